Background: an optimization exercise with open tools, aiming at small area. Do not read the settings as production practice.
At most, simulation tests tie the RTL to the original design; equivalence was not proved.
Order is by start time. A run may have started before the one above it ended, and the first run may already hold edits.
The series may have gaps, and a smaller design here may also do less where the tests do not look.
No functional check of the RTL was part of run 16.
The clock cells of runs 9 to 16 come from the design's own scripts or RTL, not from TritonCTS.
No driver is modelled on the clock port, so clock power and skew are understated where the tree is cut down; a real chip needs a root buffer or a tree.

==> flow/config.mk <==
export PLATFORM = sky130hd
export DESIGN_NAME = test_program
export DESIGN_NICKNAME = test_program
export VERILOG_FILES = /design/flow/design.v
export SDC_FILE = /design/flow/constraint.sdc
export NUM_CORES = 4
export LEC_CHECK = 0
export CAP_MARGIN = 20
export CORE_MARGIN = 2
export CORE_UTILIZATION = 40
export SLEW_MARGIN = 20
==> flow/constraint.sdc <==
create_clock -name core_clock -period 10.0 [get_ports {CLOCK_50}]
set_input_delay 2.0000 -clock core_clock [delete_from_list [all_inputs] [get_ports {CLOCK_50}]]
set_output_delay 2.0000 -clock core_clock [all_outputs]
set_load 0.01 [all_outputs]
==> flow/design.v <==
module mod_7seg#
  ( parameter DEFAULT_STATE = 7'b0000000  
  ) ( output logic [0:6] o_segments  
  , input logic [3:0] i_value  
  , input logic i_clk  
  , input logic i_nrst  
  );
  always @(posedge i_clk or negedge i_nrst)
    if (!i_nrst) begin
      o_segments <= ~DEFAULT_STATE;
    end else begin
      case (i_value)
        4'h0: begin
          o_segments <= ~7'b1111110;
        end
        4'h1: begin
          o_segments <= ~7'b0110000;
        end
        4'h2: begin
          o_segments <= ~7'b1101101;
        end
        4'h3: begin
          o_segments <= ~7'b1111001;
        end
        4'h4: begin
          o_segments <= ~7'b0110011;
        end
        4'h5: begin
          o_segments <= ~7'b1011011;
        end
        4'h6: begin
          o_segments <= ~7'b1011111;
        end
        4'h7: begin
          o_segments <= ~7'b1110000;
        end
        4'h8: begin
          o_segments <= ~7'b1111111;
        end
        4'h9: begin
          o_segments <= ~7'b1111011;
        end
        4'ha: begin
          o_segments <= ~7'b1110111;
        end
        4'hb: begin
          o_segments <= ~7'b0011111;
        end
        4'hc: begin
          o_segments <= ~7'b1001110;
        end
        4'hd: begin
          o_segments <= ~7'b0111101;
        end
        4'he: begin
          o_segments <= ~7'b1001111;
        end
        4'hf: begin
          o_segments <= ~7'b1000111;
        end
        default: begin
          o_segments <= ~DEFAULT_STATE;
        end
      endcase
    end
endmodule
module mod_byte_display
  ( output logic [0:6] o_lcd_upper_nibble
  , output logic [0:6] o_lcd_lower_nibble
  , input logic [7:0] i_value
  , input logic i_clk
  , input logic i_nrst
  );
  mod_7seg u_lcd_upper
    ( .o_segments(o_lcd_upper_nibble)
    , .i_value(i_value[7:4])
    , .i_clk(i_clk)
    , .i_nrst(i_nrst)
    );
  mod_7seg u_lcd_lower
    ( .o_segments(o_lcd_lower_nibble)
    , .i_value(i_value[3:0])
    , .i_clk(i_clk)
    , .i_nrst(i_nrst)
    );
endmodule
module midi_to_freq(
  input logic [23:0] midi,
  output logic [15:0] freq,
  input logic rst_n);
  always_comb case (midi[15:8])
    8'd66 : freq = 262;
    8'd67 : freq = 277;
    8'd68 : freq = 294;
    8'd69 : freq = 311;
    8'd70 : freq = 330;
    8'd71 : freq = 349;
    8'd72 : freq = 370;
    8'd73 : freq = 392;
    8'd74 : freq = 415;
    8'd75 : freq = 440;
    8'd76 : freq = 466;
    8'd77 : freq = 494;
    default: freq = 0;
  endcase
endmodule
module midi_custom(
    input logic clk,
    input logic serial,
	  input logic rst_n,
    output logic [23:0] out_bytes,
    output logic [3:0] state);
    logic [15:0] count;
    logic [7:0] index;
    logic [1:0] byte_count;
    always @(posedge clk) begin
		if (!rst_n) begin
			state <= 4'b0;
			count <= 15'b0;
			index <= 8'b0;
			out_bytes <= 24'b0;
			byte_count <= 2'b0;
		end else begin
	    if(state == 0 && serial == 0) begin
			state <= 1;
			count <= 0;
		end
        if(state > 0) count <= count + 1;
        if(state == 1 && count > 800) begin
            state <= 2;
            count <= 0;
        end
        if(index >= 8) begin
            index <= 0;
            state <= 3;
            count <= 0;
            byte_count <= byte_count + 1;
        end
        if(state == 2 && count > 1600 )begin
            out_bytes[index + 8*byte_count] <= serial;
            index <= index + 1;
            count <= 0;
        end
        if(byte_count >= 3) begin
            byte_count <= 0;
            state <= 3;
            count <= 0;
        end
        if(state == 3 && count > 800) begin
            state <= 0;
            count <= 0;
        end
        end
    end
endmodule
module leap_in(
    input logic clk,
    input logic serial,
	input logic rst_n,
    output logic [159:0] out_bytes,
    output logic [3:0] state);
    logic [15:0] count;
    logic [7:0] index;
    logic [5:0] byte_count;
    always @(posedge clk) begin
		if (!rst_n) begin
			state <= 4'b0;
			count <= 15'b0;
			index <= 8'b0;
			out_bytes <= 24'b0;
			byte_count <= 2'b0;
		end else begin
	    if(state == 0 && serial == 0) begin
			state <= 1;
			count <= 0;
		end
        if(state > 0) count <= count + 1;
        if(state == 1 && count > 800) begin
            state <= 2;
            count <= 0;
        end
        if(index >= 8) begin
            index <= 0;
            state <= 3;
            count <= 0;
            byte_count <= byte_count + 1;
        end
        if(state == 2 && count > 1600 )begin
            out_bytes[index + 8*byte_count] <= serial;
            index <= index + 1;
            count <= 0;
        end
        if(byte_count >= 20) begin
            byte_count <= 0;
            state <= 3;
            count <= 0;
        end
        if(state == 3 && count > 800) begin
            state <= 0;
            count <= 0;
        end
        end
    end
endmodule
module test_program(
	input logic CLOCK_50, KEY, SERIAL_IN, 
	input logic [6:0] EX_IO, 
	output logic [17:0] LEDR, 
	output logic debug_out, 
	output logic [15:0] o_freq,
	output logic [0:6] o_lcd7_0, o_lcd7_1,o_lcd7_2, o_lcd7_3,o_lcd7_4, o_lcd7_5);
	reg [3:0] leap_state;
	reg [159:0] leap_bits;
	leap_in myleap(
		.clk(CLOCK_50),
		.serial(EX_IO[5]),
		.rst_n(KEY),
		.out_bytes(leap_bits),
		.state(leap_state)
	);
	reg [3:0] midi_state;
	reg [23:0]midi_bits;
	midi_custom mymidi(
		.clk(CLOCK_50),
		.serial(EX_IO[6]),
		.rst_n(KEY),
		.out_bytes(midi_bits),
		.state(midi_state)
	);
	assign debug_out = EX_IO[6];
	assign LEDR = 18'b0;
	midi_to_freq get_freq(
		.midi(midi_bits),
		.freq(o_freq),
		.rst_n(KEY)
	);
	mod_byte_display u_7seg_0
		( .o_lcd_upper_nibble(o_lcd7_1),
		.o_lcd_lower_nibble(o_lcd7_0),
		.i_value(leap_bits[159:152]),
		.i_clk(CLOCK_50),
		.i_nrst(1'b1));
	mod_byte_display u_7seg_1
		( .o_lcd_upper_nibble(o_lcd7_3),
		.o_lcd_lower_nibble(o_lcd7_2),
		.i_value(leap_bits[151:144]),
		.i_clk(CLOCK_50),
		.i_nrst(1'b1));
	mod_byte_display u_7seg_2
		( .o_lcd_upper_nibble(o_lcd7_5),
		.o_lcd_lower_nibble(o_lcd7_4),
		.i_value(midi_bits[15:8]),
		.i_clk(CLOCK_50),
		.i_nrst(1'b1));
endmodule
==> flow/run.sh <==
#!/bin/bash
# synth_recipe.tcl (not shown) runs the flow's synth.tcl, then flattens the netlist and writes it again
# the make line also repeats each setting of config.mk as NAME=value (left out here)
make -C /OpenROAD-flow-scripts/flow DESIGN_CONFIG=/design/flow/config.mk WORK_HOME=/design/flow/orfs CLKGATE_MAP_FILE= SYNTH_SCRIPT=/design/flow/synth_recipe.tcl finish
==> summary.txt, run 1 <==
Cell Area, Synth=7720 um^2; Iter 0 DRT Violations=between 400 and 500; Post-synth EDFFs=0; setup TNS=0 ps; WP data required=~8000 ps; pin count of the biggest net entering global routing=32; layout cells sized above 1=under 10%; remaining global-route overflow=0; post-CTS resize count=0; CP max FO=6; relative slew slack=44.4%; CTS tree=done; drt wl/cell=between 10 and 15 um; Total GRT Usage=15.6%; die area=around 20000 um^2; delay-heaviest family, CP=buffers and inverters; H-tree levels=4; Most used DFF post-synth=dfxtp_1; Clock Latency Late Sink=about 420 ps; Clock Sinks=approximately 130; initial antenna violation count=0; final wirelength=15.6 mm; Critical Path Sink Type=output port; Chip Height=between 100 and 150 um; Routed Antenna Nets=0; WS Path Type=in -> out; startpoint types=input pin; CP max stage cell=clkdlybuf4s50_1; Max Root-Sink Buffers=2; fraction of registers with async set/reset=0%; Max Cap Viol=0; final period utilization=about half; root buffer cell=clkbuf_16; Syn Inst Count=~930; vias in the first global route=approximately 5.7k; synthesized flop and latch total=about 130; Ports=slightly below 90; max layer used=met4; Met2 Wirelength=7.15 mm; Synth area leader=dfxtp_1; Least-Margin Pin Slew=just over 800 ps; total CTS buffers=17; crit path DAT=3200 ps; Crit path top cell by count=clkdlybuf4s50_1; fillers=approximately 1.8k; Met1 Wirelength=between 7 and 8 mm; Final Max Slew Viols=0; min-delay worst type=reg -> reg; hold buffers post-CTS=0; n_diodes=0; Max Fclk=approximately 190 MHz; Initial Util=41.0%; commonest non-fill, non-tap cell in the layout=dfxtp_1; Period minus WS final=just over 5000 ps; sequential fraction of the synthesis area=approximately a third; DIE WIDTH=between 100 and 150 um; # nets final=about 1k; status=finished clean; DRC viols=0; final hold violation count=0; setup bufs post-CTS=0; clock slew seen by the registers of the worst setup and hold paths=60 ps; Finish-stage setup viols=0; Met3 Wirelength=~430 um; DP HPWL=approximately 11 mm; Mapped Avg Cell Area=slightly above 8 um^2; P&R area growth vs syn=15.2%; yosys warns=4; first-pass GRT wire length=26.3 mm; vias=6362; RSZ-0062 raised after global routing=false; Core ar.=about 19000 um^2; skew final=11.6 ps; CP peak stage delay=~610 ps; critical path cell sequence=clkdlybuf4s50_1, clkdlybuf4s50_1; Synth top area share=32.7%; final RePlAce weighted congestion=just under 0.8; DRT Pass-1 Iters=4; Avg Vias per Cell=between 5 and 6; most frequent cells in the layout=dfxtp_1 (126), nor2_1 (100), nand2_1 (92); post-synth cell types=70; Buf/Inv on CP=2; num rows=50; largest cells by area after synthesis=dfxtp_1 (33%), ha_1 (9.1%), mux2i_1 (4.9%), nor2_1 (4.9%), nand2_1 (4.5%); I/O Buffers=55
## Yosys cell counts, types with 13 or more instances
library cell / n
xor2_1: 13
xnor2_1: 13
o21a_1: 13
mux2i_1: 38
buf_4: 26
a21oi_1: 41
clkbuf_1: 42
nor2_1: 100
dfxtp_1: 126
nand2_1: 92
nand4_1: 22
nor2b_1: 14
or3_1: 16
ha_1: 56
nand3_1: 38
o21ai_0: 33
inv_1: 38
nor3_1: 22
## cell type report
| type | count | area [um^2] | area share [%] |
|---|---|---|---|
| clock inverters | 6 | 105 | 1.18 |
| clock buffers | 26 | 499 | 5.61 |
| repair buffers | 57 | 566 | 6.36 |
| well taps | 260 | 325 | 3.66 |
| multi-input cells | 716 | 4740 | 53.2 |
| flip-flops and latches | 126 | 2520 | 28.4 |
| inverters | 38 | 143 | 1.60 |
## per-stage QoR
stage / setup WS [ps] / util (%) / std cells / area, um^2 / hold WS, ps
global placement: 4790 / 44.0 / 1197 / 8290 / 447
detailed placement: 4810 / 44.0 / 1197 / 8290 / 459
finish: 4800 / 47.2 / 1229 / 8900 / 468
global route: 4770 / 47.2 / 1229 / 8900 / 503
floorplan: 5880 / - / 957 / 7820 / 433
CTS: 4800 / 47.2 / 1229 / 8900 / 469
## registers in the layout (all words and copies together) (netlist names), 8 cells and up
name,flops
myleap.count,16
myleap.out_bytes,16
mymidi.count,16
myleap.index,8
mymidi.index,8
mymidi.out_bytes,8
## final timing paths
kind                     from  slack [ps]  cells after the start                     to
max                  EX_IO[6]        4800                      2              debug_out
min          mymidi.count[15]         470                      2       mymidi.count[15]
max reg2reg   myleap.index[3]        6540                     12  myleap.out_bytes[148]
min reg2reg  mymidi.count[15]         470                      2       mymidi.count[15]
## cell families (layout without fill, tap and decap cells)
kind of cell    after synthesis  count (layout)  share of synthesized area (%)
compound gates              170             170                           15.1
xor+xnor                     26              26                           2.95
fa+ha+maj                    58              58                           9.59
buf+inv                     115             127                           7.19
flops                       126             126                           32.7
mux                          50              50                           7.41
other cells                   1              26                         0.0486
simple gates                386             386                           25.1
## metal layers
layer  vias up  global-route usage (%)
li1       3302                       -
met2        88                    25.2
met3        12                    3.76
met5         -                       0
met1      2960                    20.7
met4         0                    4.85
Power of run 1 is not shown: the default activity estimate is doubtful for this run.
==> run 2, diff against run 1 <==
==> flow/design.v (replaced) <==
module mod_7seg(
    output logic [0:6] o_segments,
    input  logic [3:0] i_value);
  localparam logic [15:0] SEG_A = 16'b0010100000010010;
  localparam logic [15:0] SEG_B = 16'b1101100001100000;
  localparam logic [15:0] SEG_C = 16'b1101000000000100;
  localparam logic [15:0] SEG_D = 16'b1000010010010010;
  localparam logic [15:0] SEG_E = 16'b0000001010111010;
  localparam logic [15:0] SEG_F = 16'b0010000010001110;
  localparam logic [15:0] SEG_G = 16'b0001000010000011;
  assign o_segments = {SEG_A[i_value], SEG_B[i_value], SEG_C[i_value],
                       SEG_D[i_value], SEG_E[i_value], SEG_F[i_value],
                       SEG_G[i_value]};
endmodule
module mod_byte_display(
    output logic [0:6] o_lcd_upper_nibble,
    output logic [0:6] o_lcd_lower_nibble,
    input  logic [7:0] i_value);
  mod_7seg u_lcd_upper(.o_segments(o_lcd_upper_nibble), .i_value(i_value[7:4]));
  mod_7seg u_lcd_lower(.o_segments(o_lcd_lower_nibble), .i_value(i_value[3:0]));
endmodule
module midi_to_freq(
  input logic [7:0] note,
  output logic [15:0] freq);
  localparam logic [15:0] F0 = 16'b0000010010101000;
  localparam logic [15:0] F1 = 16'b0011010101110100;
  localparam logic [15:0] F2 = 16'b0010010010111100;
  localparam logic [15:0] F3 = 16'b0010111011000000;
  localparam logic [15:0] F4 = 16'b0001110110101000;
  localparam logic [15:0] F5 = 16'b0010100100110000;
  localparam logic [15:0] F6 = 16'b0011000111000000;
  localparam logic [15:0] F7 = 16'b0011111000000000;
  localparam logic [15:0] F8 = 16'b0011111111111100;
  wire [3:0] lo = note[3:0];
  wire hit = note[7:4] == 4'h4;
  assign freq = hit ? {7'b0, F8[lo], F7[lo], F6[lo], F5[lo], F4[lo],
                       F3[lo], F2[lo], F1[lo], F0[lo]} : 16'd0;
endmodule
module midi_custom(
    input  logic       clk,
    input  logic       serial,
    input  logic       rst_n,
    output logic [7:0] note,        
    output logic [7:0] note_now);   
    logic [3:0]  ph;
    logic [10:0] count;
    logic [1:0]  byte_count;
    wire is_bit = ~ph[3];
    wire idle   = ph == 4'd10;
    wire start  = ph == 4'd11;
    wire stop   = ph == 4'd9;
    wire half   = count[9] & count[8] & count[5] & count[0];     
    wire full   = count[10] & count[9] & count[6] & count[0];    
    wire wrap   = byte_count == 2'd3;
    wire adv    = idle ? ~serial : is_bit ? full : (start | stop) ? half : 1'b1;
    wire we     = is_bit & full & (byte_count == 2'd1);
    always_comb begin
        note_now = note;
        if (we) note_now[ph[2:0]] = serial;
        if (!rst_n) note_now = 8'b0;
    end
    always_ff @(posedge clk) begin
        note  <= note_now;
        count <= (idle | adv | wrap) ? 11'd0 : count + 11'd1;
        if (!rst_n) begin
            ph <= 4'd10;
            byte_count <= 2'd0;
        end else begin
            if (adv) ph <= (ph == 4'd11) ? 4'd0 : ph + 4'd1;
            if (ph == 4'd8) byte_count <= byte_count + 2'd1;
            if (wrap) byte_count <= 2'd0;
        end
    end
endmodule
module leap_in(
    input  logic       clk,
    input  logic       serial,
    input  logic       rst_n,
    output logic [7:0] byte18,
    output logic [7:0] byte19);
    logic [3:0]  ph;
    logic [10:0] count;
    logic [4:0]  byte_count;
    wire is_bit = ~ph[3];
    wire idle   = ph == 4'd10;
    wire start  = ph == 4'd11;
    wire stop   = ph == 4'd9;
    wire half   = count[9] & count[8] & count[5] & count[0];     
    wire full   = count[10] & count[9] & count[6] & count[0];    
    wire wrap   = byte_count == 5'd20;
    wire adv    = idle ? ~serial : is_bit ? full : (start | stop) ? half : 1'b1;
    wire we     = is_bit & full;
    always_ff @(posedge clk) begin
        count <= (idle | adv | wrap) ? 11'd0 : count + 11'd1;
        if (!rst_n) begin
            ph <= 4'd10;
            byte_count <= 5'd0;
            byte18 <= 8'b0;
            byte19 <= 8'b0;
        end else begin
            if (adv) ph <= (ph == 4'd11) ? 4'd0 : ph + 4'd1;
            if (ph == 4'd8) byte_count <= byte_count + 5'd1;
            if (wrap) byte_count <= 5'd0;
            if (we && byte_count == 5'd18) byte18[ph[2:0]] <= serial;
            if (we && byte_count == 5'd19) byte19[ph[2:0]] <= serial;
        end
    end
endmodule
module test_program(
	input logic CLOCK_50, KEY, SERIAL_IN,
	input logic [6:0] EX_IO,
	output logic [17:0] LEDR,
	output logic debug_out,
	output logic [15:0] o_freq,
	output logic [0:6] o_lcd7_0, o_lcd7_1,o_lcd7_2, o_lcd7_3,o_lcd7_4, o_lcd7_5);
	logic key_d, leap_d, midi_d;
	always_ff @(posedge CLOCK_50) begin
		key_d  <= KEY;
		leap_d <= EX_IO[5];
		midi_d <= EX_IO[6];
	end
	logic [7:0] leap_b18, leap_b19;
	leap_in myleap(
		.clk(CLOCK_50),
		.serial(leap_d),
		.rst_n(key_d),
		.byte18(leap_b18),
		.byte19(leap_b19)
	);
	logic [7:0] note, note_now;
	midi_custom mymidi(
		.clk(CLOCK_50),
		.serial(midi_d),
		.rst_n(key_d),
		.note(note),
		.note_now(note_now)
	);
	assign debug_out = EX_IO[6];
	assign LEDR = 18'b0;
	midi_to_freq get_freq(
		.note(note_now),
		.freq(o_freq)
	);
	mod_byte_display u_7seg_0
		( .o_lcd_upper_nibble(o_lcd7_1),
		.o_lcd_lower_nibble(o_lcd7_0),
		.i_value(leap_b19));
	mod_byte_display u_7seg_1
		( .o_lcd_upper_nibble(o_lcd7_3),
		.o_lcd_lower_nibble(o_lcd7_2),
		.i_value(leap_b18));
	mod_byte_display u_7seg_2
		( .o_lcd_upper_nibble(o_lcd7_5),
		.o_lcd_lower_nibble(o_lcd7_4),
		.i_value(note));
endmodule
--- a/flow/config.mk
+++ b/flow/config.mk
@@ -7,2 +7,3 @@
 export LEC_CHECK = 0
+export ABC_AREA = 1
 export CAP_MARGIN = 20
==> summary.txt, run 2 <==
Most used DFF post-synth=dfxtp_1; n_diodes=0; DIE WIDTH=between 100 and 150 um; Chip Height=116 um; Mapped Avg Cell Area=between 6 and 7 um^2; fraction of registers with async set/reset=0%; Least-Margin Pin Slew=slightly below 600 ps; vias in the first global route=4259; Synth area leader=dfxtp_1; root buffer cell=clkbuf_16; CTS tree=done; post-CTS resize count=0; Critical Path Sink Type=output port; min-delay worst type=reg -> reg; clock slew seen by the registers of the worst setup and hold paths=~50 ps; Clock Latency Late Sink=approximately 330 ps; final period utilization=about 55%; commonest non-fill, non-tap cell in the layout=nand2_1; largest cells by area after synthesis=dfxtp_1 (25%), ha_1 (15%), nand2_1 (9.7%), nand3_1 (7.8%), nor2_1 (7.5%); final hold violation count=0; Max Fclk=between 150 and 200 MHz; vias=about 4.7k; worst r2r path cells=8; final wirelength=between 10 and 15 mm; Avg Vias per Cell=just under 5; Layout Utilization=48.7%; drt wl/cell=~11 um; skew final=roughly 4.1 ps; WP data required=roughly 8000 ps; Syn Inst Count=about 750; CP max FO=8; setup bufs post-CTS=0; Final Max Slew Viols=0; synthesized flop and latch total=between 60 and 70; first-pass GRT wire length=roughly 18 mm; sequential fraction of the synthesis area=around 25%; Iter 0 DRT Violations=230; startpoint types=flip-flop; # nets final=868; status=finished clean; DRC viols=0; Synth top area share=25.5%; total CTS buffers=9; Post-synth EDFFs=0; Initial Util=between 40 and 50%; RSZ-0062 raised after global routing=false; remaining global-route overflow=0; Routed Antenna Nets=0; Total GRT Usage=16.4%; Period minus WS final=approximately 5500 ps; Finish-stage setup viols=0; most frequent cells in the layout=nand2_1 (130), nor2_1 (101), inv_1 (85); most numerous cell in the Yosys netlist=nand2_1; Max Root-Sink Buffers=2; crit path DAT=~3500 ps; die area=~13000 um^2; DP HPWL=between 8 and 9 mm; pin count of the biggest net entering global routing=20; relative slew slack=approximately three fifths; DRT Pass-1 Iters=4; Largest regs=myleap.count x11, mymidi.count x11; P&R area growth vs syn=17.6%; Cell Area, Synth=a little over 5000 um^2; initial antenna violation count=0; num rows=40; WS Path Type=reg -> out; hold path depth=1; H-tree levels=3; post-synth cell types=43; Core ar.=12200 um^2; I/O Buffers=55; Max Cap Viol=0; yosys warns=3; Clock Sinks=64; hold buffers post-CTS=0; worst hold slack=465 ps; setup TNS=0 ps; Ports=87; most common library cells after synthesis=nand2_1 (130), nor2_1 (101), inv_1 (85); final RePlAce weighted congestion=approximately 0.87; layout cells sized above 1=a little under 6%
==> run 2: metal layers <==
metal	vias to the layer above	wire, um	global-route usage [%]
met4	0	128	6.43
met2	85	5030	28.7
met1	2130	4990	20.3
met3	10	419	2.23
met5	-	0	0
li1	2488	-	-
==> run 2: through the flow <==
| stage | setup slack [ps] | cells | area, um^2 |
|---|---|---|---|
| 2_1_floorplan | 5700 | 777 | 5120 |
| 3_3_place_gp | 4890 | 956 | 5610 |
| 3_5_place_dp | 4900 | 956 | 5610 |
| 4_1_cts | 4510 | 971 | 5920 |
| 5_1_grt | 4190 | 971 | 5920 |
| 6_report | 4520 | 971 | 5920 |
==> run 2: path summary, 6_finish.rpt <==
| path | from | to | slack (ps) |
|---|---|---|---|
| worst max register to register | myleap.ph[0] | myleap.byte19[3] | 7920 |
| worst min-delay path | myleap.count[0] | myleap.count[0] | 470 |
| worst min register to register | myleap.count[0] | myleap.count[0] | 470 |
| worst max-delay path | mymidi.ph[0] | o_freq[5] | 4520 |
==> run 2: critical path, stage by stage, from the launching register on <==
cell and delay (ps):
dfxtp_1 480, inv_1 150, ha_1 380, nor2_1 140, nand3_1 90, nor2_1 150, inv_1 60, nand2_1 50
inv_1 50, nor2_2 240, inv_1 170, ha_1 320, nand2_1 60, o21ai_0 80, nand2_1 70, nand2_1 40
nor2_1 80, clkdlybuf4s50_1 550
==> run 2: area by class of cell <==
cell class                      instances  area (um^2)
Multi-Input combinational cell        574         3200
Inverter                               94          355
Fill cell                            1237         6240
Timing Repair Buffer                   56          558
Clock buffer                           13          270
Sequential cell                        64         1280
Tap cell                              168          210
Clock inverter                          2         37.5
==> run 2: logic make-up (layout without fill, tap and decap cells) <==
group | after synthesis | count (layout) | share of synthesized area [%]
AO/OA/AOI/OAI | 123 | 123 | 13.5
XOR/XNOR | 15 | 15 | 2.61
adder cells (fa/ha/maj) | 59 | 59 | 14.7
buffers and inverters | 139 | 165 | 12.6
flip-flops | 64 | 64 | 25.5
other | 1 | 25 | 0.0745
AND/OR/NAND/NOR | 352 | 352 | 31.1
Power of run 2 is not shown: the default activity estimate is doubtful for this run.
==> run 3, diff against run 2 <==
--- a/flow/config.mk
+++ b/flow/config.mk
@@ -10,3 +10,4 @@
 export CORE_MARGIN = 2
-export CORE_UTILIZATION = 40
+export CORE_UTILIZATION = 60
+export CTS_BUF_LIST = sky130_fd_sc_hd__clkbuf_4 sky130_fd_sc_hd__clkbuf_2
 export SLEW_MARGIN = 20
==> summary.txt, run 3 <==
RSZ-0062 raised after global routing=false; vias in the first global route=about 4.4k; CP startpoint=mymidi.ph[0]; Largest regs=myleap.count x11, mymidi.count x11; CP max FO=8; total CTS buffers=9; WP data required=approximately 8000 ps; Routed Antenna Nets=0; final wirelength=~10 mm; Post-synth EDFFs=0; final RePlAce weighted congestion=slightly above 0.9; post-synth cell types=43; Least-Margin Pin Slew=~760 ps; final period utilization=a little under three fifths; crit path DAT=~3700 ps; most frequent cells in the layout=nand2_1 (130), nor2_1 (101), inv_1 (85); layout cells sized above 1=around 6.0%; skew final=8.34 ps; DP HPWL=about 8 mm; setup bufs post-CTS=0; Initial Util=61.5%; H-tree levels=3; Max Fclk=about 180 MHz; critical path cell sequence=inv_1, ha_1, nor2_1, nand3_1, nor2_1, inv_1, nand2_1, inv_1, nor2_2, inv_1, ha_1, nand2_1, o21ai_0, nand2_1, nand2_1, nor2_1, clkdlybuf4s50_1; multi-input logic area=between 3000 and 4000 um^2; most common library cells after synthesis=nand2_1 (130), nor2_1 (101), inv_1 (85); Critical Path Sink Type=output port; Clock Sinks=between 60 and 70; Ports=87; I/O Buffers=55; first-pass GRT wire length=~18 mm; n_diodes=0; fillers=approximately 720; startpoint types=flip-flop; CP peak stage delay=around 530 ps; Max Root-Sink Buffers=2; hold buffers post-CTS=0; Syn Inst Count=about 750; commonest non-fill, non-tap cell in the layout=nand2_1; sequential fraction of the synthesis area=approximately 25%; num rows=33; Most used DFF post-synth=dfxtp_1; root buffer cell=clkbuf_4; Avg Vias per Cell=between 5 and 6; drt wl/cell=11.5 um; CTS tree=done; post-CTS resize count=0; Worst R2R Start=key_d; Iter 0 DRT Violations=between 150 and 200; Synth top area share=between 20% and 30%; # nets final=867; status=finished clean; final hold violation count=0; vias=around 4.7k; largest cells by area after synthesis=dfxtp_1 (25%), ha_1 (15%), nand2_1 (9.7%), nand3_1 (7.8%), nor2_1 (7.5%); Finish-stage setup viols=0; DRT Pass-1 Iters=4; origin of the worst min-delay path=myleap.byte_count[3]; synthesized flop and latch total=between 60 and 70; Total GRT Usage=about a quarter; DRC viols=0; Buf/Inv on CP=5; delay-heaviest family, CP=buffers and inverters; Mapped Avg Cell Area=approximately 6.7 um^2; die area=between 9000 and 10000 um^2; fraction of registers with async set/reset=0%; Chip Height=95.6 um; DIE WIDTH=roughly 96 um; remaining global-route overflow=0; Period minus WS final=roughly 5700 ps; WS Path Type=reg -> out; CP max stage cell=clkdlybuf4s50_1; setup TNS=0 ps; Max Cap Viol=0; Cell Area, Synth=about 5000 um^2; Final Max Slew Viols=0; Synth area leader=dfxtp_1; initial antenna violation count=0; Core ar.=a little over 8000 um^2; Reg area=approximately 1300 um^2; pin count of the biggest net entering global routing=20; yosys warns=3; most numerous cell in the Yosys netlist=nand2_1; relative slew slack=49.3%; P&R area growth vs syn=12.2%; min-delay worst type=reg -> reg; Layout Utilization=approximately 69%; clock slew seen by the registers of the worst setup and hold paths=120 ps; Clock Latency Late Sink=around 430 ps
==> run 3: cell count changes in the layout (fill, tap and decap cells not counted), moves of 3 or more <==
cell / previous run / this run
clkbuf_4: 0 / 9
clkbuf_16: 9 / 0
clkbuf_8: 3 / 0
inv_6: 0 / 3
==> run 3: worst reg2reg max path, cell delays in order (launching register included) <==
cell and delay (ps):
dfxtp_1 830, clkinv_1 750, a21oi_1 350, nand2_2 170, inv_4 130
==> run 3: stage by stage <==
stage          instances  hold WS [ps]  area (um^2)  setup WS, ps
4_1_cts              908           485         5650          4320
3_3_place_gp         892           452         5520          4920
6_report             908           482         5650          4310
2_1_floorplan        777           430         5120          5700
5_1_grt              908           521         5650          4020
3_5_place_dp         892           467         5520          4860
==> run 3: final cells by class <==
type                    count  share of cell area, %
clock buffers               9                   1.20
flip-flops and latches     64                   22.7
clock inverters             7                  0.975
multi-input cells         574                   56.8
well taps                 105                   2.33
inverters                  94                   6.29
repair buffers             55                   9.75
==> run 3: cell families (layout without fill, tap and decap cells) <==
family | Yosys count | after routing | synth area share (%)
AO/OA/AOI/OAI | 123 | 123 | 13.5
XOR/XNOR | 15 | 15 | 2.61
adder cells (fa/ha/maj) | 59 | 59 | 14.7
buffers and inverters | 139 | 165 | 12.6
flip-flops | 64 | 64 | 25.5
other | 1 | 25 | 0.0745
AND/OR/NAND/NOR | 352 | 352 | 31.1
==> run 3: final timing paths <==
check / to / slack (ps) / depth (start not counted)
min: myleap.byte_count[3] / 480 / 1
max: o_freq[5] / 4310 / 17
min reg2reg: myleap.byte_count[3] / 480 / 1
max reg2reg: mymidi.note[2] / 7720 / 4
==> run 3: layer usage <==
layer / wire length, um / track usage (%) / vias up
met3: 344 / 3.08 / 16
met4: 185 / 10.0 / 0
li1: - / - / 2481
met1: 4580 / 27.6 / 2147
met5: 0 / 0 / -
met2: 5310 / 44.3 / 95
Power of run 3 is not shown: the default activity estimate is doubtful for this run.
==> run 4, diff against run 3 <==
--- a/flow/design.v
+++ b/flow/design.v
@@ -45,4 +45,5 @@
     logic [3:0]  ph;
+    logic [1:0]  byte_count;
+    localparam logic [10:0] SEED = 11'd1972;
     logic [10:0] count;
-    logic [1:0]  byte_count;
     wire is_bit = ~ph[3];
@@ -51,4 +52,4 @@
     wire stop   = ph == 4'd9;
-    wire half   = count[9] & count[8] & count[5] & count[0];     
-    wire full   = count[10] & count[9] & count[6] & count[0];    
+    wire half   = (count & 11'b10110011011) == 11'b10110011011;   
+    wire full   = (count & 11'b11111011011) == 11'b11100010011;   
     wire wrap   = byte_count == 2'd3;
@@ -63,3 +64,3 @@
         note  <= note_now;
-        count <= (idle | adv | wrap) ? 11'd0 : count + 11'd1;
+        count <= (idle | adv | wrap) ? SEED : {count[9:0], ~(count[10] ^ count[8])};
         if (!rst_n) begin
@@ -81,4 +82,5 @@
     logic [3:0]  ph;
+    logic [4:0]  byte_count;
+    localparam logic [10:0] SEED = 11'd1972;
     logic [10:0] count;
-    logic [4:0]  byte_count;
     wire is_bit = ~ph[3];
@@ -87,4 +89,4 @@
     wire stop   = ph == 4'd9;
-    wire half   = count[9] & count[8] & count[5] & count[0];     
-    wire full   = count[10] & count[9] & count[6] & count[0];    
+    wire half   = (count & 11'b10110011011) == 11'b10110011011;   
+    wire full   = (count & 11'b11111011011) == 11'b11100010011;   
     wire wrap   = byte_count == 5'd20;
@@ -93,3 +95,3 @@
     always_ff @(posedge clk) begin
-        count <= (idle | adv | wrap) ? 11'd0 : count + 11'd1;
+        count <= (idle | adv | wrap) ? SEED : {count[9:0], ~(count[10] ^ count[8])};
         if (!rst_n) begin
==> flow/flow/run.sh (new file) <==
#!/bin/bash
# The standard flow (standard.sh's make line) with these changes:
#  - synthesis: synth_recipe.tcl with a stronger, area-oriented abc script and
#    no half/full adder cells (flow/synth.tcl, flow/abc_area.script)
#  - port buffers are buf_1
#  - clock tree from clkbuf_4/clkbuf_2 without dummy loads
# make's full output goes to make.log; ORFS's own per-step logs stay under orfs/logs.
set -euo pipefail
export OWN_WORK=$PWD
export OWN_ABC_SCRIPT=$PWD/flow/abc_area.script
sed -e 's|"${@:-finish}"|SYNTH_SCRIPT=$OWN_WORK/flow/synth.tcl ADDER_MAP_FILE= BUFFER_PORTS_ARGS="-buffer_cell sky130_fd_sc_hd__buf_1" CTS_ARGS="-sink_clustering_enable -repair_clock_nets -dont_use_dummy_load -buf_list {sky130_fd_sc_hd__clkbuf_4 sky130_fd_sc_hd__clkbuf_2}" "${@:-finish}"|' standard.sh > own_standard.sh
bash own_standard.sh > make.log 2>&1
==> flow/flow/abc_area.script (new file) <==
strash
&get -n
&deepsyn -T 60
&put
dch -f
map -a
topo
==> flow/flow/synth.tcl (new file) <==
# The standard flow's synthesis (synth_recipe.tcl) with abc run on this flow's own script
# and the half/full adder extraction left out (ADDER_MAP_FILE is empty).
proc abc {args} {
  set i [lsearch -exact $args -script]
  if { $i >= 0 } { lset args [expr { $i + 1 }] $::env(OWN_ABC_SCRIPT) }
  yosys abc {*}$args
}
source $::env(OWN_WORK)/synth_recipe.tcl
==> flow/standard.sh (new file) <==
#!/bin/bash
# synth_recipe.tcl (not shown) runs the flow's synth.tcl, then flattens the netlist and writes it again
# the make line also repeats each setting of config.mk as NAME=value (left out here)
make -C /OpenROAD-flow-scripts/flow DESIGN_CONFIG=/design/flow/config.mk WORK_HOME=/design/flow/orfs CLKGATE_MAP_FILE= SYNTH_SCRIPT=/design/flow/synth_recipe.tcl "${@:-finish}"
--- a/flow/config.mk
+++ b/flow/config.mk
@@ -11,3 +11,2 @@
 export CORE_UTILIZATION = 60
-export CTS_BUF_LIST = sky130_fd_sc_hd__clkbuf_4 sky130_fd_sc_hd__clkbuf_2
 export SLEW_MARGIN = 20
removed: flow/run.sh
==> summary.txt, run 4 <==
commonest non-fill, non-tap cell in the layout=nor2_1; Clock Latency Late Sink=390 ps; Syn Inst Count=530; largest cells by area after synthesis=dfxtp_1 (37%), nor2_1 (11%), clkinv_1 (10%), o21ai_0 (9.0%), nand2_1 (7.1%); Max Cap Viol=0; most common library cells after synthesis=nor2_1 (99), clkinv_1 (94), nand2_1 (65); I/O Buffers=55; setup TNS=0 ps; relative slew slack=49.4%; Clock Sinks=64; vias=between 3k and 4k; most frequent cells in the layout=nor2_1 (99), clkinv_1 (94), nand2_1 (65); multi-input logic area=1720 um^2; r2r endpoint=myleap.ph[3]; drt wl/cell=around 10 um; setup bufs post-CTS=0; Critical Path Sink Type=output port; pin count of the biggest net entering global routing=24; Initial Util=between 60% and 70%; CTS tree=done; Iter 0 DRT Violations=170; num rows=27; remaining global-route overflow=0; vias in the first global route=~2.7k; origin of the worst min-delay path=myleap.count[2]; Least-Margin Pin Slew=between 700 and 800 ps; Largest regs=myleap.count x11, mymidi.count x11; clock slew seen by the registers of the worst setup and hold paths=around 90 ps; final wirelength=slightly below 7 mm; root buffer cell=clkbuf_4; total CTS buffers=9; final period utilization=56.2%; CP max stage cell=dfxtp_1; Max Root-Sink Buffers=2; initial antenna violation count=0; fraction of registers with async set/reset=0%; Worst R2R Start=myleap.count[8]; post-synth cell types=27; Ports=87; Finish-stage setup viols=0; skew final=about 20 ps; WS Path Type=reg -> out; DRC viols=0; CP max FO=6; Routed Antenna Nets=0; hold path depth=2; Mapped Avg Cell Area=6.52 um^2; WP data required=8000 ps; P&R area growth vs syn=7.49%; min-delay worst type=reg -> reg; DRT Pass-1 Iters=4; R2R Setup Slk=7750 ps; # nets final=approximately 600; Min-Delay Endpoint=myleap.count[3]; die area=approximately 6400 um^2; Reg area=1280 um^2; Total GRT Usage=between 20% and 30%; first-pass GRT wire length=between 10 and 15 mm; critical path cell sequence=nand2_1, nor3_1, nand4_1, clkinv_1, nand2_1, nor2_1, clkinv_1, nor3_1, nand2_1, o21ai_0, clkinv_1, a31oi_1, nand2_1, a31oi_1, nand2_1, o31ai_1, buf_1; Period minus WS final=5620 ps; Most used DFF post-synth=dfxtp_1; Synth top area share=approximately 37%; H-tree levels=3; CP peak stage delay=350 ps; Chip Height=79.9 um; Cell Area, Synth=~3500 um^2; n_diodes=0; sequential fraction of the synthesis area=37.1%; Synth area leader=dfxtp_1; final hold violation count=0; crit path DAT=~3600 ps; final RePlAce weighted congestion=0.833; startpoint types=flip-flop; layout cells sized above 1=3.38%; Post-synth EDFFs=0; Max Fclk=178 MHz; Avg Vias per Cell=slightly above 5; Crit path top cell by count=nand2_1; yosys warns=3; status=finished clean; DP HPWL=~5.3 mm; Core ar.=approximately 5500 um^2; most numerous cell in the Yosys netlist=nor2_1; RSZ-0062 raised after global routing=false; synthesized flop and latch total=between 60 and 70; hold buffers post-CTS=0; Final Max Slew Viols=0; DIE WIDTH=roughly 80 um; post-CTS resize count=0; fillers=508; worst r2r path cells=13
-- run 4: cell count changes after synthesis, moves of 12 or more --
cell | before | now
clkbuf_1 | 13 | 0
clkinv_1 | 1 | 94
ha_1 | 59 | 0
inv_1 | 85 | 0
nand2_1 | 130 | 65
nand3_1 | 78 | 15
o21ai_0 | 50 | 62
-- run 4: cell families after synthesis --
group	count (synthesis)	synth area share (%)
AND/OR/NAND/NOR	216	26.2
AO/OA/AOI/OAI	129	20.8
buffers and inverters	120	15.9
flip-flops	64	37.1
other	1	0.109
-- run 4: final cells by class --
| cell class | count | share of cell area (%) |
|---|---|---|
| Clock buffer | 9 | 1.82 |
| Tap cell | 72 | 2.43 |
| Multi-Input combinational cell | 370 | 46.2 |
| Inverter | 94 | 9.50 |
| Sequential cell | 64 | 34.5 |
| Timing Repair Buffer | 55 | 5.56 |
-- run 4: stage by stage --
stage	setup WS (ps)	hold slack [ps]	cell area (um^2)	instances	util, %
6_report	4380	393	3710	664	67.1
5_1_grt	3870	414	3710	664	67.1
2_1_floorplan	5230	388	3550	554	-
3_3_place_gp	4970	392	3650	655	65.8
3_5_place_dp	4850	396	3650	655	65.8
4_1_cts	4380	396	3710	664	67.1
-- run 4: worst max-delay path by stage --
stage / startpoint / to / cells after the start
2_1_floorplan: mymidi.count[8] / o_freq[5] / 16
3_3_place_gp: mymidi.count[8] / o_freq[5] / 17
3_5_place_dp: mymidi.count[8] / o_freq[5] / 17
4_1_cts: mymidi.count[8] / o_freq[5] / 17
5_1_grt: mymidi.count[8] / o_freq[5] / 17
6_report: mymidi.count[8] / o_freq[5] / 17
-- run 4: metal layers --
layer	up-vias	GRT usage, %	wire length (um)
li1	1830	-	-
met1	1469	30.7	3460
met2	73	34.4	2930
met3	10	3.73	289
met4	0	10.5	124
met5	-	0	0
-- run 4: critical path: cells and delay by family (launching register included) --
family                 cells  cell delay [ps]
AO/OA/AOI/OAI              4              960
buffers and inverters      4              610
flip-flops                 1              350
AND/OR/NAND/NOR            9             1300
Power of run 4 is not shown: the default activity estimate is doubtful for this run.
==> run 5, diff against run 4 <==
==> flow/flow/run.sh (replaced) <==
#!/bin/bash
# The standard flow (standard.sh's make line) with these changes:
#  - synthesis: synth_recipe.tcl with a stronger, area-oriented abc script and
#    no half/full adder cells (flow/synth.tcl, flow/abc_area.script)
#  - one tie cell for all constant outputs
#  - port buffers are buf_1
#  - clock tree from larger sink clusters, without dummy loads
# make's full output goes to make.log; ORFS's own per-step logs stay under orfs/logs.
set -euo pipefail
export OWN_WORK=$PWD
export OWN_ABC_SCRIPT=$PWD/flow/abc_area.script
CTS="-sink_clustering_enable -repair_clock_nets -dont_use_dummy_load -sink_clustering_size 30 -sink_clustering_max_diameter 100 -buf_list {sky130_fd_sc_hd__clkbuf_8 sky130_fd_sc_hd__clkbuf_4}"
sed -e "s|\"\${@:-finish}\"|SYNTH_SCRIPT=\$OWN_WORK/flow/synth.tcl ADDER_MAP_FILE= SKIP_REPAIR_TIE_FANOUT=1 BUFFER_PORTS_ARGS='-buffer_cell sky130_fd_sc_hd__buf_1' CTS_ARGS='$CTS' \"\${@:-finish}\"|" standard.sh > own_standard.sh
bash own_standard.sh > make.log 2>&1
--- a/flow/config.mk
+++ b/flow/config.mk
@@ -10,3 +10,3 @@
 export CORE_MARGIN = 2
-export CORE_UTILIZATION = 60
+export CORE_UTILIZATION = 70
 export SLEW_MARGIN = 20
==> summary.txt, run 5 <==
post-synthesis xor/xnor area fraction=0%; Core ar.=approximately 4800 um^2; Clock Sinks=between 60 and 70; CTS tree=done; Max Cap Viol=0; Initial Util=between 70% and 80%; yosys warns=3; Max Fclk=around 190 MHz; Period minus WS final=about 5400 ps; post-synthesis mux area share=0%; Largest regs=myleap.count x11, mymidi.count x11; drt wl/cell=about 11 um; Iter 0 DRT Violations=between 150 and 200; most common library cells after synthesis=nor2_1 (99), clkinv_1 (94), nand2_1 (65); final wirelength=between 6 and 7 mm; initial antenna violation count=0; I/O Buffers=between 50 and 60; Synth area leader=dfxtp_1; fraction of registers with async set/reset=0%; setup TNS=0 ps; P&R area growth vs syn=6.34%; status=finished clean; Max Root-Sink Buffers=2; Finish-stage setup viols=0; Mapped Avg Cell Area=about 6.5 um^2; remaining global-route overflow=0; final RePlAce weighted congestion=0.820; total CTS buffers=9; setup bufs post-CTS=0; sequential fraction of the synthesis area=37.1%; Syn Inst Count=530; Chip Height=74.3 um; commonest non-fill, non-tap cell in the layout=nor2_1; DP HPWL=approximately 5.3 mm; post-CTS resize count=0; crit path DAT=between 3000 and 4000 ps; # nets final=580; worst hold slack=408 ps; WS Path Type=reg -> out; post-synth cell types=27; first-pass GRT wire length=roughly 12 mm; largest cells by area after synthesis=dfxtp_1 (37%), nor2_1 (11%), clkinv_1 (10%), o21ai_0 (9.0%), nand2_1 (7.1%); vias=roughly 3.4k; DRT Pass-1 Iters=4; CP max FO=6; min-delay worst type=reg -> reg; root buffer cell=clkbuf_8; fillers=around 390; skew final=roughly 27 ps; Post-synth EDFFs=0; hold buffers post-CTS=0; Synth top area share=between 30% and 40%; Most used DFF post-synth=dfxtp_1; Ports=87; final hold violation count=0; Layout Utilization=77.3%; Critical Path Sink Type=output port; pin count of the biggest net entering global routing=26; DRC viols=0; Synth Area in Compound Gates=between 20% and 30%; DIE WIDTH=around 74 um; Least-Margin Pin Slew=~650 ps; most numerous cell in the Yosys netlist=nor2_1; H-tree levels=3; Total GRT Usage=26.5%; n_diodes=0; largest family of logic cells by synthesized area=simple AND/OR/NAND/NOR gates; Cell Area, Synth=roughly 3500 um^2; startpoint types=flip-flop; clock slew seen by the registers of the worst setup and hold paths=around 70 ps; WP data required=8000 ps; Clock Latency Late Sink=~340 ps; Routed Antenna Nets=0; RSZ-0062 raised after global routing=false; layout cells sized above 1=between 3 and 4%; Synth Area in Simple Gates=around a quarter; synthesized flop and latch total=64; Avg Vias per Cell=roughly 5.3; vias in the first global route=between 2k and 3k; Adder-Cell Fraction of Synth Area=0%; die area=around 5500 um^2; final period utilization=a little over half; Final Max Slew Viols=0; num rows=25; relative slew slack=56.4%; most frequent cells in the layout=nor2_1 (99), clkinv_1 (94), nand2_1 (65)
[run 5: worst max-delay path: stages (launching register included)]
cell      delay, ps
dfxtp_1         340
nand2_1          70
nor3_1          280
nand4_1         130
clkinv_1         80
nand2_1          80
nor2_1          180
clkinv_1        130
nor3_1          190
nand2_1          70
o21ai_0         260
clkinv_1        200
a31oi_1         210
nand2_1         120
a31oi_1         200
nand2_1         120
o31ai_1         240
buf_1           180
[run 5: layout make-up]
type / instances / area (um^2) / area share (%)
flip-flops and latches: 64 / 1280 / 34.9
repair buffers: 55 / 206 / 5.62
inverters: 94 / 353 / 9.60
well taps: 67 / 83.8 / 2.28
multi-input cells: 346 / 1630 / 44.3
clock buffers: 9 / 124 / 3.37
[run 5: logic make-up (layout without fill, tap and decap cells)]
kind of cell,Yosys count,in the layout
compound gates,129,129
buf+inv,120,158
flops,64,64
other cells,1,1
simple gates,216,216
[run 5: final timing paths]
path / startpoint / to / slack, ps / cells past startpoint
worst min register to register: mymidi.count[2] / mymidi.count[3] / 410 / 2
worst min-delay path: mymidi.count[2] / mymidi.count[3] / 410 / 2
worst max register to register: myleap.count[8] / myleap.ph[2] / 7740 / 14
worst max-delay path: mymidi.count[8] / o_freq[5] / 4600 / 17
[run 5: through the flow]
step | std cells | cell area [um^2] | setup WS, ps
after floorplan | 530 | 3460 | 5230
after detailed placement | 626 | 3550 | 4960
final | 635 | 3670 | 4600
after global placement | 626 | 3550 | 5020
after global routing | 635 | 3670 | 4110
after CTS | 635 | 3670 | 4590
[run 5: metal layers]
layer | up-vias | global-route usage (%) | share of wire, %
met2 | 88 | 45.0 | 47
met1 | 1494 | 33.3 | 47
met5 | - | 0 | 0
li1 | 1802 | - | -
met4 | 0 | 9.33 | 1.0
met3 | 9 | 5.96 | 4.7
Power of run 5 is not shown: the default activity estimate is doubtful for this run.
==> run 6, diff against run 5 <==
--- a/flow/flow/run.sh
+++ b/flow/flow/run.sh
@@ -11,3 +11,3 @@
 export OWN_ABC_SCRIPT=$PWD/flow/abc_area.script
-CTS="-sink_clustering_enable -repair_clock_nets -dont_use_dummy_load -sink_clustering_size 30 -sink_clustering_max_diameter 100 -buf_list {sky130_fd_sc_hd__clkbuf_8 sky130_fd_sc_hd__clkbuf_4}"
+CTS="-sink_clustering_enable -repair_clock_nets -dont_use_dummy_load -sink_clustering_size 40 -sink_clustering_max_diameter 200 -buf_list {sky130_fd_sc_hd__clkbuf_16}"
 sed -e "s|\"\${@:-finish}\"|SYNTH_SCRIPT=\$OWN_WORK/flow/synth.tcl ADDER_MAP_FILE= SKIP_REPAIR_TIE_FANOUT=1 BUFFER_PORTS_ARGS='-buffer_cell sky130_fd_sc_hd__buf_1' CTS_ARGS='$CTS' \"\${@:-finish}\"|" standard.sh > own_standard.sh
==> summary.txt, run 6 <==
status=finished clean; Most used DFF post-synth=dfxtp_1; first-pass GRT wire length=between 10 and 15 mm; root buffer cell=clkbuf_16; DRT Pass-1 Iters=4; Syn Inst Count=530; Period minus WS final=~5400 ps; CP max FO=6; critical path cell sequence=nand2_1, nor3_1, nand4_1, clkinv_1, nand2_1, nor2_1, clkinv_1, nor3_1, nand2_1, o21ai_0, clkinv_1, a31oi_1, nand2_1, a31oi_1, nand2_1, o31ai_1, buf_1; # nets final=between 500 and 600; multi-input logic area=~1600 um^2; CP max stage cell=dfxtp_1; DP HPWL=5.33 mm; die area=roughly 5500 um^2; Routed Antenna Nets=0; fraction of registers with async set/reset=0%; DRC viols=0; sequential fraction of the synthesis area=between 30% and 40%; Clock Latency Late Sink=between 300 and 400 ps; Mapped Avg Cell Area=6.52 um^2; Cell Area, Synth=between 3000 and 4000 um^2; most numerous cell in the Yosys netlist=nor2_1; skew final=15.8 ps; final RePlAce weighted congestion=0.820; Total GRT Usage=roughly 28%; hold buffers post-CTS=0; final wirelength=~7.3 mm; Reg area=roughly 1300 um^2; Critical Path Sink Type=output port; Finish-stage setup viols=0; clock slew seen by the registers of the worst setup and hold paths=60 ps; synthesized flop and latch total=between 60 and 70; drt wl/cell=around 12 um; Clock Sinks=64; crit path DAT=~3400 ps; Final Max Slew Viols=0; H-tree levels=3; Max Cap Viol=0; Ports=a little under 90; total CTS buffers=9; Synth area leader=dfxtp_1; num rows=25; min-delay worst type=reg -> reg; initial antenna violation count=0; delay-heaviest family, CP=simple AND/OR/NAND/NOR gates; Synth top area share=37.1%; largest cells by area after synthesis=dfxtp_1 (37%), nor2_1 (11%), clkinv_1 (10%), o21ai_0 (9.0%), nand2_1 (7.1%); WP data required=approximately 8000 ps; fillers=approximately 370; setup TNS=0 ps; Least-Margin Pin Slew=between 600 and 700 ps; most common library cells after synthesis=nor2_1 (99), clkinv_1 (94), nand2_1 (65); relative slew slack=about 55%; yosys warns=3; Max Fclk=184 MHz; Core ar.=between 4000 and 5000 um^2; most frequent cells in the layout=nor2_1 (99), clkinv_1 (94), nand2_1 (65); post-synth cell types=27; WS Path Type=reg -> out; Post-synth EDFFs=0; CP peak stage delay=between 300 and 400 ps; final hold violation count=0; Crit path top cell by count=nand2_1; RSZ-0062 raised after global routing=false; Largest regs=myleap.count x11, mymidi.count x11; Max Root-Sink Buffers=2; Chip Height=around 74 um; CTS tree=done; vias in the first global route=approximately 3.0k; Avg Vias per Cell=between 5 and 6; post-CTS resize count=0; vias=~3.4k; Initial Util=just over 70%; pin count of the biggest net entering global routing=26; n_diodes=0; setup bufs post-CTS=0; commonest non-fill, non-tap cell in the layout=nor2_1; I/O Buffers=55; remaining global-route overflow=0; DIE WIDTH=around 74 um; Buf/Inv on CP=4; layout cells sized above 1=3.52%; P&R area growth vs syn=9.27%; startpoint types=flip-flop; Iter 0 DRT Violations=around 210; final period utilization=a little over half
run 6: layout make-up:
cell class,count,share of cell area (%)
Sequential cell,64,33.9
Tap cell,67,2.22
Multi-Input combinational cell,346,43.1
Clock buffer,9,5.96
Inverter,94,9.34
Timing Repair Buffer,55,5.47
run 6: tightest hold or removal path, cell delays in order, from the launching register on:
cell and delay (ps):
dfxtp_1 300, clkinv_1 40, nor2_1 30
run 6: path summary, 6_finish.rpt:
kind,startpoint,cells past startpoint,end,slack (ps)
worst min-delay path,mymidi.count[2],2,mymidi.count[3],410
worst max register to register,myleap.count[8],14,myleap.ph[2],7630
worst max-delay path,mymidi.count[8],17,o_freq[5],4570
worst min register to register,mymidi.count[2],2,mymidi.count[3],410
run 6: kinds of logic (layout without fill, tap and decap cells):
family	count (synthesis)	after routing	synth area share, %
DFF	64	64	37.1
and+or+nand+nor	216	216	26.2
AOI/OAI and AO/OA	129	129	20.8
other	1	1	0.109
buffers and inverters	120	158	15.9
run 6: stage by stage:
stage	area [um^2]	cells	setup WS (ps)	hold WS (ps)	util [%]
6_report	3780	635	4570	406	79.4
5_1_grt	3780	635	4140	422	79.4
3_5_place_dp	3550	626	4960	396	74.7
2_1_floorplan	3460	530	5230	388	-
4_1_cts	3780	635	4580	409	79.4
3_3_place_gp	3550	626	5020	390	74.7
run 6: per-layer routing:
layer	vias to the layer above	wire length [um]	track usage [%]
met5	-	0	0
met4	0	65	10.3
met3	11	345	5.56
met2	95	3560	49.7
met1	1535	3370	33.2
li1	1803	-	-
Power of run 6 is not shown: the default activity estimate is doubtful for this run.
==> run 7, diff against run 6 <==
--- a/flow/flow/run.sh
+++ b/flow/flow/run.sh
@@ -11,3 +11,3 @@
 export OWN_ABC_SCRIPT=$PWD/flow/abc_area.script
-CTS="-sink_clustering_enable -repair_clock_nets -dont_use_dummy_load -sink_clustering_size 40 -sink_clustering_max_diameter 200 -buf_list {sky130_fd_sc_hd__clkbuf_16}"
+CTS="-repair_clock_nets -dont_use_dummy_load -buf_list {sky130_fd_sc_hd__clkbuf_8} -root_buf sky130_fd_sc_hd__clkbuf_8 -distance_between_buffers 500"
 sed -e "s|\"\${@:-finish}\"|SYNTH_SCRIPT=\$OWN_WORK/flow/synth.tcl ADDER_MAP_FILE= SKIP_REPAIR_TIE_FANOUT=1 BUFFER_PORTS_ARGS='-buffer_cell sky130_fd_sc_hd__buf_1' CTS_ARGS='$CTS' \"\${@:-finish}\"|" standard.sh > own_standard.sh
==> summary.txt, run 7 <==
Ports=87; final period utilization=a little over half; startpoint types=flip-flop; most numerous cell in the Yosys netlist=nor2_1; Max Fclk=185 MHz; final wirelength=around 7 mm; crit path DAT=~3400 ps; DRT Pass-1 Iters=4; Mapped Avg Cell Area=around 6.5 um^2; initial antenna violation count=0; relative slew slack=a little under three fifths; clock slew seen by the registers of the worst setup and hold paths=around 70 ps; CP max stage cell=dfxtp_1; Period minus WS final=about 5400 ps; Setup WS post-layout=about 4600 ps; vias=3393; I/O Buffers=55; Most used DFF post-synth=dfxtp_1; most common library cells after synthesis=nor2_1 (99), clkinv_1 (94), nand2_1 (65); commonest non-fill, non-tap cell in the layout=nor2_1; final hold violation count=0; pin count of the biggest net entering global routing=26; Least-Margin Pin Slew=around 650 ps; post-CTS resize count=0; Critical Path Sink Type=output port; DIE WIDTH=about 74 um; H-tree levels=3; RSZ-0062 raised after global routing=false; # nets final=a little under 600; yosys warns=3; status=finished clean; hold buffers post-CTS=0; DRC viols=0; Post-synth EDFFs=0; sequential fraction of the synthesis area=between 30 and 40%; Iter 0 DRT Violations=roughly 190; P&R area growth vs syn=6.34%; Inst Count DP=around 630; Cell Area, Synth=roughly 3500 um^2; drt wl/cell=10.9 um; largest cells by area after synthesis=dfxtp_1 (37%), nor2_1 (11%), clkinv_1 (10%), o21ai_0 (9.0%), nand2_1 (7.1%); Crit path top cell by count=nand2_1; CTS tree=done; critical path cell sequence=nand2_1, nor3_1, nand4_1, clkinv_1, nand2_1, nor2_1, clkinv_1, nor3_1, nand2_1, o21ai_0, clkinv_1, a31oi_1, nand2_1, a31oi_1, nand2_1, o31ai_1, buf_1; total CTS buffers=9; n_diodes=0; Largest regs=myleap.count x11, mymidi.count x11; Core ar.=4750 um^2; Synth area leader=dfxtp_1; setup TNS=0 ps; die area=between 5000 and 6000 um^2; CP peak stage delay=about 340 ps; post-synth cell types=27; skew final=27.4 ps; min-delay worst type=reg -> reg; Chip Height=approximately 74 um; Routed Antenna Nets=0; DP HPWL=around 5.3 mm; Max Cap Viol=0; setup bufs post-CTS=0; most frequent cells in the layout=nor2_1 (99), clkinv_1 (94), nand2_1 (65); Avg Vias per Cell=5.34; Clock Sinks=between 60 and 70; WP data required=~8000 ps; num rows=25; WS Path Type=reg -> out; Layout Cells excl Fill=635; CP max FO=6; synthesized flop and latch total=64; Total GRT Usage=a little over a quarter; Initial Util=roughly 73%; Clock Latency Late Sink=340 ps; final RePlAce weighted congestion=0.820; remaining global-route overflow=0; Layout Utilization=77.3%; root buffer cell=clkbuf_8; Syn Inst Count=between 500 and 600; Finish-stage setup viols=0; Synth top area share=between 30% and 40%; first-pass GRT wire length=about 12 mm; layout cells sized above 1=under 10%; fraction of registers with async set/reset=0%; Final Max Slew Viols=0; Setup WS pre-CTS=a little under 5000 ps; vias in the first global route=2898; Max Root-Sink Buffers=2
run 7: per-stage QoR:
step	hold WS, ps	instance area, um^2
floorplan	388	3460
global placement	390	3550
detailed placement	396	3550
CTS	412	3670
global route	430	3670
finish	408	3670
run 7: routing by layer:
layer	vias to the layer above	share of wire (%)	GRT usage (%)
met5	-	0	0
met2	88	47	45.0
met3	9	4.7	5.96
met4	0	1.0	9.33
met1	1494	47	33.3
li1	1802	-	-
run 7: kinds of logic (layout without fill, tap and decap cells):
kind of cell / count (synthesis) / after routing / share of synthesized area (%)
and+or+nand+nor: 216 / 216 / 26.2
AOI/OAI and AO/OA: 129 / 129 / 20.8
buffers and inverters: 120 / 158 / 15.9
DFF: 64 / 64 / 37.1
other: 1 / 1 / 0.109
run 7: final timing paths:
| path | slack, ps | depth (start not counted) | to | from |
|---|---|---|---|---|
| max | 4600 | 17 | o_freq[5] | mymidi.count[8] |
| max reg2reg | 7740 | 14 | myleap.ph[2] | myleap.count[8] |
| min | 410 | 2 | mymidi.count[3] | mymidi.count[2] |
| min reg2reg | 410 | 2 | mymidi.count[3] | mymidi.count[2] |
run 7: critical path: cells and delay by family (launching register included):
family,cells,cell delay (ps)
flip-flops,1,340
AO/OA/AOI/OAI,4,910
buffers and inverters,4,590
AND/OR/NAND/NOR,9,1240
run 7: cell type report:
class / instances / area [um^2]
well taps: 67 / 83.8
flip-flops and latches: 64 / 1280
repair buffers: 55 / 206
clock buffers: 9 / 124
multi-input cells: 346 / 1630
fillers: 393 / 1080
inverters: 94 / 353
Power of run 7 is not shown: the default activity estimate is doubtful for this run.
==> run 8, diff against run 7 <==
--- a/flow/design.v
+++ b/flow/design.v
@@ -48,2 +48,5 @@
     logic [10:0] count;
+    localparam logic [10:0] POL = 11'b10101010101;
+    logic [10:0] cnt_q;
+    assign count = cnt_q ^ POL;
     wire is_bit = ~ph[3];
@@ -57,2 +60,5 @@
     wire we     = is_bit & full & (byte_count == 2'd1);
+    localparam logic [7:0] SPOL = 8'h22;
+    logic [7:0] note_q;
+    assign note = note_q ^ SPOL;
     always_comb begin
@@ -63,4 +69,4 @@
     always_ff @(posedge clk) begin
-        note  <= note_now;
-        count <= (idle | adv | wrap) ? SEED : {count[9:0], ~(count[10] ^ count[8])};
+        note_q <= note_now ^ SPOL;
+        cnt_q <= POL ^ ((idle | adv | wrap) ? SEED : {count[9:0], ~(count[10] ^ count[8])});
         if (!rst_n) begin
@@ -81,2 +87,7 @@
     output logic [7:0] byte19);
+    localparam logic [7:0] SPOL = 8'h22;
+    logic [7:0] b18_q, b19_q;
+    logic [7:0] b18_d, b19_d;
+    assign byte18 = b18_q ^ SPOL;
+    assign byte19 = b19_q ^ SPOL;
     logic [3:0]  ph;
@@ -85,2 +96,5 @@
     logic [10:0] count;
+    localparam logic [10:0] POL = 11'b10101010101;
+    logic [10:0] cnt_q;
+    assign count = cnt_q ^ POL;
     wire is_bit = ~ph[3];
@@ -94,4 +108,16 @@
     wire we     = is_bit & full;
+    always_comb begin
+        b18_d = byte18;
+        b19_d = byte19;
+        if (we && byte_count == 5'd18) b18_d[ph[2:0]] = serial;
+        if (we && byte_count == 5'd19) b19_d[ph[2:0]] = serial;
+        if (!rst_n) begin
+            b18_d = 8'b0;
+            b19_d = 8'b0;
+        end
+    end
     always_ff @(posedge clk) begin
-        count <= (idle | adv | wrap) ? SEED : {count[9:0], ~(count[10] ^ count[8])};
+        b18_q <= b18_d ^ SPOL;
+        b19_q <= b19_d ^ SPOL;
+        cnt_q <= POL ^ ((idle | adv | wrap) ? SEED : {count[9:0], ~(count[10] ^ count[8])});
         if (!rst_n) begin
@@ -99,4 +125,2 @@
             byte_count <= 5'd0;
-            byte18 <= 8'b0;
-            byte19 <= 8'b0;
         end else begin
@@ -105,4 +129,2 @@
             if (wrap) byte_count <= 5'd0;
-            if (we && byte_count == 5'd18) byte18[ph[2:0]] <= serial;
-            if (we && byte_count == 5'd19) byte19[ph[2:0]] <= serial;
         end
--- a/flow/flow/run.sh
+++ b/flow/flow/run.sh
@@ -11,3 +11,3 @@
 export OWN_ABC_SCRIPT=$PWD/flow/abc_area.script
-CTS="-repair_clock_nets -dont_use_dummy_load -buf_list {sky130_fd_sc_hd__clkbuf_8} -root_buf sky130_fd_sc_hd__clkbuf_8 -distance_between_buffers 500"
+CTS="-sink_clustering_enable -repair_clock_nets -dont_use_dummy_load -sink_clustering_size 30 -sink_clustering_max_diameter 100 -buf_list {sky130_fd_sc_hd__clkbuf_8 sky130_fd_sc_hd__clkbuf_4}"
 sed -e "s|\"\${@:-finish}\"|SYNTH_SCRIPT=\$OWN_WORK/flow/synth.tcl ADDER_MAP_FILE= SKIP_REPAIR_TIE_FANOUT=1 BUFFER_PORTS_ARGS='-buffer_cell sky130_fd_sc_hd__buf_1' CTS_ARGS='$CTS' \"\${@:-finish}\"|" standard.sh > own_standard.sh
==> summary.txt, run 8 <==
yosys warns=3; skew final=18.0 ps; Post-synth EDFFs=0; most frequent cells in the layout=nor2_1 (94), nand2_1 (83), clkinv_1 (81); pin count of the biggest net entering global routing=26; WP data required=around 8000 ps; CP startpoint=mymidi.cnt_q[1]; remaining global-route overflow=0; RSZ-0062 raised after global routing=false; H-tree levels=3; final RePlAce weighted congestion=0.888; Buf/Inv on CP=5; hold buffers post-CTS=0; post-CTS resize count=0; sequential fraction of the synthesis area=between 30% and 40%; Total GRT Usage=25.9%; DP HPWL=5.29 mm; CP max stage cell=dfxtp_1; Syn Inst Count=517; WS Path Type=reg -> out; Iter 0 DRT Violations=between 150 and 200; DIE WIDTH=73.7 um; Worst R2R Start=mymidi.cnt_q[1]; most common library cells after synthesis=nor2_1 (94), nand2_1 (83), clkinv_1 (81); drt wl/cell=11.3 um; min-delay worst type=reg -> reg; root buffer cell=clkbuf_8; busiest grt layer=met2; Reg area=1280 um^2; total CTS buffers=9; post-synth cell types=32; vias=between 3k and 4k; Period minus WS final=~5300 ps; crit path DAT=around 3300 ps; # nets final=roughly 570; Core ar.=between 4000 and 5000 um^2; vias in the first global route=2727; Final Max Slew Viols=0; startpoint types=flip-flop; worst hold slack=376 ps; Most used DFF post-synth=dfxtp_1; Max Fclk=about 190 MHz; Ports=87; fillers=between 300 and 400; fraction of registers with async set/reset=0%; clock slew seen by the registers of the worst setup and hold paths=around 70 ps; die area=between 5000 and 6000 um^2; Synth area leader=dfxtp_1; first-pass GRT wire length=11.1 mm; multi-input logic area=about 1600 um^2; Routed Antenna Nets=0; Largest regs=myleap.cnt_q x11, mymidi.cnt_q x11; P&R area growth vs syn=5.96%; Avg Vias per Cell=5.44; Finish-stage setup viols=0; initial antenna violation count=0; Max Cap Viol=0; final period utilization=between 50% and 60%; Mapped Avg Cell Area=roughly 6.6 um^2; synthesized flop and latch total=64; Crit path top cell by count=nand2_1; final wirelength=6.87 mm; delay-heaviest family, CP=simple AND/OR/NAND/NOR gates; met2 GRT Util=42.6%; met1 usage=between 30% and 40%; Max Root-Sink Buffers=2; Critical Path Sink Type=output port; setup bufs post-CTS=0; layout cells sized above 1=2.88%; I/O Buffers=between 50 and 60; setup TNS=0 ps; most numerous cell in the Yosys netlist=nor2_1; relative slew slack=between 50 and 60%; critical path cell sequence=nor3b_1, and2_2, clkinv_1, nor3_1, nand2_1, nor3_1, nand2_1, o21ai_0, clkinv_1, nor2_1, nand2_1, clkinv_1, nand2_1, or2_2, o21ai_0, nand3_1, nand2_1, clkinv_1, nand2_1, nand3_1, o21ai_0, buf_1; CP peak stage delay=330 ps; Clock Latency Late Sink=approximately 330 ps; final hold violation count=0; DRT Pass-1 Iters=4; num rows=25; commonest non-fill, non-tap cell in the layout=nor2_1; Cell Area, Synth=approximately 3400 um^2; n_diodes=0; CTS tree=done; largest cells by area after synthesis=dfxtp_1 (38%), nor2_1 (10%), nand2_1 (9.2%), clkinv_1 (8.9%), o21ai_0 (8.1%); status=finished clean; CP max FO=5; Initial Util=72.5%; Chip Height=73.7 um; Clock Sinks=64; origin of the worst min-delay path=mymidi.cnt_q[5]; DRC viols=0; Least-Margin Pin Slew=approximately 670 ps; Synth top area share=around 38%; GR Util met3=under 10%
## run 8: changes by cell type in the layout (fill, tap and decap cells not counted), moves of 4 or more
cell      previous run  this run
nor2_1              99        94
o21ai_0             62        55
a31oi_1              5         1
nor3_1              19        25
o31ai_1              3        10
or2_2                7         3
clkinv_1            94        81
nand2_1             65        83
## run 8: final cells by class
type | count | area share, %
inverter | 81 | 8.43
tap | 54 | 1.87
timing repair buffer | 55 | 5.73
clock buffer | 9 | 3.44
multi-input combinational | 346 | 45.0
sequential | 64 | 35.5
## run 8: cells by family after synthesis
group                     count (synthesis)  share of synthesized area, %
xor gates and xnor gates                  3                         0.772
other                                     1                         0.110
and+or+nand+nor                         226                          27.3
buffers and inverters                   107                          14.7
DFF                                      64                          37.6
AOI/OAI and AO/OA                       116                          19.5
## run 8: per-layer routing
layer / vias to the layer above / routed length, um
met5: - / 0
met4: 0 / 99
met3: 12 / 359
met2: 92 / 3120
met1: 1450 / 3290
li1: 1758 / -
## run 8: stage by stage
step | instance area, um^2 | util [%] | setup slack, ps | std cells
floorplan | 3400 | - | 5320 | 517
detailed placement | 3480 | 74.2 | 5070 | 600
global placement | 3480 | 74.2 | 5140 | 600
CTS | 3610 | 76.9 | 4680 | 609
finish | 3610 | 76.9 | 4720 | 609
global route | 3610 | 76.9 | 4210 | 609
## run 8: worst paths after layout
kind,to,slack [ps],cells after the start
max,o_freq[5],4720,22
min,mymidi.cnt_q[6],380,1
min reg2reg,mymidi.cnt_q[6],380,1
max reg2reg,mymidi.cnt_q[2],7720,9
Power of run 8 is not shown: the default activity estimate is doubtful for this run.
==> run 9, diff against run 8 <==
--- a/flow/design.v
+++ b/flow/design.v
@@ -48,5 +48,2 @@
     logic [10:0] count;
-    localparam logic [10:0] POL = 11'b10101010101;
-    logic [10:0] cnt_q;
-    assign count = cnt_q ^ POL;
     wire is_bit = ~ph[3];
@@ -60,5 +57,2 @@
     wire we     = is_bit & full & (byte_count == 2'd1);
-    localparam logic [7:0] SPOL = 8'h22;
-    logic [7:0] note_q;
-    assign note = note_q ^ SPOL;
     always_comb begin
@@ -69,4 +63,4 @@
     always_ff @(posedge clk) begin
-        note_q <= note_now ^ SPOL;
-        cnt_q <= POL ^ ((idle | adv | wrap) ? SEED : {count[9:0], ~(count[10] ^ count[8])});
+        note  <= note_now;
+        count <= (idle | adv | wrap) ? SEED : {count[9:0], ~(count[10] ^ count[8])};
         if (!rst_n) begin
@@ -87,7 +81,2 @@
     output logic [7:0] byte19);
-    localparam logic [7:0] SPOL = 8'h22;
-    logic [7:0] b18_q, b19_q;
-    logic [7:0] b18_d, b19_d;
-    assign byte18 = b18_q ^ SPOL;
-    assign byte19 = b19_q ^ SPOL;
     logic [3:0]  ph;
@@ -96,5 +85,2 @@
     logic [10:0] count;
-    localparam logic [10:0] POL = 11'b10101010101;
-    logic [10:0] cnt_q;
-    assign count = cnt_q ^ POL;
     wire is_bit = ~ph[3];
@@ -108,16 +94,4 @@
     wire we     = is_bit & full;
-    always_comb begin
-        b18_d = byte18;
-        b19_d = byte19;
-        if (we && byte_count == 5'd18) b18_d[ph[2:0]] = serial;
-        if (we && byte_count == 5'd19) b19_d[ph[2:0]] = serial;
-        if (!rst_n) begin
-            b18_d = 8'b0;
-            b19_d = 8'b0;
-        end
-    end
     always_ff @(posedge clk) begin
-        b18_q <= b18_d ^ SPOL;
-        b19_q <= b19_d ^ SPOL;
-        cnt_q <= POL ^ ((idle | adv | wrap) ? SEED : {count[9:0], ~(count[10] ^ count[8])});
+        count <= (idle | adv | wrap) ? SEED : {count[9:0], ~(count[10] ^ count[8])};
         if (!rst_n) begin
@@ -125,2 +99,4 @@
             byte_count <= 5'd0;
+            byte18 <= 8'b0;
+            byte19 <= 8'b0;
         end else begin
@@ -129,2 +105,4 @@
             if (wrap) byte_count <= 5'd0;
+            if (we && byte_count == 5'd18) byte18[ph[2:0]] <= serial;
+            if (we && byte_count == 5'd19) byte19[ph[2:0]] <= serial;
         end
==> flow/flow/run.sh (replaced) <==
#!/bin/bash
# The standard flow (standard.sh's make line) with these changes:
#  - synthesis: synth_recipe.tcl with a stronger, area-oriented abc script and
#    no half/full adder cells (flow/synth.tcl, flow/abc_area.script)
#  - one tie cell for all constant outputs
#  - port buffers are buf_1
#  - a one-level clock tree: a few clock buffers, each driving the
#    flip-flops near it (flow/clock_tree.tcl), in place of TritonCTS's tree
# make's full output goes to make.log; ORFS's own per-step logs stay under orfs/logs.
set -euo pipefail
export OWN_WORK=$PWD
export OWN_ABC_SCRIPT=$PWD/flow/abc_area.script
export OWN_CLK_GROUPS=4
export OWN_CLK_BUF=sky130_fd_sc_hd__clkbuf_8
sed -e "s|\"\${@:-finish}\"|SYNTH_SCRIPT=\$OWN_WORK/flow/synth.tcl ADDER_MAP_FILE= SKIP_REPAIR_TIE_FANOUT=1 BUFFER_PORTS_ARGS='-buffer_cell sky130_fd_sc_hd__buf_1' PRE_CTS_TCL=\$OWN_WORK/flow/clock_tree.tcl \"\${@:-finish}\"|" standard.sh > own_standard.sh
bash own_standard.sh > make.log 2>&1
==> flow/flow/clock_tree.tcl (new file) <==
# PRE_CTS_TCL hook: a one-level clock tree. The flip-flops are split into
# OWN_CLK_GROUPS groups by position (k-means); each group gets one
# OWN_CLK_BUF placed at its centre, driven straight from the clock port.
# clock_tree_synthesis is then made a no-op for the rest of cts.tcl.
set block [ord::get_db_block]
set clk_net [$block findNet CLOCK_50]
set sinks {}
foreach it [$clk_net getITerms] {
  set inst [$it getInst]
  lassign [$inst getLocation] x y
  set m [$inst getMaster]
  set cx [expr { ($x + [$m getWidth] / 2.0) / 1000.0 }]
  set cy [expr { ($y + [$m getHeight] / 2.0) / 1000.0 }]
  lappend sinks [list "[$inst getName]/[[$it getMTerm] getName]" $cx $cy]
}
set k $::env(OWN_CLK_GROUPS)
# start the centres spread along x
set sorted [lsort -real -index 1 $sinks]
set n [llength $sorted]
set cents {}
for { set i 0 } { $i < $k } { incr i } {
  set s [lindex $sorted [expr { int(($i + 0.5) * $n / $k) }]]
  lappend cents [list [lindex $s 1] [lindex $s 2]]
}
for { set iter 0 } { $iter < 50 } { incr iter } {
  set groups [lrepeat $k {}]
  foreach s $sinks {
    set best 0
    set bd 1e30
    for { set i 0 } { $i < $k } { incr i } {
      lassign [lindex $cents $i] cx cy
      set d [expr { ([lindex $s 1] - $cx) ** 2 + ([lindex $s 2] - $cy) ** 2 }]
      if { $d < $bd } { set bd $d; set best $i }
    }
    lset groups $best [concat [lindex $groups $best] [list $s]]
  }
  set cents {}
  foreach g $groups {
    set sx 0; set sy 0
    foreach s $g { set sx [expr { $sx + [lindex $s 1] }]; set sy [expr { $sy + [lindex $s 2] }] }
    set c [llength $g]
    if { $c == 0 } { set c 1 }
    lappend cents [list [expr { $sx / $c }] [expr { $sy / $c }]]
  }
}
for { set i 0 } { $i < $k } { incr i } {
  set g [lindex $groups $i]
  if { [llength $g] == 0 } { continue }
  set pins {}
  foreach s $g { lappend pins [get_pins [lindex $s 0]] }
  lassign [lindex $cents $i] cx cy
  puts "own clock tree: buffer $i drives [llength $g] sinks at ($cx, $cy)"
  insert_buffer -buffer_cell $::env(OWN_CLK_BUF) -net CLOCK_50 -load_pins $pins \
    -location [list $cx $cy] -buffer_name clkbuf_own_$i -net_name clknet_own_$i
}
set_propagated_clock [all_clocks]
proc clock_tree_synthesis { args } { puts "clock_tree_synthesis skipped: own clock tree in place" }
==> summary.txt, run 9 <==
Worst R2R Start=myleap.count[8]; Clock Latency Late Sink=160 ps; final wirelength=6.76 mm; Iter 0 DRT Violations=170; crit path DAT=~3300 ps; Final Max Slew Viols=0; Finish-stage setup viols=0; Chip Height=around 74 um; clock slew seen by the registers of the worst setup and hold paths=between 100 and 150 ps; Max Cap Viol=0; first-pass GRT wire length=~11 mm; WP data required=8000 ps; CP max FO=6; Mapped Avg Cell Area=6.52 um^2; Crit path top cell by count=nand2_1; critical path cell sequence=nand2_1, nor3_1, nand4_1, clkinv_1, nand2_1, nor2_1, clkinv_1, nor3_1, nand2_1, o21ai_0, clkinv_1, a31oi_1, nand2_1, a31oi_1, nand2_1, o31ai_1, buf_1; Ports=87; post-synth cell types=27; startpoint types=flip-flop; Final Cell Area=3610 um^2; # nets final=between 500 and 600; setup bufs post-CTS=0; largest cells by area after synthesis=dfxtp_1 (37%), nor2_1 (11%), clkinv_1 (10%), o21ai_0 (9.0%), nand2_1 (7.1%); Avg Vias per Cell=around 5.3; yosys warns=3; origin of the worst min-delay path=mymidi.count[2]; CP max stage cell=dfxtp_1; die area=5510 um^2; relative slew slack=a little under three fifths; Initial Util=between 70% and 80%; Routed Antenna Nets=0; initial antenna violation count=0; worst hold slack=between 400 and 500 ps; fraction of registers with async set/reset=0%; most common library cells after synthesis=nor2_1 (99), clkinv_1 (94), nand2_1 (65); skew final=23.4 ps; Period minus WS final=5260 ps; remaining global-route overflow=0; drt wl/cell=around 11 um; pin count of the biggest net entering global routing=26; DP HPWL=5.33 mm; DRC viols=0; DRT Pass-1 Iters=4; dpl cell area=3550 um^2; Syn Inst Count=530; Largest regs=myleap.count x11, mymidi.count x11; DIE WIDTH=between 70 and 80 um; CP peak stage delay=360 ps; sequential fraction of the synthesis area=a little under two fifths; Least-Margin Pin Slew=around 640 ps; n_diodes=0; P&R area growth vs syn=4.34%; vias in the first global route=roughly 2.8k; final RePlAce weighted congestion=0.820; Most used DFF post-synth=dfxtp_1; most numerous cell in the Yosys netlist=nor2_1; CP startpoint=mymidi.count[8]; I/O Buffers=55; num rows=25; WS Path Type=reg -> out; vias=between 3k and 4k; hold buffers post-CTS=0; Synth area leader=dfxtp_1; min-delay worst type=reg -> reg; Core ar.=4750 um^2; Max Fclk=between 150 and 200 MHz; final hold violation count=0; synthesized flop and latch total=64; Cell Area, Synth=3460 um^2; RSZ-0062 raised after global routing=false; Critical Path Sink Type=output port; Total GRT Usage=between 20% and 30%; Post-synth EDFFs=0; post-CTS resize count=0; layout cells sized above 1=around 2.7%; most frequent cells in the layout=nor2_1 (99), clkinv_1 (94), nand2_1 (65); Synth top area share=37.1%; final period utilization=between 50% and 60%; setup TNS=0 ps; commonest non-fill, non-tap cell in the layout=nor2_1; status=finished clean
-- run 9: changes by cell type after synthesis, sizes merged, moves of 5 or more --
cell	before	now
clkinv	81	94
nand2	83	65
nor2	94	99
nor3	25	19
o21ai	55	62
o31ai	10	3
-- run 9: stage by stage --
step | worst slack [ps] | util, % | cells
finish | 4740 | 75.8 | 630
detailed placement | 4960 | 74.7 | 626
global placement | 5020 | 74.7 | 626
floorplan | 5230 | - | 530
CTS | 4740 | 75.8 | 630
global route | 4260 | 75.8 | 630
-- run 9: path summary, 6_finish.rpt --
| check | depth (start not counted) | to | slack (ps) |
|---|---|---|---|
| hold reg to reg | 2 | mymidi.count[3] | 410 |
| setup reg to reg | 14 | myleap.ph[2] | 7760 |
| setup / recovery | 17 | o_freq[5] | 4740 |
| hold / removal | 2 | mymidi.count[3] | 410 |
-- run 9: layout make-up, without the clock buffers --
cell class                 count  area, um^2
inverter                      94         353
tap                           67        83.8
sequential                    64        1280
multi-input combinational    346        1630
fill                         413        1150
timing repair buffer          55         206
-- run 9: worst max-delay path: cells and delay by family, from the launching register on --
family                 cells  cell delay (ps)
DFF                        1              360
buffers and inverters      4              590
AOI/OAI and AO/OA          4              900
and+or+nand+nor            9             1260
-- run 9: logic make-up (layout without fill, tap and decap cells) --
family          Yosys count  in the layout  synth area share, %
simple gates            216            216                 26.2
flops                    64             64                 37.1
compound gates          129            129                 20.8
buf+inv                 120            153                 15.9
other cells               1              1                0.109
-- run 9: per-layer routing --
metal	GRT usage, %	part of all wire, %	up-vias
li1	-	-	1797
met1	32.6	47	1476
met2	45.1	48	85
met3	1.49	4.6	5
met4	2.58	0.62	0
met5	0	0	-
Power of run 9 is not shown: the default activity estimate is doubtful for this run.
==> run 10, diff against run 9 <==
--- a/flow/design.v
+++ b/flow/design.v
@@ -48,2 +48,5 @@
     logic [10:0] count;
+    localparam logic [10:0] POL = 11'b10101010101;
+    logic [10:0] cnt_q;
+    assign count = cnt_q ^ POL;
     wire is_bit = ~ph[3];
@@ -57,2 +60,5 @@
     wire we     = is_bit & full & (byte_count == 2'd1);
+    localparam logic [7:0] SPOL = 8'h22;
+    logic [7:0] note_q;
+    assign note = note_q ^ SPOL;
     always_comb begin
@@ -63,4 +69,4 @@
     always_ff @(posedge clk) begin
-        note  <= note_now;
-        count <= (idle | adv | wrap) ? SEED : {count[9:0], ~(count[10] ^ count[8])};
+        note_q <= note_now ^ SPOL;
+        cnt_q <= POL ^ ((idle | adv | wrap) ? SEED : {count[9:0], ~(count[10] ^ count[8])});
         if (!rst_n) begin
@@ -81,2 +87,7 @@
     output logic [7:0] byte19);
+    localparam logic [7:0] SPOL = 8'h22;
+    logic [7:0] b18_q, b19_q;
+    logic [7:0] b18_d, b19_d;
+    assign byte18 = b18_q ^ SPOL;
+    assign byte19 = b19_q ^ SPOL;
     logic [3:0]  ph;
@@ -85,2 +96,5 @@
     logic [10:0] count;
+    localparam logic [10:0] POL = 11'b10101010101;
+    logic [10:0] cnt_q;
+    assign count = cnt_q ^ POL;
     wire is_bit = ~ph[3];
@@ -94,4 +108,16 @@
     wire we     = is_bit & full;
+    always_comb begin
+        b18_d = byte18;
+        b19_d = byte19;
+        if (we && byte_count == 5'd18) b18_d[ph[2:0]] = serial;
+        if (we && byte_count == 5'd19) b19_d[ph[2:0]] = serial;
+        if (!rst_n) begin
+            b18_d = 8'b0;
+            b19_d = 8'b0;
+        end
+    end
     always_ff @(posedge clk) begin
-        count <= (idle | adv | wrap) ? SEED : {count[9:0], ~(count[10] ^ count[8])};
+        b18_q <= b18_d ^ SPOL;
+        b19_q <= b19_d ^ SPOL;
+        cnt_q <= POL ^ ((idle | adv | wrap) ? SEED : {count[9:0], ~(count[10] ^ count[8])});
         if (!rst_n) begin
@@ -99,4 +125,2 @@
             byte_count <= 5'd0;
-            byte18 <= 8'b0;
-            byte19 <= 8'b0;
         end else begin
@@ -105,4 +129,2 @@
             if (wrap) byte_count <= 5'd0;
-            if (we && byte_count == 5'd18) byte18[ph[2:0]] <= serial;
-            if (we && byte_count == 5'd19) byte19[ph[2:0]] <= serial;
         end
==> summary.txt, run 10 <==
Post-synth EDFFs=0; Most used DFF post-synth=dfxtp_1; synthesized flop and latch total=64; final period utilization=around 51%; initial antenna violation count=0; r2r endpoint=mymidi.cnt_q[2]; Ports=87; final RePlAce weighted congestion=slightly below 0.9; # nets final=~560; Worst R2R Start=mymidi.cnt_q[1]; Period minus WS final=5110 ps; most frequent cells in the layout=nor2_1 (94), nand2_1 (83), clkinv_1 (81); DIE WIDTH=about 74 um; Max Cap Viol=0; Largest regs=myleap.cnt_q x11, mymidi.cnt_q x11; Crit path top cell by count=nand2_1; worst r2r path cells=9; Mapped Avg Cell Area=around 6.6 um^2; DRT Pass-1 Iters=4; Finish-stage setup viols=0; vias=3286; Routed Antenna Nets=0; largest cells by area after synthesis=dfxtp_1 (38%), nor2_1 (10%), nand2_1 (9.2%), clkinv_1 (8.9%), o21ai_0 (8.1%); relative slew slack=between 50% and 60%; post-CTS resize count=0; Iter 0 DRT Violations=between 150 and 200; status=finished clean; multi-input logic area=1620 um^2; RSZ-0062 raised after global routing=false; final hold violation count=0; skew final=24.2 ps; first-pass GRT wire length=between 10 and 15 mm; Chip Height=approximately 74 um; yosys warns=3; worst setup path end=o_freq[5]; Reg area=approximately 1300 um^2; sequential fraction of the synthesis area=around 38%; Avg Vias per Cell=5.44; final wirelength=roughly 6.7 mm; most numerous cell in the Yosys netlist=nor2_1; setup TNS=0 ps; Clock Latency Late Sink=160 ps; I/O Buffers=55; pin count of the biggest net entering global routing=26; CP max stage cell=dfxtp_1; hold buffers post-CTS=0; DP HPWL=about 5.3 mm; CP startpoint=mymidi.cnt_q[1]; Cell Area, Synth=3400 um^2; Buf/Inv on CP=5; layout cells sized above 1=around 2%; Final Max Slew Viols=0; critical path cell sequence=nor3b_1, and2_2, clkinv_1, nor3_1, nand2_1, nor3_1, nand2_1, o21ai_0, clkinv_1, nor2_1, nand2_1, clkinv_1, nand2_1, or2_2, o21ai_0, nand3_1, nand2_1, clkinv_1, nand2_1, nand3_1, o21ai_0, buf_1; Initial Util=slightly above 70%; Max Fclk=around 200 MHz; most common library cells after synthesis=nor2_1 (94), nand2_1 (83), clkinv_1 (81); Core ar.=between 4000 and 5000 um^2; num rows=25; Critical Path Sink Type=output port; Synth top area share=roughly 38%; drt wl/cell=around 11 um; setup bufs post-CTS=0; CP max FO=5; Crit. path cell count=22; startpoint types=flip-flop; n_diodes=0; Total GRT Usage=about a quarter; Least-Margin Pin Slew=around 650 ps; worst hold slack=around 380 ps; post-synth cell types=32; DRC viols=0; P&R area growth vs syn=3.93%; min-delay worst type=reg -> reg; remaining global-route overflow=0; die area=5440 um^2; Syn Inst Count=517; clock slew seen by the registers of the worst setup and hold paths=100 ps; Synth area leader=dfxtp_1; CP peak stage delay=340 ps; vias in the first global route=about 2.6k; delay-heaviest family, CP=simple AND/OR/NAND/NOR gates; crit path DAT=between 3000 and 4000 ps; R2R Setup Slk=around 7700 ps; WP data required=roughly 8000 ps; commonest non-fill, non-tap cell in the layout=nor2_1; fillers=between 300 and 400; WS Path Type=reg -> out; fraction of registers with async set/reset=0%
[run 10: changes by cell type after synthesis, sizes merged, moves of 3 or more]
cell    delta
nand2     +18
clkinv    -13
o21ai      -7
o31ai      +7
nor3       +6
nor2       -5
a31oi      -4
or2        -4
a21oi      -3
a22oi      -3
o211ai     -3
o22ai      -3
[run 10: layer usage]
layer  track usage (%)  up-vias  share of wire [%]
met5                 0        -                  0
met3              1.51        6                5.0
met1              32.6     1442                 48
met4              3.03        0               0.51
met2              42.2       88                 47
li1                  -     1750                  -
[run 10: layout make-up, without the clock buffers]
class | instances | area share, %
Inverter | 81 | 8.60
Multi-Input combinational cell | 346 | 45.9
Sequential cell | 64 | 36.2
Tap cell | 54 | 1.91
Timing Repair Buffer | 55 | 5.84
[run 10: worst min path at each step]
stage	start	end	slack (ps)	depth (start not counted)
final	mymidi.cnt_q[5]	mymidi.cnt_q[6]	380	1
after global routing	myleap.cnt_q[5]	myleap.cnt_q[6]	410	1
after CTS	mymidi.cnt_q[5]	mymidi.cnt_q[6]	390	1
after detailed placement	mymidi.cnt_q[5]	mymidi.cnt_q[6]	360	1
after global placement	mymidi.cnt_q[5]	mymidi.cnt_q[6]	360	1
after floorplan	myleap.cnt_q[5]	myleap.cnt_q[6]	350	1
[run 10: metrics by stage]
step	setup slack [ps]	utilization [%]	instance area, um^2	instances
2_1_floorplan	5320	-	3400	517
3_3_place_gp	5140	74.2	3480	600
3_5_place_dp	5070	74.2	3480	600
4_1_cts	4860	75.4	3540	604
5_1_grt	4380	75.4	3540	604
6_report	4890	75.4	3540	604
[run 10: logic make-up after synthesis]
logic type | Yosys count | synth area share [%]
AO/OA/AOI/OAI | 116 | 19.5
XOR/XNOR | 3 | 0.772
buffers and inverters | 107 | 14.7
flip-flops | 64 | 37.6
other | 1 | 0.110
AND/OR/NAND/NOR | 226 | 27.3
Power of run 10 is not shown: the default activity estimate is doubtful for this run.
==> run 11, diff against run 10 <==
--- a/flow/flow/run.sh
+++ b/flow/flow/run.sh
@@ -12,4 +12,4 @@
 export OWN_ABC_SCRIPT=$PWD/flow/abc_area.script
-export OWN_CLK_GROUPS=4
-export OWN_CLK_BUF=sky130_fd_sc_hd__clkbuf_8
+export OWN_CLK_GROUPS=2
+export OWN_CLK_BUF=sky130_fd_sc_hd__clkbuf_16
 sed -e "s|\"\${@:-finish}\"|SYNTH_SCRIPT=\$OWN_WORK/flow/synth.tcl ADDER_MAP_FILE= SKIP_REPAIR_TIE_FANOUT=1 BUFFER_PORTS_ARGS='-buffer_cell sky130_fd_sc_hd__buf_1' PRE_CTS_TCL=\$OWN_WORK/flow/clock_tree.tcl \"\${@:-finish}\"|" standard.sh > own_standard.sh
==> summary.txt, run 11 <==
status=finished clean; Chip Height=roughly 74 um; drt wl/cell=around 11 um; Period minus WS final=5120 ps; vias=between 3k and 4k; most frequent cells in the layout=nor2_1 (94), nand2_1 (83), clkinv_1 (81); Iter 0 DRT Violations=between 150 and 200; Final Max Slew Viols=0; post-CTS resize count=0; worst r2r path cells=9; first-pass GRT wire length=about 11 mm; layout cells sized above 1=approximately 1.6%; DIE WIDTH=73.7 um; skew final=approximately 12 ps; Final Cell Area=3530 um^2; most numerous cell in the Yosys netlist=nor2_1; initial antenna violation count=0; Finish-stage setup viols=0; hold buffers post-CTS=0; Worst R2R Start=mymidi.cnt_q[1]; setup TNS=0 ps; P&R area growth vs syn=3.79%; yosys warns=3; Total GRT Usage=23.6%; Syn Inst Count=around 520; most common library cells after synthesis=nor2_1 (94), nand2_1 (83), clkinv_1 (81); Avg Vias per Cell=about 5.4; synthesized flop and latch total=64; # nets final=560; Most used DFF post-synth=dfxtp_1; DRT Pass-1 Iters=4; sequential fraction of the synthesis area=37.6%; R2R Setup Slk=~7700 ps; RSZ-0062 raised after global routing=false; final hold violation count=0; Least-Margin Pin Slew=663 ps; min-delay worst type=reg -> reg; Cell Area, Synth=between 3000 and 4000 um^2; Synth top area share=a little under two fifths; startpoint types=flip-flop; Initial Util=between 70% and 80%; WS Path Type=reg -> out; Clock Latency Late Sink=between 150 and 200 ps; final RePlAce weighted congestion=between 0.8 and 0.9; largest cells by area after synthesis=dfxtp_1 (38%), nor2_1 (10%), nand2_1 (9.2%), clkinv_1 (8.9%), o21ai_0 (8.1%); num rows=25; Routed Antenna Nets=0; commonest non-fill, non-tap cell in the layout=nor2_1; WP data required=~8000 ps; crit path DAT=between 3000 and 4000 ps; Ports=87; Synth area leader=dfxtp_1; dpl cell area=around 3500 um^2; Critical Path Sink Type=output port; DP HPWL=roughly 5.3 mm; die area=~5400 um^2; Mapped Avg Cell Area=around 6.6 um^2; CP max FO=5; I/O Buffers=55; Core ar.=4690 um^2; n_diodes=0; pin count of the biggest net entering global routing=36; setup bufs post-CTS=0; fraction of registers with async set/reset=0%; vias in the first global route=roughly 2.6k; Largest regs=myleap.cnt_q x11, mymidi.cnt_q x11; clock slew seen by the registers of the worst setup and hold paths=around 110 ps; remaining global-route overflow=0; r2r endpoint=mymidi.cnt_q[2]; Max Cap Viol=0; final period utilization=51.2%; Max Fclk=195 MHz; post-synth cell types=32; Post-synth EDFFs=0; hold path depth=1; origin of the worst min-delay path=mymidi.cnt_q[5]; Min-Delay Endpoint=mymidi.cnt_q[6]; DRC viols=0; final wirelength=between 6 and 7 mm; relative slew slack=between 50% and 60%
-- run 11: per-layer routing --
metal	vias to the layer above	track usage (%)	share of wire (%)
met5	-	0	0
met4	0	2.22	0.60
met3	5	1.51	4.7
met2	86	41.7	47
met1	1426	33.0	48
li1	1752	-	-
-- run 11: how the worst max path moves through the flow --
stage,cells past startpoint,slack (ps),startpoint,endpoint
after floorplan,20,5320,mymidi.cnt_q[0],o_freq[5]
final,22,4880,mymidi.cnt_q[1],o_freq[5]
after global routing,21,4360,mymidi.cnt_q[1],o_freq[5]
after CTS,22,4840,mymidi.cnt_q[1],o_freq[5]
after global placement,22,5140,mymidi.cnt_q[1],o_freq[5]
after detailed placement,22,5070,mymidi.cnt_q[1],o_freq[5]
-- run 11: cells by family after synthesis --
kind of cell | count (synthesis) | synth area share, %
buf+inv | 107 | 14.7
compound gates | 116 | 19.5
flops | 64 | 37.6
simple gates | 226 | 27.3
xor+xnor | 3 | 0.772
other cells | 1 | 0.110
-- run 11: final cells by class, without the clock buffers --
class	instances	area, um^2
sequential	64	1280
timing repair buffer	55	206
tap	54	67.6
fill	394	1160
multi-input combinational	346	1620
inverter	81	304
-- run 11: critical path, stage by stage (launching register included) --
cell and delay [ps]:
dfxtp_1 350, nor3b_1 180, and2_2 190, clkinv_1 70, nor3_1 220, nand2_1 180
nor3_1 210, nand2_1 70, o21ai_0 110, clkinv_1 90, nor2_1 90, nand2_1 80
clkinv_1 60, nand2_1 50, or2_2 290, o21ai_0 100, nand3_1 100, nand2_1 70
clkinv_1 80, nand2_1 70, nand3_1 60, o21ai_0 70, buf_1 170
-- run 11: per-stage QoR --
stage	worst slack (ps)	std cells	hold WS (ps)	util, %
2_1_floorplan	5320	517	352	-
3_3_place_gp	5140	600	359	74.2
3_5_place_dp	5070	600	364	74.2
4_1_cts	4840	602	392	75.3
5_1_grt	4360	602	413	75.3
6_report	4880	602	387	75.3
Power of run 11 is not shown: the default activity estimate is doubtful for this run.
==> run 12, diff against run 11 <==
--- a/flow/design.v
+++ b/flow/design.v
@@ -2,13 +2,41 @@
     output logic [0:6] o_segments,
-    input  logic [3:0] i_value);
-  localparam logic [15:0] SEG_A = 16'b0010100000010010;
-  localparam logic [15:0] SEG_B = 16'b1101100001100000;
-  localparam logic [15:0] SEG_C = 16'b1101000000000100;
-  localparam logic [15:0] SEG_D = 16'b1000010010010010;
-  localparam logic [15:0] SEG_E = 16'b0000001010111010;
-  localparam logic [15:0] SEG_F = 16'b0010000010001110;
-  localparam logic [15:0] SEG_G = 16'b0001000010000011;
-  assign o_segments = {SEG_A[i_value], SEG_B[i_value], SEG_C[i_value],
-                       SEG_D[i_value], SEG_E[i_value], SEG_F[i_value],
-                       SEG_G[i_value]};
+    input  logic [3:0] i_value_q);
+  wire [3:0] w = i_value_q;
+  wire _00_;
+  wire _01_;
+  wire _02_;
+  wire _03_;
+  wire _04_;
+  wire _05_;
+  wire _06_;
+  wire _07_;
+  wire _08_;
+  wire _09_;
+  wire _10_;
+  wire _11_;
+  wire _12_;
+  wire _13_;
+  wire _14_;
+  assign _00_ = (~(w[2]));
+  assign _01_ = (~(_00_)) | (~(w[1]));
+  assign _02_ = (~(w[0])&~(_00_)) | (~(_01_));
+  assign _03_ = (~(w[3]));
+  assign _04_ = (~(w[0]));
+  assign _05_ = (~(w[1])&~(_04_)) | (~(w[2]));
+  assign _06_ = (~(w[1])&~(w[2])) | (~(_05_));
+  assign _07_ = (~(w[0])&~(_03_)) | (~(_06_));
+  assign _08_ = (~(_07_));
+  assign _09_ = (~(w[1])) | (~(w[2]));
+  assign _10_ = (~(_09_)&~(w[3])) | (~(_04_)&~(w[3]));
+  assign _11_ = (~(_10_)) | (~(_02_));
+  assign o_segments[3] = (~(_02_)&~(_08_)) | (~(_11_));
+  assign o_segments[0] = (~(_03_)&~(_07_)) | (~(_11_));
+  assign _12_ = (~(w[1])&~(_03_)) | (~(w[2])&~(_03_));
+  assign _13_ = (~(_05_)&~(o_segments[0]));
+  assign o_segments[5] = (~(w[1])&~(_12_)&~(_13_)) | (~(_04_)&~(_12_)&~(_13_));
+  assign _14_ = (~(_12_)&~(_13_));
+  assign o_segments[1] = (~(_00_)&~(_14_)) | (~(_07_)&~(_14_));
+  assign o_segments[4] = (~(_04_)&~(_01_)) | (~(_04_)&~(w[3])) | (~(_09_)&~(_01_)) | (~(_09_)&~(w[3]));
+  assign o_segments[6] = (~(_12_)&~(_08_));
+  assign o_segments[2] = ((o_segments[1])&(_07_)) | ((_04_)&(o_segments[5]));
 endmodule
@@ -17,5 +45,5 @@
     output logic [0:6] o_lcd_lower_nibble,
-    input  logic [7:0] i_value);
-  mod_7seg u_lcd_upper(.o_segments(o_lcd_upper_nibble), .i_value(i_value[7:4]));
-  mod_7seg u_lcd_lower(.o_segments(o_lcd_lower_nibble), .i_value(i_value[3:0]));
+    input  logic [7:0] i_value_q);
+  mod_7seg u_lcd_upper(.o_segments(o_lcd_upper_nibble), .i_value_q(i_value_q[7:4]));
+  mod_7seg u_lcd_lower(.o_segments(o_lcd_lower_nibble), .i_value_q(i_value_q[3:0]));
 endmodule
@@ -42,3 +70,3 @@
     input  logic       rst_n,
-    output logic [7:0] note,        
+    output logic [7:0] note_q,      
     output logic [7:0] note_now);   
@@ -61,3 +89,3 @@
     localparam logic [7:0] SPOL = 8'h22;
-    logic [7:0] note_q;
+    logic [7:0] note;
     assign note = note_q ^ SPOL;
@@ -85,6 +113,6 @@
     input  logic       rst_n,
-    output logic [7:0] byte18,
-    output logic [7:0] byte19);
+    output logic [7:0] b18_q,      
+    output logic [7:0] b19_q);     
     localparam logic [7:0] SPOL = 8'h22;
-    logic [7:0] b18_q, b19_q;
+    logic [7:0] byte18, byte19;
     logic [7:0] b18_d, b19_d;
@@ -145,3 +173,3 @@
 	end
-	logic [7:0] leap_b18, leap_b19;
+	logic [7:0] leap_b18, leap_b19;   
 	leap_in myleap(
@@ -150,6 +178,6 @@
 		.rst_n(key_d),
-		.byte18(leap_b18),
-		.byte19(leap_b19)
+		.b18_q(leap_b18),
+		.b19_q(leap_b19)
 	);
-	logic [7:0] note, note_now;
+	logic [7:0] note, note_now;   
 	midi_custom mymidi(
@@ -158,3 +186,3 @@
 		.rst_n(key_d),
-		.note(note),
+		.note_q(note),
 		.note_now(note_now)
@@ -170,3 +198,3 @@
 		.o_lcd_lower_nibble(o_lcd7_0),
-		.i_value(leap_b19));
+		.i_value_q(leap_b19));
 	mod_byte_display u_7seg_1
@@ -174,3 +202,3 @@
 		.o_lcd_lower_nibble(o_lcd7_2),
-		.i_value(leap_b18));
+		.i_value_q(leap_b18));
 	mod_byte_display u_7seg_2
@@ -178,3 +206,3 @@
 		.o_lcd_lower_nibble(o_lcd7_4),
-		.i_value(note));
-endmodule
+		.i_value_q(note));
+endmodule
==> summary.txt, run 12 <==
relative slew slack=between 60 and 70%; post-CTS resize count=0; Critical Path Sink Type=output port; Finish-stage setup viols=0; final period utilization=55.8%; Layout Utilization=between 70 and 80%; Iter 0 DRT Violations=about 160; Core ar.=between 4000 and 5000 um^2; CP max stage cell=dfxtp_1; commonest non-fill, non-tap cell in the layout=nor2_1; Final Cell Area=about 3600 um^2; # nets final=between 500 and 600; final RePlAce weighted congestion=0.923; final hold violation count=0; initial antenna violation count=0; Avg Vias per Cell=about 5.3; critical path cell sequence=clkinv_1, nor2_1, clkinv_1, a211oi_1, nand2_1, nor2_1, nand2_1, o21a_1, o21ai_0, and2_2, buf_1; Synth area leader=dfxtp_1; largest cells by area after synthesis=dfxtp_1 (37%), nor2_1 (11%), clkinv_1 (9.3%), nand2_1 (9.1%), o21ai_0 (7.9%); synthesized flop and latch total=between 60 and 70; Layout Cells excl Fill=approximately 620; Most used DFF post-synth=dfxtp_1; num rows=25; sequential fraction of the synthesis area=37.5%; Mapped Avg Cell Area=approximately 6.5 um^2; yosys warns=3; RSZ-0062 raised after global routing=false; n_diodes=0; most frequent cells in the layout=nor2_1 (97), clkinv_1 (85), nand2_1 (83); I/O Buffers=55; Inst Count DP=about 620; P&R area growth vs syn=4.24%; Max Cap Viol=0; fraction of registers with async set/reset=0%; Synth top area share=37.5%; status=finished clean; WP data required=approximately 8000 ps; remaining global-route overflow=0; min-delay worst type=reg -> reg; dpl cell area=3510 um^2; worst r2r path cells=4; CP max FO=19; first-pass GRT wire length=~12 mm; DP HPWL=5.46 mm; post-synth cell types=28; Least-Margin Pin Slew=about 560 ps; DIE WIDTH=around 74 um; layout cells sized above 1=1.62%; Post-synth EDFFs=0; vias in the first global route=~2.9k; Chip Height=between 70 and 80 um; Ports=slightly below 90; Largest regs=myleap.cnt_q x11, mymidi.cnt_q x11; setup TNS=0 ps; DRC viols=0; Period minus WS final=~5600 ps; hold path depth=1; Total GRT Usage=25.3%; skew final=~13 ps; DRT Pass-1 Iters=4; Routed Antenna Nets=0; crit path DAT=3580 ps; vias=approximately 3.3k; Final Max Slew Viols=0; Cell Area, Synth=3420 um^2; startpoint types=flip-flop; setup bufs post-CTS=0; Initial Util=between 70% and 80%; most common library cells after synthesis=nor2_1 (97), clkinv_1 (85), nand2_1 (83); WS Path Type=reg -> out; Syn Inst Count=approximately 530; CP peak stage delay=just under 700 ps; final wirelength=6.82 mm; pin count of the biggest net entering global routing=35; die area=roughly 5500 um^2; drt wl/cell=approximately 11 um; Clock Latency Late Sink=170 ps; clock slew seen by the registers of the worst setup and hold paths=roughly 100 ps; most numerous cell in the Yosys netlist=nor2_1; Max Fclk=roughly 180 MHz; hold buffers post-CTS=0
-- run 12: cell count changes in the layout (fill, tap and decap cells not counted), moves of 3 or more --
cell	change
o31ai_1	-10
o22ai_1	+5
a211oi_1	-4
a21oi_1	+4
clkinv_1	+4
nand4_1	+4
a22oi_1	+3
nor2_1	+3
-- run 12: logic make-up after synthesis --
logic type	count (synthesis)	share of synthesized area [%]
flops	64	37.5
compound gates	117	19.1
simple gates	232	28.0
buf+inv	111	15.0
other cells	1	0.110
xor+xnor	1	0.256
-- run 12: critical path: cells and delay by family, from the launching register on --
family | cells | cell delay [ps]
simple gates | 5 | 1100
buf+inv | 3 | 960
compound gates | 3 | 670
flops | 1 | 690
-- run 12: per-layer routing --
layer | global-route usage [%] | routed length [um] | share of wire (%) | vias to the layer above
met5 | 0 | 0 | 0 | -
met4 | 1.62 | 33 | 0.48 | 0
met3 | 1.37 | 205 | 3.0 | 2
met2 | 48.3 | 3430 | 50 | 79
met1 | 32.4 | 3150 | 46 | 1482
li1 | - | - | - | 1772
-- run 12: layout make-up, without the clock buffers --
class	instances	area [um^2]
Fill cell	409	1160
Sequential cell	64	1280
Multi-Input combinational cell	351	1620
Timing Repair Buffer	55	206
Inverter	85	319
Tap cell	67	83.8
-- run 12: metrics by stage --
stage                     hold slack [ps]  setup WS, ps
final                                 381          4420
after global routing                  413          4140
after CTS                             382          4470
after detailed placement              363          4680
after global placement                354          4800
after floorplan                       352          5420
-- run 12: path summary, 6_finish.rpt --
kind	from	to	slack [ps]
worst max-delay path	key_d	o_freq[0]	4420
worst min-delay path	myleap.cnt_q[5]	myleap.cnt_q[6]	380
worst max register to register	key_d	mymidi.note_q[4]	7760
worst min register to register	myleap.cnt_q[5]	myleap.cnt_q[6]	380
Power of run 12 is not shown: the default activity estimate is doubtful for this run.
==> run 13, diff against run 12 <==
--- a/flow/config.mk
+++ b/flow/config.mk
@@ -12 +12,2 @@
 export SLEW_MARGIN = 20
+export SYNTH_HIERARCHICAL = 1
==> summary.txt, run 13 <==
status=finished clean; most numerous cell in the Yosys netlist=clkinv_1; Cell Area, Synth=3310 um^2; clock slew seen by the registers of the worst setup and hold paths=110 ps; commonest non-fill, non-tap cell in the layout=clkinv_1; crit path DAT=roughly 4000 ps; Mapped Avg Cell Area=6.68 um^2; final hold violation count=0; Synth Area in Compound Gates=19.9%; min-delay worst type=reg -> reg; WP data required=approximately 8000 ps; largest family of logic cells by synthesized area=simple AND/OR/NAND/NOR gates; post-synthesis xor/xnor area fraction=less than 1%; # nets final=roughly 540; hold path depth=1; Buf/Inv on CP=4; largest cells by area after synthesis=dfxtp_1 (39%), clkinv_1 (11%), nand2_1 (7.6%), nor2_1 (7.5%), o21ai_0 (7.1%); DP HPWL=5.13 mm; drt wl/cell=11.1 um; Worst R2R Start=mymidi.cnt_q[8]; startpoint types=flip-flop; Post-synth EDFFs=0; Max Cap Viol=0; DRC viols=0; Min-Delay Endpoint=myleap.cnt_q[6]; final RePlAce weighted congestion=0.877; delay-heaviest family, CP=simple AND/OR/NAND/NOR gates; origin of the worst min-delay path=myleap.cnt_q[5]; layout cells sized above 1=between 2 and 2.5%; die area=approximately 5300 um^2; post-synthesis mux area share=0%; r2r endpoint=mymidi.note_q[1]; yosys warns=9; Clock Latency Late Sink=approximately 170 ps; Period minus WS final=6010 ps; Final Max Slew Viols=0; Most used DFF post-synth=dfxtp_1; remaining global-route overflow=0; CP peak stage delay=between 600 and 700 ps; CP max FO=5; final wirelength=6.48 mm; critical path cell sequence=nor2_1, clkinv_1, nor4_1, nand2_1, nor4_1, nand3_1, o21ai_0, a21oi_1, nor4_1, clkinv_1, nor3_1, clkinv_1, a21oi_1, nand2_1, nand3_1, nand2_1, a21oi_1, buf_1; hold buffers post-CTS=0; most frequent cells in the layout=clkinv_1 (94), nand2_1 (67), nor2_1 (66); Largest regs=myleap.cnt_q x11, mymidi.cnt_q x11; Syn Inst Count=between 400 and 500; pin count of the biggest net entering global routing=36; post-CTS resize count=0; Chip Height=~73 um; initial antenna violation count=0; relative slew slack=47.7%; Total GRT Usage=between 20% and 30%; worst r2r path cells=10; busiest grt layer=met2; WS Path Type=reg -> out; fillers=404; Adder-Cell Fraction of Synth Area=0%; setup bufs post-CTS=0; met2 GRT Util=between 40 and 50%; R2R Setup Slk=around 7600 ps; num rows=25; synthesized flop and latch total=64; post-synth cell types=22; skew final=just under 10 ps; Least-Margin Pin Slew=slightly below 800 ps; Avg Vias per Cell=between 5 and 6; Synth Area in Simple Gates=24.4%; Finish-stage setup viols=0; Routed Antenna Nets=0; vias=3150; P&R area growth vs syn=3.89%; Core ar.=about 4600 um^2; Critical Path Sink Type=output port; final period utilization=about three fifths; GR Util met3=0.691%; Initial Util=71.6%; Max Fclk=between 150 and 200 MHz; DRT Pass-1 Iters=4; CP max stage cell=nor4_1; n_diodes=0; fraction of registers with async set/reset=0%; most common library cells after synthesis=clkinv_1 (94), nand2_1 (67), nor2_1 (66); RSZ-0062 raised after global routing=false; I/O Buffers=55; first-pass GRT wire length=about 11 mm; Iter 0 DRT Violations=161; met1 usage=33.6%; DIE WIDTH=72.8 um; vias in the first global route=2653; Synth top area share=about 39%; Synth area leader=dfxtp_1; sequential fraction of the synthesis area=slightly below 40%; Ports=87; setup TNS=0 ps
==> run 13: cell types whose count changed in the layout (fill, tap and decap cells not counted), sizes merged, moves of 7 or more <==
cell,before,now
o21ai,54,47
nand2,83,67
a31oi,3,13
clkinv,85,94
nor2,97,66
==> run 13: worst max path at each step <==
stage	start	to	depth (start not counted)	slack [ps]
6_report	mymidi.cnt_q[8]	o_freq[5]	18	3990
5_1_grt	mymidi.cnt_q[8]	o_freq[5]	20	3400
4_1_cts	mymidi.cnt_q[8]	o_freq[5]	18	4000
3_5_place_dp	mymidi.cnt_q[8]	o_freq[5]	18	4260
3_3_place_gp	mymidi.cnt_q[8]	o_freq[5]	18	4330
2_1_floorplan	mymidi.cnt_q[8]	o_freq[5]	17	4810
==> run 13: per-module statistics from Yosys, one instance, submodules excluded, excerpt <==
module | cells inside | flip-flops and latches | cell area [um^2] | copies in the design
leap_in | 174 | 36 | 1340 | 1
midi_custom | 114 | 25 | 903 | 1
test_program | 23 | 3 | 206 | 1
midi_to_freq | 41 | 0 | 198 | 1
mod_7seg | 24 | 0 | 111 | 6
==> run 13: final cells by class, without the clock buffers <==
type / count / area (um^2) / share of cell area (%)
flip-flops and latches: 64 / 1280 / 37.2
well taps: 54 / 67.6 / 1.96
repair buffers: 55 / 206 / 6.00
multi-input cells: 312 / 1480 / 43.1
inverters: 94 / 353 / 10.3
==> run 13: kinds of logic (layout without fill, tap and decap cells) <==
family,count (synthesis),after routing
other,2,2
flip-flops,64,64
AO/OA/AOI/OAI,121,121
XOR/XNOR,1,1
AND/OR/NAND/NOR,188,188
buffers and inverters,120,151
==> run 13: routing by layer <==
| layer | vias up | part of all wire (%) |
|---|---|---|
| met5 | - | 0 |
| met4 | 0 | 0.82 |
| met3 | 4 | 3.5 |
| met2 | 80 | 48 |
| met1 | 1392 | 48 |
| li1 | 1674 | - |
==> run 13: worst register-to-register path, delay by kind of cell, from the launching register on <==
kind | cells | cell delay (ps)
simple gates | 8 | 1800
flops | 1 | 340
buf+inv | 2 | 170
==> run 13: metrics by stage <==
stage	utilization [%]	cells	worst slack, ps	cell area, um^2	hold WS [ps]
floorplan	-	496	4810	3310	352
global placement	73.3	579	4330	3390	353
detailed placement	73.3	579	4260	3390	361
CTS	74.4	581	4000	3440	389
global route	74.4	581	3400	3440	396
finish	74.4	581	3990	3440	387
Power of run 13 is not shown: the default activity estimate is doubtful for this run.
==> run 14, diff against run 13 <==
--- a/flow/design.v
+++ b/flow/design.v
@@ -52,15 +52,58 @@
   output logic [15:0] freq);
-  localparam logic [15:0] F0 = 16'b0000010010101000;
-  localparam logic [15:0] F1 = 16'b0011010101110100;
-  localparam logic [15:0] F2 = 16'b0010010010111100;
-  localparam logic [15:0] F3 = 16'b0010111011000000;
-  localparam logic [15:0] F4 = 16'b0001110110101000;
-  localparam logic [15:0] F5 = 16'b0010100100110000;
-  localparam logic [15:0] F6 = 16'b0011000111000000;
-  localparam logic [15:0] F7 = 16'b0011111000000000;
-  localparam logic [15:0] F8 = 16'b0011111111111100;
-  wire [3:0] lo = note[3:0];
-  wire hit = note[7:4] == 4'h4;
-  assign freq = hit ? {7'b0, F8[lo], F7[lo], F6[lo], F5[lo], F4[lo],
-                       F3[lo], F2[lo], F1[lo], F0[lo]} : 16'd0;
+  wire _00_;
+  wire _01_;
+  wire _02_;
+  wire _03_;
+  wire _04_;
+  wire _05_;
+  wire _06_;
+  wire _07_;
+  wire _08_;
+  wire _09_;
+  wire _10_;
+  wire _11_;
+  wire _12_;
+  wire _13_;
+  wire _14_;
+  wire _15_;
+  wire _16_;
+  wire _17_;
+  wire _18_;
+  wire _19_;
+  wire _20_;
+  wire _21_;
+  wire _22_;
+  assign _00_ = (~(note[1]));
+  assign _01_ = (~(note[3]));
+  assign _02_ = (~(note[0])&~(_01_));
+  assign _03_ = (~(note[6]));
+  assign _04_ = (~(note[5])&~(note[4])&~(note[7])&~(_03_));
+  assign _05_ = (~(_04_)) | (~(_00_)) | (~(note[2]));
+  assign _06_ = (~(note[2]));
+  assign _07_ = (~(_04_)) | (~(_06_));
+  assign _08_ = (~(_05_)&~(_01_)) | (~(_07_)&~(_01_));
+  assign _09_ = (~(_08_));
+  assign _10_ = (~(_04_)) | (~(_01_)) | (~(note[1])) | (~(note[2]));
+  assign freq[3] = (~(_00_)&~(_09_)) | (~(_00_)&~(_10_)) | (~(_02_)&~(_09_)) | (~(_02_)&~(_10_));
+  assign _11_ = (~(_00_)&~(_07_));
+  assign _12_ = (~(note[0]));
+  assign _13_ = (~(_01_)&~(_11_)) | (~(note[2])&~(_11_)) | (~(_04_)&~(_11_));
+  assign _14_ = (~(_12_)&~(_13_));
+  assign _15_ = (~(_14_)) | (~(note[3]));
+  assign _16_ = (~(_11_)&~(_14_)) | (~(_15_));
+  assign _17_ = (~(_02_));
+  assign _18_ = (~(_17_)) | (~(_04_)) | (~(_00_)) | (~(note[2]));
+  assign freq[2] = (~(_16_)) | (~(_18_));
+  assign freq[8] = (~(_09_)) | (~(_13_));
+  assign _19_ = (~(freq[8])) | (~(_12_));
+  assign freq[1] = (~(_19_)) | (~(_18_));
+  assign _20_ = (~(freq[8])&~(_14_)) | (~(_02_)&~(_14_));
+  assign freq[0] = (~(_16_)&~(_20_)) | (~(_18_)&~(_20_));
+  assign _21_ = (~(note[1])&~(_17_)&~(_07_));
+  assign freq[5] = ((_21_)) | (~(_15_)) | (~(_18_));
+  assign _22_ = (~(freq[1])) | (~(_13_));
+  assign freq[6] = (~(_22_)) | (~(_10_));
+  assign freq[7] = (~(_21_)&~(_09_));
+  assign freq[4] = (~(_20_));
+  assign freq[15:9] = 7'h00;
 endmodule
==> flow/flow/abc_area.script (replaced) <==
strash
&get -n
&deepsyn -T 30
&put
dch -f
map -a
topo
==> summary.txt, run 14 <==
status=finished clean; min-delay worst type=reg -> reg; critical path cell sequence=nor2_1, clkinv_1, nor4_1, nand2_1, nor4_1, nand3_1, o21ai_0, a21oi_1, nor4_1, clkinv_1, nor2_1, clkinv_1, nor2_1, a21oi_1, nor2_1, o21ai_0, a21oi_1, buf_1; commonest non-fill, non-tap cell in the layout=clkinv_1; first-pass GRT wire length=about 11 mm; hold path depth=1; remaining global-route overflow=0; Worst R2R Start=mymidi.cnt_q[8]; DP HPWL=5.06 mm; DRC viols=0; post-synth cell types=22; final period utilization=between 60% and 70%; setup bufs post-CTS=0; R2R Setup Slk=about 7600 ps; final RePlAce weighted congestion=between 0.9 and 1; CP peak stage delay=640 ps; Critical Path Sink Type=output port; most numerous cell in the Yosys netlist=clkinv_1; Post-synth EDFFs=0; Avg Vias per Cell=roughly 5.5; WP data required=8000 ps; Max Cap Viol=0; initial antenna violation count=0; fraction of registers with async set/reset=0%; P&R area growth vs syn=3.89%; Finish-stage setup viols=0; Final Max Slew Viols=0; Synth top area share=about 39%; yosys warns=9; final wirelength=approximately 6.4 mm; synthesized flop and latch total=64; r2r endpoint=mymidi.note_q[3]; # nets final=around 530; origin of the worst min-delay path=myleap.cnt_q[5]; Total GRT Usage=24.1%; Most used DFF post-synth=dfxtp_1; Ports=87; largest cells by area after synthesis=dfxtp_1 (39%), clkinv_1 (10%), nand2_1 (8.4%), nor2_1 (6.5%), o21ai_0 (6.4%); pin count of the biggest net entering global routing=39; I/O Buffers=55; drt wl/cell=11.1 um; final hold violation count=0; num rows=25; most frequent cells in the layout=clkinv_1 (92), nand2_1 (74), dfxtp_1 (64); post-CTS resize count=0; Max Fclk=roughly 160 MHz; worst r2r path cells=7; Syn Inst Count=approximately 500; CP max FO=5; DRT Pass-1 Iters=4; sequential fraction of the synthesis area=between 30% and 40%; skew final=roughly 26 ps; Synth area leader=dfxtp_1; relative slew slack=45.5%; Least-Margin Pin Slew=~810 ps; DIE WIDTH=between 70 and 80 um; Chip Height=about 73 um; RSZ-0062 raised after global routing=false; Clock Latency Late Sink=180 ps; crit path DAT=a little over 4000 ps; Largest regs=myleap.cnt_q x11, mymidi.cnt_q x11; clock slew seen by the registers of the worst setup and hold paths=120 ps; Iter 0 DRT Violations=113; WS Path Type=reg -> out; Mapped Avg Cell Area=roughly 6.7 um^2; n_diodes=0; Period minus WS final=just over 6000 ps; most common library cells after synthesis=clkinv_1 (92), nand2_1 (74), dfxtp_1 (64); CP max stage cell=nor4_1; setup TNS=0 ps; Crit path top cell by count=nor2_1; vias=~3.2k; Core ar.=around 4600 um^2; startpoint types=flip-flop; Initial Util=a little under three quarters; Routed Antenna Nets=0; die area=5290 um^2; Min-Delay Endpoint=myleap.cnt_q[6]; vias in the first global route=roughly 2.7k; hold buffers post-CTS=0; Cell Area, Synth=3310 um^2; layout cells sized above 1=1.92%
[run 14: critical path: cells and delay by family (launching register included)]
kind | cells | cell delay [ps]
simple gates | 9 | 2360
flops | 1 | 340
buf+inv | 4 | 520
compound gates | 5 | 650
[run 14: metal layers]
layer	vias up	routed length, um	global-route usage, %
met2	84	2990	43.1
li1	1677	-	-
met3	6	333	2.07
met1	1392	3020	31.8
met5	-	0	0
met4	0	59	5.14
[run 14: cell type report, without the clock buffers]
cell class	count	area, um^2
well taps	54	67.6
flip-flops and latches	64	1280
repair buffers	55	206
multi-input cells	309	1490
fillers	382	1190
inverters	92	345
[run 14: modules after synthesis (local to each module, per instance), excerpt]
module / cell area, um^2 / flip-flops and latches / times used
mod_7seg: 111 / 0 / 6
midi_to_freq: 211 / 0 / 1
test_program: 206 / 3 / 1
midi_custom: 903 / 25 / 1
leap_in: 1320 / 36 / 1
[run 14: how the worst max path moves through the flow]
| stage | slack (ps) | depth (start not counted) | endpoint | start |
|---|---|---|---|---|
| final | 3940 | 18 | o_freq[0] | mymidi.cnt_q[8] |
| after global routing | 3260 | 19 | o_freq[2] | mymidi.cnt_q[8] |
| after CTS | 4020 | 18 | o_freq[0] | mymidi.cnt_q[8] |
| after detailed placement | 4270 | 19 | o_freq[2] | mymidi.cnt_q[8] |
| after global placement | 4460 | 18 | o_freq[0] | mymidi.cnt_q[8] |
| after floorplan | 4920 | 19 | o_freq[6] | mymidi.cnt_q[8] |
[run 14: kinds of logic (layout without fill, tap and decap cells)]
family	after synthesis	count (layout)	share of synthesized area (%)
simple gates	183	183	23.6
xor+xnor	1	1	0.265
other cells	2	2	0.227
flops	64	64	38.7
buf+inv	118	149	16.3
compound gates	123	123	20.8
[run 14: stage by stage]
step / instances / area (um^2) / hold WS [ps] / worst slack (ps) / util (%)
floorplan: 491 / 3310 / 352 / 4920 / -
global placement: 574 / 3390 / 353 / 4460 / 73.2
detailed placement: 574 / 3390 / 359 / 4270 / 73.2
CTS: 576 / 3440 / 394 / 4020 / 74.3
global route: 576 / 3440 / 398 / 3260 / 74.3
finish: 576 / 3440 / 387 / 3940 / 74.3
Power of run 14 is not shown: the default activity estimate is doubtful for this run.
==> run 15, diff against run 14 <==
--- a/flow/flow/run.sh
+++ b/flow/flow/run.sh
@@ -2,4 +2,2 @@
 # The standard flow (standard.sh's make line) with these changes:
-#  - synthesis: synth_recipe.tcl with a stronger, area-oriented abc script and
-#    no half/full adder cells (flow/synth.tcl, flow/abc_area.script)
 #  - one tie cell for all constant outputs
==> summary.txt, run 15 <==
Final Max Slew Viols=0; Ports=between 80 and 90; Total GRT Usage=between 20% and 30%; remaining global-route overflow=0; initial antenna violation count=0; DRT Pass-1 Iters=4; Clock Latency Late Sink=between 150 and 200 ps; worst r2r path cells=7; # nets final=around 530; Avg Vias per Cell=5.48; drt wl/cell=between 10 and 15 um; WP data required=about 8000 ps; r2r endpoint=mymidi.note_q[3]; Final Cell Area=between 3000 and 4000 um^2; DP HPWL=slightly above 5 mm; commonest non-fill, non-tap cell in the layout=clkinv_1; final period utilization=around 60%; layout cells sized above 1=1.92%; hold buffers post-CTS=0; I/O Buffers=55; multi-input logic area=1490 um^2; Initial Util=between 70% and 80%; status=finished clean; DIE WIDTH=between 70 and 80 um; relative slew slack=between 40% and 50%; P&R area growth vs syn=3.89%; vias=~3.2k; R2R Setup Slk=about 7600 ps; n_diodes=0; post-synth cell types=22; WS Path Type=reg -> out; Syn Inst Count=491; final wirelength=between 6 and 7 mm; pin count of the biggest net entering global routing=39; final hold violation count=0; post-CTS resize count=0; Period minus WS final=6060 ps; Chip Height=72.8 um; Critical Path Sink Type=output port; Routed Antenna Nets=0; Reg area=between 1000 and 1500 um^2; Max Cap Viol=0; skew final=26.1 ps; Finish-stage setup viols=0; sequential fraction of the synthesis area=38.7%; yosys warns=9; setup TNS=0 ps; startpoint types=flip-flop; first-pass GRT wire length=approximately 11 mm; synthesized flop and latch total=64; min-delay worst type=reg -> reg; CP max FO=5; RSZ-0062 raised after global routing=false; hold path depth=1; most frequent cells in the layout=clkinv_1 (92), nand2_1 (74), dfxtp_1 (64); dpl cell area=3390 um^2; Cell Area, Synth=between 3000 and 4000 um^2; final RePlAce weighted congestion=slightly above 0.9; vias in the first global route=roughly 2.7k; die area=between 5000 and 6000 um^2; Post-synth EDFFs=0; Largest regs=myleap.cnt_q x11, mymidi.cnt_q x11; origin of the worst min-delay path=myleap.cnt_q[5]; num rows=25; most numerous cell in the Yosys netlist=clkinv_1; clock slew seen by the registers of the worst setup and hold paths=~120 ps; largest cells by area after synthesis=dfxtp_1 (39%), clkinv_1 (10%), nand2_1 (8.4%), nor2_1 (6.5%), o21ai_0 (6.4%); fillers=between 300 and 400; Core ar.=4630 um^2; Synth top area share=38.7%; Min-Delay Endpoint=myleap.cnt_q[6]; Least-Margin Pin Slew=between 800 and 900 ps; fraction of registers with async set/reset=0%; setup bufs post-CTS=0; Max Fclk=165 MHz; Worst R2R Start=mymidi.cnt_q[8]; Iter 0 DRT Violations=roughly 110; Synth area leader=dfxtp_1; most common library cells after synthesis=clkinv_1 (92), nand2_1 (74), dfxtp_1 (64); Most used DFF post-synth=dfxtp_1; crit path DAT=roughly 4100 ps; DRC viols=0; Mapped Avg Cell Area=between 6 and 7 um^2
-- run 15: cell counts in the layout (fill, tap and decap cells not counted) --
Identical to the previous run, type by type.
-- run 15: cells by family after synthesis --
logic type | Yosys count | share of synthesized area, %
flip-flops | 64 | 38.7
AO/OA/AOI/OAI | 123 | 20.8
AND/OR/NAND/NOR | 183 | 23.6
XOR/XNOR | 1 | 0.265
other | 2 | 0.227
buffers and inverters | 118 | 16.3
-- run 15: per-layer routing --
layer  global-route usage (%)  routed length, um
met5                        0                  0
met4                     5.14                 59
met3                     2.07                333
met2                     43.1               2990
met1                     31.8               3020
-- run 15: Yosys stat by module (local to each module, per instance), a selection --
module,copies in the design,flip-flops and latches,area (um^2)
midi_to_freq,1,0,211
mod_7seg,6,0,111
leap_in,1,36,1320
midi_custom,1,25,903
test_program,1,3,206
-- run 15: worst max path at each step --
stage | startpoint | end
2_1_floorplan | mymidi.cnt_q[8] | o_freq[6]
3_3_place_gp | mymidi.cnt_q[8] | o_freq[0]
3_5_place_dp | mymidi.cnt_q[8] | o_freq[2]
4_1_cts | mymidi.cnt_q[8] | o_freq[0]
5_1_grt | mymidi.cnt_q[8] | o_freq[2]
6_report | mymidi.cnt_q[8] | o_freq[0]
-- run 15: worst max-delay path: stages, from the launching register on --
cell and delay [ps]:
dfxtp_1 340, nor2_1 150, clkinv_1 70, nor4_1 300
nand2_1 160, nor4_1 640, nand3_1 220, o21ai_0 200
a21oi_1 70, nor4_1 340, clkinv_1 160, nor2_1 210
clkinv_1 130, nor2_1 150, a21oi_1 90, nor2_1 190
o21ai_0 140, a21oi_1 150, buf_1 160
-- run 15: through the flow --
| step | setup slack [ps] | util, % | instances | hold WS [ps] |
|---|---|---|---|---|
| 3_3_place_gp | 4460 | 73.2 | 574 | 353 |
| 4_1_cts | 4020 | 74.3 | 576 | 394 |
| 3_5_place_dp | 4270 | 73.2 | 574 | 359 |
| 5_1_grt | 3260 | 74.3 | 576 | 398 |
| 6_report | 3940 | 74.3 | 576 | 387 |
| 2_1_floorplan | 4920 | - | 491 | 352 |
-- run 15: area by class of cell, without the clock buffers --
class,count,share of cell area [%]
multi-input cells,309,43.3
repair buffers,55,6.00
flip-flops and latches,64,37.3
well taps,54,1.97
inverters,92,10.0
Power of run 15 is not shown: the default activity estimate is doubtful for this run.
==> run 16, diff against run 15 <==
--- a/flow/design.v
+++ b/flow/design.v
@@ -115,3 +115,6 @@
     output logic [7:0] note_now);   
-    logic [3:0]  ph;
+    logic [3:0]  ph, ph_n;
+    localparam logic [3:0] PHX = 4'b0111;
+    logic [3:0]  ph_q;
+    assign ph = ph_q ^ PHX;
     logic [1:0]  byte_count;
@@ -139,3 +142,9 @@
     end
+    always_comb begin
+        ph_n = ph;
+        if (adv) ph_n = (ph == 4'd11) ? 4'd0 : ph + 4'd1;
+        if (!rst_n) ph_n = 4'd10;
+    end
     always_ff @(posedge clk) begin
+        ph_q <= ph_n ^ PHX;
         note_q <= note_now ^ SPOL;
@@ -143,6 +152,4 @@
         if (!rst_n) begin
-            ph <= 4'd10;
             byte_count <= 2'd0;
         end else begin
-            if (adv) ph <= (ph == 4'd11) ? 4'd0 : ph + 4'd1;
             if (ph == 4'd8) byte_count <= byte_count + 2'd1;
@@ -163,3 +170,6 @@
     assign byte19 = b19_q ^ SPOL;
-    logic [3:0]  ph;
+    logic [3:0]  ph, ph_n;
+    localparam logic [3:0] PHX = 4'b0100;
+    logic [3:0]  ph_q;
+    assign ph = ph_q ^ PHX;
     logic [4:0]  byte_count;
@@ -189,3 +199,9 @@
     end
+    always_comb begin
+        ph_n = ph;
+        if (adv) ph_n = (ph == 4'd11) ? 4'd0 : ph + 4'd1;
+        if (!rst_n) ph_n = 4'd10;
+    end
     always_ff @(posedge clk) begin
+        ph_q <= ph_n ^ PHX;
         b18_q <= b18_d ^ SPOL;
@@ -194,6 +210,4 @@
         if (!rst_n) begin
-            ph <= 4'd10;
             byte_count <= 5'd0;
         end else begin
-            if (adv) ph <= (ph == 4'd11) ? 4'd0 : ph + 4'd1;
             if (ph == 4'd8) byte_count <= byte_count + 5'd1;
==> summary.txt, run 16 <==
WS Path Type=reg -> out; drt wl/cell=~11 um; Total GRT Usage=around 24%; Worst R2R Start=myleap.ph_q[3]; setup bufs post-CTS=0; Syn Inst Count=a little under 500; final hold violation count=0; crit path DAT=about 3200 ps; DIE WIDTH=between 70 and 80 um; pin count of the biggest net entering global routing=35; critical path cell sequence=nor3b_1, nand2_1, nor2_1, nand2_1, clkinv_1, nand2_1, nor3_1, nor3_1, a21oi_1, clkinv_1, nor4_1, clkinv_1, nor2_1, clkinv_1, nor2_1, a21oi_1, nor2_1, o21ai_0, a21oi_1, buf_1; remaining global-route overflow=0; CP peak stage delay=340 ps; most frequent cells in the layout=clkinv_1 (91), nand2_1 (78), dfxtp_1 (64); Post-synth EDFFs=0; Finish-stage setup viols=0; skew final=around 7.5 ps; Chip Height=about 73 um; min-delay worst type=reg -> reg; RSZ-0062 raised after global routing=false; num rows=24; Min-Delay Endpoint=myleap.cnt_q[6]; # nets final=between 500 and 600; Iter 0 DRT Violations=167; CP max stage cell=dfxtp_1; Core ar.=4440 um^2; Avg Vias per Cell=between 5 and 6; Reg area=between 1000 and 1500 um^2; setup TNS=0 ps; fraction of registers with async set/reset=0%; status=finished clean; initial antenna violation count=0; hold path depth=1; Least-Margin Pin Slew=approximately 700 ps; final RePlAce weighted congestion=slightly below 0.9; DP HPWL=a little over 5 mm; synthesized flop and latch total=64; Max Fclk=between 150 and 200 MHz; Synth top area share=about two fifths; first-pass GRT wire length=10.9 mm; Largest regs=myleap.cnt_q x11, mymidi.cnt_q x11; Mapped Avg Cell Area=approximately 6.7 um^2; die area=between 5000 and 6000 um^2; CP max FO=3; post-synth cell types=22; most numerous cell in the Yosys netlist=clkinv_1; Routed Antenna Nets=0; most common library cells after synthesis=clkinv_1 (91), nand2_1 (78), dfxtp_1 (64); relative slew slack=52.7%; Synth area leader=dfxtp_1; P&R area growth vs syn=3.83%; post-CTS resize count=0; Clock Latency Late Sink=roughly 170 ps; hold buffers post-CTS=0; sequential fraction of the synthesis area=about two fifths; Cell Area, Synth=between 3000 and 4000 um^2; vias in the first global route=between 2k and 3k; fillers=about 360; Max Cap Viol=0; worst r2r path cells=7; Final Max Slew Viols=0; worst hold slack=384 ps; commonest non-fill, non-tap cell in the layout=clkinv_1; WP data required=approximately 8000 ps; Initial Util=74.3%; r2r endpoint=myleap.b19_q[4]; clock slew seen by the registers of the worst setup and hold paths=about 110 ps; Most used DFF post-synth=dfxtp_1; Period minus WS final=about 5200 ps; R2R Setup Slk=7490 ps; Critical Path Sink Type=output port; multi-input logic area=1490 um^2; origin of the worst min-delay path=myleap.cnt_q[5]; yosys warns=9; DRT Pass-1 Iters=4; Setup WS post-layout=4760 ps; DRC viols=0; vias=about 3.1k; layout cells sized above 1=around 2.5%; largest cells by area after synthesis=dfxtp_1 (39%), clkinv_1 (10%), o21ai_0 (8.9%), nand2_1 (8.9%), nor2_1 (6.9%); startpoint types=flip-flop; n_diodes=0; Setup WS pre-CTS=about 5000 ps; final period utilization=between 50% and 60%; final wirelength=6.35 mm; Ports=87; I/O Buffers=between 50 and 60
run 16: final cells by class, without the clock buffers:
type,instances,area share (%)
multi-input cells,315,43.3
inverters,91,9.96
repair buffers,55,6.02
flip-flops and latches,64,37.4
well taps,52,1.90
run 16: worst max path at each step:
stage               startpoint         to  slack (ps)
3_5_place_dp   mymidi.cnt_q[4]  o_freq[0]        5010
2_1_floorplan  mymidi.cnt_q[4]  o_freq[6]        5350
6_report       mymidi.cnt_q[4]  o_freq[0]        4760
4_1_cts        mymidi.cnt_q[4]  o_freq[0]        4780
5_1_grt        mymidi.cnt_q[4]  o_freq[0]        4270
3_3_place_gp   mymidi.cnt_q[4]  o_freq[6]        5080
run 16: modules after synthesis, one instance, submodules excluded, excerpt:
module,copies in the design,cell area (um^2),flip-flops and latches,cells
mod_7seg,6,111,0,24
leap_in,1,1330,36,171
midi_custom,1,892,25,114
midi_to_freq,1,211,0,44
test_program,1,206,3,23
run 16: logic make-up after synthesis:
| group | Yosys count | share of synthesized area (%) |
|---|---|---|
| compound gates | 125 | 20.3 |
| buf+inv | 117 | 16.3 |
| flops | 64 | 38.8 |
| other cells | 2 | 0.227 |
| simple gates | 188 | 24.4 |
run 16: critical path: cells and delay by family (launching register included):
kind | cells | cell delay (ps)
simple gates | 11 | 1610
buf+inv | 5 | 600
compound gates | 4 | 560
flops | 1 | 340
run 16: layer usage:
layer / global-route usage (%) / vias up / share of wire [%]
li1: - / 1667 / -
met1: 33.8 / 1397 / 48
met2: 43.3 / 75 / 47
met3: 0.829 / 7 / 4.5
met4: 3.09 / 0 / 1.1
met5: 0 / - / 0
run 16: stage by stage:
| step | utilization, % | cells | cell area (um^2) |
|---|---|---|---|
| 2_1_floorplan | - | 496 | 3300 |
| 3_3_place_gp | 76.0 | 577 | 3380 |
| 3_5_place_dp | 76.0 | 577 | 3380 |
| 4_1_cts | 77.2 | 579 | 3430 |
| 5_1_grt | 77.2 | 579 | 3430 |
| 6_report | 77.2 | 579 | 3430 |
Power of run 16 is not shown: the default activity estimate is doubtful for this run.

[re-timing with driven ports]
Ports are ideal in the flow. The routed layouts listed here were re-timed in OpenROAD. Step 1 (the two cells are an assumption about what drives the block):
set clk [get_ports {CLOCK_50}]
set_driving_cell -lib_cell sky130_fd_sc_hd__clkbuf_16 $clk
set_driving_cell -lib_cell sky130_fd_sc_hd__buf_2 [delete_from_list [all_inputs] $clk]
Step 2, shift: input delay + t, output delay - t, t = (earliest + latest rising clock arrival at the registers) / 2. This alone moves slack from input paths to output paths. Slacks: ideal ports / drivers / drivers and shift; pairs: ideal ports / drivers.
| run | shift t [ns] | setup slack, ns | clock arrival spread, ns | worst register clock-pin slew, ns | worst data-port slew with drivers (ns) |
|---|---|---|---|---|---|
| run 1 | 0.456 | 4.802 / 4.777 / 4.777 | 0.013 / 0.013 | 0.06 / 0.06 | 0.03 |
| run 2 | 0.362 | 4.520 / 4.482 / 4.844 | 0.004 / 0.004 | 0.05 / 0.05 | 0.03 |
| run 3 | 0.452 | 4.312 / 4.283 / 4.735 | 0.008 / 0.008 | 0.12 / 0.12 | 0.03 |
| run 4 | 0.404 | 4.381 / 4.354 / 4.758 | 0.020 / 0.021 | 0.10 / 0.10 | 0.03 |
| run 5 | 0.353 | 4.598 / 4.573 / 4.926 | 0.027 / 0.027 | 0.07 / 0.07 | 0.03 |
| run 6 | 0.343 | 4.574 / 4.545 / 4.888 | 0.017 / 0.017 | 0.06 / 0.06 | 0.03 |
| run 7 | 0.353 | 4.598 / 4.573 / 4.926 | 0.027 / 0.027 | 0.07 / 0.07 | 0.03 |
| run 8 | 0.353 | 4.725 / 4.697 / 5.050 | 0.019 / 0.019 | 0.07 / 0.07 | 0.03 |
| run 9 | 0.206 | 4.739 / 4.682 / 4.888 | 0.023 / 0.024 | 0.11 / 0.11 | 0.03 |
| run 10 | 0.203 | 4.890 / 4.835 / 5.038 | 0.024 / 0.024 | 0.10 / 0.10 | 0.03 |
| run 11 | 0.214 | 4.878 / 4.829 / 5.043 | 0.014 / 0.014 | 0.11 / 0.11 | 0.03 |
| run 12 | 0.211 | 4.420 / 4.374 / 4.585 | 0.013 / 0.013 | 0.11 / 0.11 | 0.03 |
| run 13 | 0.211 | 3.986 / 3.943 / 4.154 | 0.010 / 0.010 | 0.11 / 0.11 | 0.03 |
| run 14 | 0.212 | 3.939 / 3.892 / 4.104 | 0.027 / 0.026 | 0.12 / 0.12 | 0.03 |
| run 15 | 0.212 | 3.939 / 3.892 / 4.104 | 0.027 / 0.026 | 0.12 / 0.12 | 0.03 |
| run 16 | 0.213 | 4.756 / 4.709 / 4.922 | 0.009 / 0.008 | 0.11 / 0.11 | 0.03 |
After both steps every run listed still meets setup and hold. The setup slack of run 1, which loses most, moves by -0.025 ns with the drivers and by -0.025 ns with both steps.
